Context: an optimization exercise on an open-source flow, tuned for small area. The choices shown serve that exercise and are no tape-out recipe.
Function was checked by simulation only, so behaviour that the tests miss may differ from the original.
Runs are listed by start time; runs that overlapped did not see each other's results, and the first one shown may already differ from the original design.
The series may have gaps, and a smaller design here may also do less where the tests do not look.
The flow treats the clock pin as an ideal source, which a real chip does not have.
Power and IR drop assume default switching activity.

===== flow/config.mk =====
export PLATFORM = sky130hd
export DESIGN_NAME = MyUART
export DESIGN_NICKNAME = MyUART
export VERILOG_FILES = /design/flow/design.v
export SDC_FILE = /design/flow/constraint.sdc
export NUM_CORES = 4
export LEC_CHECK = 0
export CAP_MARGIN = 20
export CORE_MARGIN = 2
export CORE_UTILIZATION = 40
export SLEW_MARGIN = 20

===== flow/constraint.sdc =====
create_clock -name core_clock -period 10.0 [get_ports {clk}]
set_input_delay 2.0000 -clock core_clock [delete_from_list [all_inputs] [get_ports {clk}]]
set_output_delay 2.0000 -clock core_clock [all_outputs]
set_load 0.01 [all_outputs]

===== flow/design.v =====
module Timer 
				#(parameter n = 8)
				(
				input clk,reset_n,
				input [n-1:0] final_value,
				output reg done
				);
				reg [n-1:0] Q;
				always @ (posedge clk , negedge reset_n)
				begin
					if (~reset_n)
						Q <= 'b0;
					else
					begin
						if ( Q == final_value)
						begin
							done <= 1'b1;
							Q <= 'b0;
						end
						else 
						begin
							done <= 1'b0;
							Q <= Q+1;
						end
					end
				end
endmodule 					
module MyFIFO 
				#(parameter Adress = 8,  
				parameter DataBits = 9)  
				(
				input clk,reset_n,
				input rd_en,wr_en,
				input [DataBits-2:0] data_wr,
				output reg [DataBits-2:0] data_rd,
				output [DataBits-2:0] head,                  
				output reg full,empty
				);
				reg [DataBits-2:0] MyFIFO [Adress-1:0];
				reg [2:0] wr_ptr,rd_ptr;
				reg [3:0] count;
				wire do_rd = !empty && rd_en;
				wire do_wr = !full && wr_en;
				always @ (*)
				begin
					empty = (count == 0);
					full = (count == 8);
				end
				always @ (posedge clk,negedge reset_n)       
				begin
					if (~reset_n)
						count <= 0;
					else if (do_rd && !do_wr)
						count <= count - 1;
					else if (do_wr && !do_rd)
						count <= count + 1;
					else
						count <= count;
				end
				always @ (posedge clk,negedge reset_n)      
				begin
					if (~reset_n)
						data_rd <= 0;
					else
					begin
						if (do_rd)
							data_rd <= MyFIFO[rd_ptr];
						else
							data_rd <= data_rd;
					end
				end
				assign head = MyFIFO[rd_ptr];
				always @ (posedge clk)    
				begin
					if (do_wr)
						MyFIFO[wr_ptr] <= data_wr ;
				end
				always @ (posedge clk ,negedge reset_n)         
				begin
					if (~reset_n)
					begin
						wr_ptr <= 0;
						rd_ptr <= 0;
					end
					else
				   begin	
						if (do_wr)
							wr_ptr <= wr_ptr + 1;
						else
							wr_ptr <= wr_ptr;
						if (do_rd)
							rd_ptr <= rd_ptr + 1;
						else
							rd_ptr <= rd_ptr;
					end
				end	
endmodule
module MyTransmitter
						 #(parameter DataBits = 9,ClkTicks = 16)
						 (
						 input clk,reset_n,
						 input tick,
						 input [DataBits-2:0] DataIn,
						 input DataTStart,
						 output reg DataTake,
						 output reg DataDone,
						 output DataT
						 );
						 reg [1:0] Q_next, Q_present;                            
						 reg DataT_next, DataT_present;
						 reg [$clog2(ClkTicks)-1:0] c_next, c_present;                                  
						 reg [$clog2(DataBits)-1:0] n_next, n_present;                          
						 reg [DataBits-2:0] st_next, st_present;                                   
						 reg parity_next,parity_present;
						 localparam idle = 0, start = 1, trans = 2, stop = 3;
						 always @ (posedge clk,negedge reset_n)
						 begin
							if (~reset_n)
							begin
								Q_present <= idle;
								c_present <= 0;
								n_present <= 0;
								st_present <= 0;
								DataT_present <= 1'b1;
								parity_present <= 1'b0;
							end
							else
							begin
								Q_present <= Q_next;
								c_present <= c_next;
								n_present <= n_next;
								st_present <= st_next;
								parity_present	<= parity_next;
								DataT_present <= DataT_next;
							end
						end
						always @ (*)
						begin
							Q_next = Q_present;
							st_next = st_present;
							c_next = c_present;
							n_next = n_present;
							DataTake = 1'b0;
							DataDone = 1'b0;
							parity_next	= parity_present;
							DataT_next = 1'b1;
							case (Q_present)
								idle:                                       
								begin
									DataT_next = 1'b1;
									if (DataTStart)
									begin
										c_next = 0;
										n_next = 0;
										st_next = DataIn;
										parity_next = 1'b0;
										DataTake = 1'b1;
										Q_next = start;
									end
									else
										Q_next = idle;
								end
								start:                                       
								begin
									DataT_next = 1'b0;
									if (tick)
									begin
										if (c_next == (ClkTicks-1))
										begin
											c_next = 0;
											n_next = 0;
											Q_next = trans;
										end
										else
										begin
											c_next = c_next + 1;
											Q_next = start;
										end
									end
									else
										Q_next = start;
								end
								trans:                                               
								begin
									if (n_next == (DataBits-1))
										DataT_next = parity_next;
									else
										DataT_next = st_next[0];
									if (tick)
									begin
										if (c_next == (ClkTicks-1))
										begin
											c_next = 0;
											if (n_next == (DataBits-1))
											begin
												n_next = 0;
												Q_next = stop;
											end
											else
											begin
												n_next = n_next + 1;
												parity_next = parity_next ^ st_next[0];
												st_next = st_next >> 1;
												Q_next = trans;
											end
										end
										else
										begin
											c_next = c_next + 1;
											Q_next = trans;
										end
									end
									else
										Q_next = trans;
								end
								stop:                                                                
								begin
									DataT_next = 1'b1;
									if (tick)
									begin
										if (c_next == (ClkTicks-1))
										begin
											DataDone = 1'b1;
											c_next = 0;
											Q_next = idle;
										end
										else
										begin
											c_next = c_next + 1;
											Q_next = stop;
										end
									end
									else
										Q_next = stop;
								end
								default:
									Q_next = idle;
							endcase
						end
					assign DataT = DataT_present;
endmodule
module MyReceiver 
						 #(parameter DataBits = 9,ClkTicks = 16)
						 (
						 input clk,reset_n,
						 input tick,
						 input DataR,
						 output reg DataDone,
						 output reg error_check,                                            
						 output [DataBits-2:0] DataROut
						 );
						 reg [1:0] Q_next , Q_present;
						 reg [$clog2(ClkTicks)-1:0] c_next, c_present;                                  
						 reg [$clog2(DataBits)-1:0] n_next, n_present;                          
						 reg [DataBits-2:0] st_next, st_present;                                   
						 reg parity_next,parity_present;
						 localparam idle = 0, start = 1, recieve = 2, stop = 3;
						 always @ (posedge clk,negedge reset_n)
						 begin
							if (~reset_n)
							begin
								Q_present <= idle;
								c_present <= 0;
								n_present <= 0;
								st_present <= 0;
								parity_present <= 0;
							end
							else
							begin
								Q_present <= Q_next;
								c_present <= c_next;
								n_present <= n_next;
								st_present <= st_next;
								parity_present	<=	parity_next;			
							end
						end
						always @ (*)
						begin
							Q_next = Q_present;
							st_next = st_present;
							c_next = c_present;
							n_next = n_present;
							DataDone = 1'b0;
							parity_next = parity_present;
							error_check = 0;
							case (Q_present)
								idle:                                       
								begin
									if (~DataR)
									begin
										c_next = 0;
										n_next = 0;
										parity_next = 1'b0;
										Q_next = start;
									end
									else
										Q_next = idle;
								end
								start:                                       
								begin
									if (tick)
									begin
										if (c_next == 7)
										begin
											c_next = 0;
											n_next = 0;
											Q_next = recieve;
										end
										else
										begin
											c_next = c_next + 1;
											Q_next = start;
										end
									end
									else
										Q_next = start;
								end
								recieve:                                               
								begin
									if (tick)
									begin
										if (c_next == (ClkTicks-1))
										begin
											c_next = 0;
											if (n_next == (DataBits-1))
											begin
												DataDone = 1'b1;
												Q_next = stop;
												error_check = (parity_next == DataR);
											end
											else
											begin
												st_next = {DataR,st_next[DataBits-2:1]};
												parity_next = parity_next ^ DataR;
												n_next = n_next + 1;
												Q_next = recieve;
											end
										end
										else
										begin
											c_next = c_next + 1;
											Q_next = recieve;
										end
									end
									else
										Q_next = recieve;
								end
								stop:                                                                
								begin
									if (tick)
									begin
										if (c_next == (ClkTicks-1))
										begin
											c_next = 0;
											Q_next = idle;								
										end
										else
										begin
											c_next = c_next + 1;
											Q_next = stop;
										end
									end
									else
										Q_next = stop;
								end
								default:
									Q_next = idle;
							endcase
						end
					assign DataROut = st_present;
endmodule
module MyUART 
				#(parameter DataBits = 9,ClkTicks = 16)
				(
				input clk,reset_n,
				input [11:0] FinalValue,
				input [DataBits-2:0] w_data,
				input wr_en,
				output T_full,
				output tx,                      
				input rx,                       
				output [DataBits-2:0] r_data,
				input rd_en,
				output R_empty,
			   output error_check
				);
				wire tick_en;               
				wire read_en_FIFO;          
				wire FIFO_T_empty;
				wire startT_en;             
				wire [DataBits-2:0] Data_FT;          
				wire write_en_FIFO;
				wire [DataBits-2:0] Data_RF; 
				Timer #(.n(12)) Stage0
				(
				.clk(clk),
				.reset_n(reset_n),
				.final_value(FinalValue),               
				.done(tick_en)                                 
				);   
				MyFIFO #(.DataBits(DataBits), .Adress(8)) Stage1
				(
				.clk(clk),
				.reset_n(reset_n),
			   .wr_en(wr_en),                                           
				.rd_en(read_en_FIFO),                                          
				.data_wr(w_data),                                            
				.data_rd(),
				.head(Data_FT),                                          
				.empty(FIFO_T_empty),                                               
				.full(T_full)                                                
				);
				assign startT_en = ~FIFO_T_empty;
				MyTransmitter #(.DataBits(DataBits), .ClkTicks(ClkTicks)) Stage2
				(
				.clk(clk),
				.reset_n(reset_n),
			   .tick(tick_en),                                             
				.DataIn(Data_FT),                                          
				.DataTStart(startT_en),                                     
				.DataTake(read_en_FIFO),                                      
				.DataDone(),
				.DataT(tx)
				);
				MyReceiver #(.DataBits(DataBits), .ClkTicks(ClkTicks))  Stage3
				(
				.clk(clk),
				.reset_n(reset_n),
				.tick(tick_en),																		
				.DataR(rx),
				.DataDone(write_en_FIFO),
            .DataROut(Data_RF),
				.error_check(error_check)
				);
				MyFIFO #(.DataBits(DataBits), .Adress(8)) Stage4
				(
				.clk(clk),
				.reset_n(reset_n),
			   .wr_en(write_en_FIFO),
				.rd_en(rd_en),
				.data_wr(Data_RF),
				.data_rd(r_data),
				.head(),
				.empty(R_empty),
				.full()
				);
endmodule

===== flow/run.sh =====
#!/bin/bash
# synth_recipe.tcl (not shown) runs the flow's synth.tcl, then flattens the netlist and writes it again
# the make line also repeats each setting of config.mk as NAME=value (left out here)
make -C /OpenROAD-flow-scripts/flow DESIGN_CONFIG=/design/flow/config.mk WORK_HOME=/design/flow/orfs CLKGATE_MAP_FILE= SYNTH_SCRIPT=/design/flow/synth_recipe.tcl finish

==> results of run 1 <==
==> power breakdown <==
| part | switching (W) | internal, W | total, W |
|---|---|---|---|
| logic | 0.000285 | 0.000357 | 0.000642 |
| registers | 0.000219 | 0.00106 | 0.00128 |
| clock network | 0.000335 | 0.000502 | 0.000837 |
| total | 0.000838 | 0.00192 | 0.00276 |
==> per-layer routing <==
metal / up-vias / part of all wire
met2: 77 / 0.51
met1: 2579 / 0.44
li1: 2415 / -
met4: 0 / 0.027
met3: 31 / 0.026
met5: - / 0
==> logic make-up after synthesis <==
logic type,Yosys count,synth area share
simple gates,162,0.0938
mux,64,0.116
fa+ha+maj,24,0.0345
compound gates,73,0.0553
buf+inv,48,0.0229
xor+xnor,38,0.0365
flops,208,0.641
==> per-stage QoR <==
stage               utilization  setup WS (ns)  cells
floorplan                     -           5.33    617
global placement          0.435           4.50    921
detailed placement        0.435           4.43    921
CTS                       0.468           4.43    963
global route              0.468           4.40    963
finish                    0.468           4.43    963
==> synth_stat cells, types with 8 or more instances <==
master	instances	area, um2
ha_1	22	275
nor2_1	31	116
xnor2_1	26	228
nand2b_1	9	56.3
nor3_1	16	80.1
xor2_1	12	105
nand3_1	16	80.1
mux4_2	32	721
o21ai_0	31	155
a221o_1	8	80.1
clkbuf_1	9	33.8
mux2_2	13	146
inv_1	23	86.3
nand2_1	39	146
edfxtp_1	129	3870
mux2i_1	19	190
dfrtp_1	78	1950
==> layout make-up <==
class | count | area, um2
Multi-Input combinational cell | 361 | 3080
Clock inverter | 14 | 155
Timing Repair Buffer | 44 | 418
Tap cell | 285 | 357
Sequential cell | 208 | 5850
Inverter | 23 | 86.3
Clock buffer | 28 | 594
Fill cell | 1939 | 12000
==> final timing paths <==
| kind | from | end | slack, ns |
|---|---|---|---|
| setup / recovery | rx | error_check | 4.43 |
| hold / removal | Stage4.data_rd[7] | Stage4.data_rd[7] | 0.48 |
| setup reg to reg | Stage3.c_present[1] | Stage4.count[3] | 6.95 |
| hold reg to reg | Stage4.data_rd[7] | Stage4.data_rd[7] | 0.48 |
| max in group asynchronous | reset_n | Stage1.rd_ptr[1] | 7.46 |
| min in group asynchronous | reset_n | Stage4.data_rd[7] | 1.33 |
==> critical path: cells and delay by family <==
kind	cells	cell delay, ns
XOR/XNOR	1	0.22
AND/OR/NAND/NOR	1	0.22
buffers and inverters	2	1.13
==> sequential cells by signal, summed over array words and instances, names as in the netlist, 2 cells and up <==
| signal | cells |
|---|---|
| Stage2.c_present | 4 |
| Stage1.count | 4 |
| Stage0.Q | 12 |
| Stage4.MyFIFO | 64 |
| Stage4.rd_ptr | 3 |
| Stage3.c_present | 4 |
| Stage3.n_present | 4 |
| Stage4.wr_ptr | 3 |
| Stage2.st_present | 8 |
| Stage1.MyFIFO | 64 |
| Stage2.n_present | 4 |
| Stage4.data_rd | 8 |
| Stage2.Q_present | 2 |
| Stage1.wr_ptr | 3 |
| Stage3.Q_present | 2 |
| Stage1.rd_ptr | 3 |
| Stage3.st_present | 8 |
| Stage4.count | 4 |
==> flow_summary.ini, run 1 <==
[global_route]
grt_pass1_wl_mm = 27.1
antenna_found_initial = 0
grt_pass1_vias = 5306
globalRouteOverflowTotal = 0
gr-usage-met3 = 0.0223
grt_usage = 0.140
grt_max_degree = 69
grt.met1_usage = 0.174
grt_util_met2 = 0.251
grt_busiest_layer = met2

[timing]
setup_tns_ns = 0
relSlewSlack = 0.388
setup_violations = 0
period_minus_slack_ns = 5.57
clock_skew_ns = 0.0114
hold_violations = 0
slew_violations = 0
rsz0062_at_grt = no
tightest_slew_ns = 0.918
fmax_mhz = 180
fin_crit_sh = 0.557
fin_hold_ws_ns = 0.478

[routing]
route.detailed.wl_per_inst_um = 16.7
vias = 5102
drtPass1Iterations = 4
drc = 0
detail_route.vias_per_cell = 5.30
drt-total-wl_mm = 16.1
drtIter0Drc = 239
ant_nets = 0

[power]
total_power_w = 0.00276
p_leak_nw = 3.81
p_per_area_mw_per_mm2 = 262
vdd_ir_drop_max_mv = 0.155

[logic_synthesis]
yosysWarnings = 4
ys_ff_latch = 208
ys.flop_type = edfxtp_1
synth_nets = 666
syn_inst = 617
ys_seq_area_frac = 0.641
yosysUniqueCellTypes = 61
synth_edf_count = 129
async_flop_share = 0.380
syn_avg_cell_area_um2 = 14.8
syn-cell-area_mm2 = 0.00913

[finish]
final_common_cell = edfxtp_1
num_antenna_cells = 0
finalInstanceArea_mm2 = 0.0105
nets = 710
final_cell_mix = edfxtp_1, dfrtp_1, nand2_1
area_growth_pct = 15.5
layout-drive-gt1-share = 0.149

[run_status]
run_status = no timing/DRC/antenna violations

[clocking]
insertion_delay_ns = 0.51
clk_pin_slew_ns = 0.06
ctsResizeCount = 0
cts_tree = built
clock-sinks = 208
clk_path_buf_depth = 3
post_cts_buffers = 0
htreeDepth = 1
holdBufCountCts = 0
clockRootBuffer = clkbuf_16
numCtsBuffers = 23

[worst_setup_path]
cp_max_fo = 8
crit_arrival_ns = 3.57
rr_worst_depth = 9
critPathMaxStageDelay_ns = 0.60
critPathSlowestCell = clkdlybuf4s50_1
crit_path_end_kind = primary output
worst-setup-path-type = in -> out
worstPathCellList = clkdlybuf4s50_1 > xor2_1 > nor4_1 > clkdlybuf4s50_1
cp_common_cell = clkdlybuf4s50_1
worstPathRequired_ns = 8.00
critPathLaunchType = input pin

[job]
max-cap-violations = 0

[place]
place.gp.congestion = 0.737
io_buffers = 36
placed_area_mm2 = 0.00979
hpwl_mm = 10.6

[floorplan]
rows = 55
core_mm2 = 0.0225
die_x_um = 155
initial_utilization = 0.406
io_pins = 37
fp.dieArea_mm2 = 0.0240
die_h_um = 155

[hold_path]
hold_path.class = reg -> reg
hold_depth = 2
==> run 2, diff against run 1 <==
==> flow/design.v (replaced) <==
module Timer
				#(parameter n = 12)
				(
				input clk,reset_n,
				input [n-1:0] final_value,
				output reg done
				);
				reg [n-1:0] Q;
				wire hit = (Q == final_value);
				always @ (posedge clk , negedge reset_n)
					if (~reset_n)
						Q <= 'b0;
					else
						Q <= hit ? {n{1'b0}} : Q + 1'b1;
				always @ (posedge clk)
					done <= hit;
endmodule
module MyFIFO
				(
				input clk,reset_n,
				input rd_en,wr_en,
				input [7:0] data_wr,
				output [7:0] head,
				output full,empty
				);
				reg [7:0] mem [0:7];
				reg [3:0] wr_ptr,rd_ptr;
				assign empty = (wr_ptr == rd_ptr);
				assign full  = (wr_ptr == {~rd_ptr[3],rd_ptr[2:0]});
				assign head  = mem[rd_ptr[2:0]];
				wire do_rd = !empty && rd_en;
				wire do_wr = !full && wr_en;
				always @ (posedge clk)
					if (do_wr)
						mem[wr_ptr[2:0]] <= data_wr;
				always @ (posedge clk ,negedge reset_n)
					if (~reset_n)
					begin
						wr_ptr <= 0;
						rd_ptr <= 0;
					end
					else
					begin
						if (do_wr)
							wr_ptr <= wr_ptr + 1'b1;
						if (do_rd)
							rd_ptr <= rd_ptr + 1'b1;
					end
endmodule
module MyTransmitter
						 (
						 input clk,reset_n,
						 input tick,
						 input [7:0] DataIn,
						 input DataTStart,
						 output DataTake,
						 output reg DataT
						 );
						 reg [3:0] s;
						 reg [3:0] c;
						 reg [7:0] st;
						 wire idle = (s == 4'd0);
						 wire last = tick && (c == 4'd15);
						 assign DataTake = idle && DataTStart;
						 always @ (posedge clk,negedge reset_n)
							if (~reset_n)
								s <= 4'd0;
							else if (DataTake)
								s <= 4'd5;
							else if (!idle && last)
								s <= s + 1'b1;
						 always @ (posedge clk)
							if (DataTake)
								c <= 4'd0;
							else if (!idle && tick)
								c <= c + 1'b1;
						 always @ (posedge clk)
							if (DataTake)
								st <= DataIn;
							else if (last && (s[3] || (s[2] && s[1])))
								st <= {st[0]^st[7], st[7:1]};
						 reg tx_next;
						 always @ (*)
							case (s)
								4'd5:  tx_next = 1'b0;
								4'd14: tx_next = st[6];
								4'd15: tx_next = 1'b1;
								4'd0:  tx_next = 1'b1;
								default: tx_next = st[0];
							endcase
						 always @ (posedge clk,negedge reset_n)
							if (~reset_n)
								DataT <= 1'b1;
							else
								DataT <= tx_next;
endmodule
module MyReceiver
						 (
						 input clk,reset_n,
						 input tick,
						 input DataR,
						 output DataDone,
						 output error_check,
						 output reg [7:0] st
						 );
						 reg [3:0] s;
						 reg [3:0] c;
						 reg parity;
						 wire idle = (s == 4'd0);
						 wire last = tick && (c == 4'd15);
						 wire go = idle && !DataR;
						 assign DataDone = last && (s == 4'd14);
						 assign error_check = DataDone && (parity == DataR);
						 always @ (posedge clk,negedge reset_n)
							if (~reset_n)
								s <= 4'd0;
							else if (go)
								s <= 4'd5;
							else if (!idle && last)
								s <= s + 1'b1;
						 always @ (posedge clk)
							if (go)
								c <= 4'd8;
							else if (!idle && tick)
								c <= c + 1'b1;
						 always @ (posedge clk)
							if (last)
								st <= {DataR, st[7:1]};
						 always @ (posedge clk)
							if (s == 4'd5)
								parity <= 1'b0;
							else if (last)
								parity <= parity ^ DataR;
endmodule
module MyUART
				(
				input clk,reset_n,
				input [11:0] FinalValue,
				input [7:0] w_data,
				input wr_en,
				output T_full,
				output tx,
				input rx,
				output reg [7:0] r_data,
				input rd_en,
				output R_empty,
				output error_check
				);
				wire tick;
				wire t_empty, t_take;
				wire [7:0] t_head;
				wire r_wr, r_full;
				wire [7:0] r_byte, r_head;
				Timer #(.n(12)) Stage0 (.clk(clk), .reset_n(reset_n), .final_value(FinalValue), .done(tick));
				MyFIFO Stage1 (.clk(clk), .reset_n(reset_n), .wr_en(wr_en), .rd_en(t_take),
				               .data_wr(w_data), .head(t_head), .empty(t_empty), .full(T_full));
				MyTransmitter Stage2 (.clk(clk), .reset_n(reset_n), .tick(tick), .DataIn(t_head),
				                      .DataTStart(~t_empty), .DataTake(t_take), .DataT(tx));
				MyReceiver Stage3 (.clk(clk), .reset_n(reset_n), .tick(tick), .DataR(rx),
				                   .DataDone(r_wr), .error_check(error_check), .st(r_byte));
				MyFIFO Stage4 (.clk(clk), .reset_n(reset_n), .wr_en(r_wr), .rd_en(rd_en),
				               .data_wr(r_byte), .head(r_head), .empty(R_empty), .full(r_full));
				wire r_pop = rd_en && !R_empty;
				always @ (posedge clk, negedge reset_n)
					if (~reset_n)
						r_data <= 8'd0;
					else if (r_pop)
						r_data <= r_head;
endmodule
==> flow_summary.ini, run 2 <==
[logic_synthesis]
synth_edf_count = 144
synth_nets = 568
yosysMostFrequentCell = edfxtp_1
ys_seq_area_frac = 0.677
syn_inst = 528
yosysWarnings = 5
yosysUniqueCellTypes = 48
yosysTopAreaCell = edfxtp_1
syn_avg_cell_area_um2 = 15.8
synth_top_area_frac = 0.518
async_flop_share = 0.226
synthTopCellsByCount = edfxtp_1, dfrtp_1, xnor2_1
ys_ff_latch = 199
syn-cell-area_mm2 = 0.00835
ys.flop_type = edfxtp_1
netlist_top_cells_area = edfxtp_1, dfrtp_1, mux4_2

[timing]
rsz0062_at_grt = no
setup_tns_ns = 0
hold_violations = 0
fmax_mhz = 186
tightest_slew_ns = 1.03
clock_skew_ns = 0.0151
relSlewSlack = 0.313
fin_crit_sh = 0.537
postLayoutSetupSlackWorst_ns = 4.63
slew_violations = 0
setup_violations = 0
period_minus_slack_ns = 5.37

[global_route]
globalRouteOverflowTotal = 0
grt_usage = 0.142
grt_pass1_vias = 4464
antenna_found_initial = 0
grt_max_degree = 46
grt_pass1_wl_mm = 23.7

[worst_setup_path]
endpoint = error_check
crit_path_end_kind = primary output
cp_max_fo = 4
worst-setup-path-type = in -> out
r2r_end = Stage1.mem[3][1]
worstPathCellList = clkdlybuf4s50_1 > xor2_1 > nor3_1 > clkdlybuf4s50_1
r2r-start = Stage1.rd_ptr[1]
rr_worst_depth = 4
critPathMaxStageDelay_ns = 0.56
r2r_slack_ns = 7.20
worstPathRequired_ns = 8.00
critPathSlowestCell = clkdlybuf4s50_1
cp_common_cell = clkdlybuf4s50_1
crit_path_start = rx
crit_arrival_ns = 3.37
critPathLaunchType = input pin

[power]
p_leak_nw = 3.35
vdd_ir_drop_max_mv = 0.136
p_per_area_mw_per_mm2 = 241

[hold_path]
hold_path.class = reg -> reg

[floorplan]
fp.dieArea_mm2 = 0.0220
initial_utilization = 0.410
die_x_um = 148
die_h_um = 148
core_mm2 = 0.0204
io_pins = 37
rows = 52

[clocking]
clockRootBuffer = clkbuf_16
ctsResizeCount = 0
post_cts_buffers = 0
holdBufCountCts = 0
numCtsBuffers = 17
cts_tree = built
clock-sinks = 199
htreeDepth = 4
clk_path_buf_depth = 2
clk_pin_slew_ns = 0.07
insertion_delay_ns = 0.43

[finish]
area_growth_pct = 14.8
final_cell_mix = edfxtp_1, dfrtp_1, xnor2_1
final_common_cell = edfxtp_1
nets = 609
finalInstanceArea_mm2 = 0.00958
layout-drive-gt1-share = 0.153
finalNonFillerCells = 852
num_antenna_cells = 0

[place]
place.gp.congestion = 0.734
dp_slack_ns = 4.64
placed_area_mm2 = 0.00899
hpwl_mm = 9.29
io_buffers = 36
place_inst = 820

[routing]
drt-total-wl_mm = 14.8
wl_met1_mm = 6.84
vias = 4318
drtPass1Iterations = 4
dr.max_layer_used = met4
route.met2.wl_mm = 7.30
drc = 0
drtIter0Drc = 143
detail_route.vias_per_cell = 5.07
wl_met3_um = 482
route.detailed.wl_per_inst_um = 17.3
ant_nets = 0

[run_status]
run_status = no timing/DRC/antenna violations

[job]
max-cap-violations = 0
run 2: layer usage:
metal  global-route usage  vias up
met1                0.188     2195
met2                0.234       63
li1                     -     2052
met4               0.0457        0
met3               0.0347        8
met5                    0        -
run 2: report_power, final:
part	leakage, nW	switching, W	internal, W
registers	1.94	0.000121	0.000984
clock network	0.279	0.000323	0.000357
logic	1.14	0.000243	0.000283
run 2: how the worst min path moves through the flow:
stage | start | depth (start not counted) | slack (ns) | end
floorplan | Stage3.c[3] | 1 | 0.43 | Stage3.c[3]
global placement | Stage3.c[3] | 1 | 0.44 | Stage3.c[3]
detailed placement | r_data[1] | 2 | 0.47 | r_data[1]
CTS | Stage3.c[3] | 1 | 0.48 | Stage3.c[3]
global route | Stage3.c[3] | 1 | 0.49 | Stage3.c[3]
finish | Stage3.c[3] | 1 | 0.48 | Stage3.c[3]
run 2: logic make-up after synthesis:
family | count (synthesis) | share of synthesized area
buffers and inverters | 40 | 0.0235
adder cells (fa/ha/maj) | 15 | 0.0225
AO/OA/AOI/OAI | 45 | 0.0343
XOR/XNOR | 53 | 0.0596
flip-flops | 199 | 0.677
multiplexers | 52 | 0.111
AND/OR/NAND/NOR | 124 | 0.0718
run 2: worst max-delay path, delay by kind of cell:
| family | cells | cell delay [ns] |
|---|---|---|
| buf+inv | 2 | 1.05 |
| xor+xnor | 1 | 0.17 |
| simple gates | 1 | 0.15 |
run 2: metrics by stage:
stage | hold WS [ns] | power (W) | util
2_1_floorplan | 0.429 | 0.00150 | -
3_3_place_gp | 0.442 | 0.00164 | 0.442
3_5_place_dp | 0.473 | 0.00166 | 0.442
4_1_cts | 0.484 | 0.00234 | 0.471
5_1_grt | 0.494 | 0.00243 | 0.471
6_report | 0.480 | 0.00231 | 0.471
run 2: cell type report:
cell class	count	area, um2
clock inverters	14	163
fillers	1744	10800
clock buffers	18	429
flip-flops and latches	199	5650
well taps	270	338
repair buffers	45	423
multi-input cells	289	2520
inverters	17	63.8
==> run 3, diff against run 2 <==
--- a/flow/design.v
+++ b/flow/design.v
@@ -24,27 +24,33 @@
 				output full,empty
 				);
-				reg [7:0] mem [0:7];
-				reg [3:0] wr_ptr,rd_ptr;
-				assign empty = (wr_ptr == rd_ptr);
-				assign full  = (wr_ptr == {~rd_ptr[3],rd_ptr[2:0]});
-				assign head  = mem[rd_ptr[2:0]];
+				reg [63:0] sr;
+				reg [3:0] m;
+				assign empty = m[3];
+				assign full  = (m == 4'd7);
+				reg [7:0] head_r;
+				always @ (*)
+					case (m[2:0])
+						3'd0: head_r = sr[7:0];
+						3'd1: head_r = sr[15:8];
+						3'd2: head_r = sr[23:16];
+						3'd3: head_r = sr[31:24];
+						3'd4: head_r = sr[39:32];
+						3'd5: head_r = sr[47:40];
+						3'd6: head_r = sr[55:48];
+						default: head_r = sr[63:56];
+					endcase
+				assign head = head_r;
 				wire do_rd = !empty && rd_en;
 				wire do_wr = !full && wr_en;
 				always @ (posedge clk)
 					if (do_wr)
-						mem[wr_ptr[2:0]] <= data_wr;
+						sr <= {sr[55:0], data_wr};
 				always @ (posedge clk ,negedge reset_n)
 					if (~reset_n)
-					begin
-						wr_ptr <= 0;
-						rd_ptr <= 0;
-					end
-					else
-					begin
-						if (do_wr)
-							wr_ptr <= wr_ptr + 1'b1;
-						if (do_rd)
-							rd_ptr <= rd_ptr + 1'b1;
-					end
+						m <= 4'd15;
+					else if (do_wr && !do_rd)
+						m <= m + 1'b1;
+					else if (do_rd && !do_wr)
+						m <= m - 1'b1;
 endmodule
 module MyTransmitter
==> flow/flow/run.sh (new file) <==
#!/bin/bash
set -euo pipefail
bash standard.sh \
  "BUFFER_PORTS_ARGS=-buffer_cell sky130_fd_sc_hd__buf_1" \
  "CTS_ARGS=-sink_clustering_enable -repair_clock_nets -dont_use_dummy_load -buf_list sky130_fd_sc_hd__clkbuf_8" \
  finish > standard.log 2>&1
==> flow/standard.sh (new file) <==
#!/bin/bash
# synth_recipe.tcl (not shown) runs the flow's synth.tcl, then flattens the netlist and writes it again
# the make line also repeats each setting of config.mk as NAME=value (left out here)
make -C /OpenROAD-flow-scripts/flow DESIGN_CONFIG=/design/flow/config.mk WORK_HOME=/design/flow/orfs CLKGATE_MAP_FILE= SYNTH_SCRIPT=/design/flow/synth_recipe.tcl "${@:-finish}"
removed: flow/run.sh
==> flow_summary.ini, run 3 <==
[timing]
fin_crit_sh = 0.451
fmax_mhz = 222
setup_violations = 0
slew_violations = 0
relSlewSlack = 0.396
postLayoutSetupSlackWorst_ns = 5.49
fin_hold_ws_ns = 0.431
rsz0062_at_grt = no
period_minus_slack_ns = 4.51
clock_skew_ns = 0.0402
setup_tns_ns = 0
tightest_slew_ns = 0.907
hold_violations = 0

[worst_setup_path]
critPathLaunchType = input pin
worst-setup-path-type = in -> out
crit_arrival_ns = 2.51
worstPathRequired_ns = 8.00
r2r_end = Stage4.m[3]
r2r-start = Stage0.done
crit_path_start = rx
crit_path_end_kind = primary output
cp_max_fo = 5
rr_worst_depth = 10
r2r_slack_ns = 6.12

[floorplan]
core_mm2 = 0.0200
io_pins = 37
initial_utilization = 0.405
fp.dieArea_mm2 = 0.0214
die_x_um = 146
rows = 52
die_h_um = 146

[finish]
finalNonFillerCells = 868
finalInstanceArea_mm2 = 0.00871
final_cell_mix = edfxtp_1, o21ai_0, nor2_1
num_antenna_cells = 0
nets = 644
fillers = 1838
area_growth_pct = 7.34
layout-drive-gt1-share = 0.0803
final_common_cell = edfxtp_1

[place]
place.gp.congestion = 0.756
hpwl_mm = 8.98
dp_slack_ns = 5.48
place_inst = 851
placed_area_mm2 = 0.00848
io_buffers = 36

[hold_path]
hold_end = Stage3.st[6]
hold_path.class = reg -> reg
hold_depth = 0
hold_start = Stage3.st[7]

[power]
p_leak_nw = 3.02
p_comb_frac = 0.241
p_per_area_mw_per_mm2 = 230
clock_power_share = 0.190
p_switching_w = 0.000648
power_frac_seq = 0.569
p_int_w = 0.00136
swShare = 0.323
vdd_ir_drop_max_mv = 0.108

[logic_synthesis]
syn-cell-area_mm2 = 0.00812
netlist_top_cells_area = edfxtp_1, dfrtp_1, mux2i_1
yosysWarnings = 5
synth_top_area_frac = 0.533
synth_edf_count = 144
syn_inst = 570
yosysTopAreaCell = edfxtp_1
synthTopCellsByCount = edfxtp_1, o21ai_0, nor2_1
ys_ff_latch = 191
yosysUniqueCellTypes = 56
ys.flop_type = edfxtp_1
synth_nets = 614
yosysMostFrequentCell = edfxtp_1
ys_seq_area_frac = 0.673
syn_avg_cell_area_um2 = 14.2
async_flop_share = 0.194

[routing]
drt-total-wl_mm = 14.0
wl_met1_mm = 6.60
route.detailed.wl_per_inst_um = 16.1
drtPass1Iterations = 4
detail_route.vias_per_cell = 5.26
drtIter0Drc = 322
ant_nets = 0
wl_met3_um = 381
dr.max_layer_used = met4
vias = 4570
drc = 0
route.met2.wl_mm = 6.88

[global_route]
grt_usage = 0.139
globalRouteOverflowTotal = 0
grt_max_degree = 66
grt_pass1_vias = 4680
antenna_found_initial = 0
grt_pass1_wl_mm = 23.9

[clocking]
clk_pin_slew_ns = 0.11
insertion_delay_ns = 0.46
clockRootBuffer = clkbuf_8
clk_path_buf_depth = 2
ctsResizeCount = 0
post_cts_buffers = 0
holdBufCountCts = 0
cts_tree = built
htreeDepth = 4
clock-sinks = 191
numCtsBuffers = 17

[job]
max-cap-violations = 0

[run_status]
run_status = no timing/DRC/antenna violations
run 3: cell count changes after synthesis, sizes merged, moves of 7 or more:
cell | previous run | this run
o31ai | 1 | 10
a21oi | 10 | 22
a211o | 0 | 7
and2 | 0 | 11
xnor2 | 38 | 21
dfstp | 1 | 9
clkbuf | 5 | 13
mux2i | 16 | 29
dfrtp | 44 | 28
a22o | 0 | 7
mux4 | 32 | 6
o21ai | 26 | 38
a21boi | 0 | 7
a211oi | 0 | 8
run 3: critical path, stage by stage:
cell and delay [ns]:
buf_1 0.12, xor2_1 0.15, nor2_1 0.08, buf_1 0.15
run 3: routing by layer:
metal | vias up | GRT usage
met5 | - | 0
met4 | 0 | 0.0442
met3 | 10 | 0.0309
met2 | 74 | 0.225
met1 | 2283 | 0.188
li1 | 2203 | -
run 3: how the worst max path moves through the flow:
stage / endpoint / depth (start not counted)
6_report: error_check / 4
5_1_grt: error_check / 4
4_1_cts: error_check / 4
3_5_place_dp: Stage1.m[3] / 9
3_3_place_gp: error_check / 4
2_1_floorplan: Stage1.m[3] / 7
run 3: stage by stage:
stage               total power, W   util
finish                     0.00201  0.435
detailed placement         0.00164  0.423
global route               0.00213  0.435
floorplan                  0.00150      -
global placement           0.00162  0.423
CTS                        0.00203  0.435
run 3: logic make-up after synthesis:
group | count (synthesis) | share of synthesized area
AO/OA/AOI/OAI | 125 | 0.102
multiplexers | 38 | 0.0566
AND/OR/NAND/NOR | 125 | 0.0789
XOR/XNOR | 32 | 0.0345
adder cells (fa/ha/maj) | 19 | 0.0311
flip-flops | 191 | 0.673
buffers and inverters | 40 | 0.0241
run 3: cell type report:
class / instances / area [um2] / share of cell area
timing repair buffer: 39 / 159 / 0.0182
inverter: 12 / 45.0 / 0.00517
sequential: 191 / 5460 / 0.627
clock buffer: 17 / 234 / 0.0269
multi-input combinational: 339 / 2470 / 0.284
tap: 270 / 338 / 0.0388
run 3: power by group through the flow:
stage	sequential (W)	combinational, W	clock [W]
finish	0.00114	0.000484	0.000381
global route	0.00117	0.000541	0.000422
CTS	0.00115	0.000483	0.000400
detailed placement	0.00116	0.000481	0
global placement	0.00116	0.000459	0
floorplan	0.00106	0.000438	0
==> run 4, diff against run 3 <==
--- a/flow/design.v
+++ b/flow/design.v
@@ -28,17 +28,9 @@
 				assign empty = m[3];
 				assign full  = (m == 4'd7);
-				reg [7:0] head_r;
-				always @ (*)
-					case (m[2:0])
-						3'd0: head_r = sr[7:0];
-						3'd1: head_r = sr[15:8];
-						3'd2: head_r = sr[23:16];
-						3'd3: head_r = sr[31:24];
-						3'd4: head_r = sr[39:32];
-						3'd5: head_r = sr[47:40];
-						3'd6: head_r = sr[55:48];
-						default: head_r = sr[63:56];
-					endcase
-				assign head = head_r;
+				wire [7:0] e0 = sr[7:0],   e1 = sr[15:8],  e2 = sr[23:16], e3 = sr[31:24];
+				wire [7:0] e4 = sr[39:32], e5 = sr[47:40], e6 = sr[55:48], e7 = sr[63:56];
+				wire [7:0] lo = m[1] ? (m[0] ? e3 : e2) : (m[0] ? e1 : e0);
+				wire [7:0] hi = m[1] ? (m[0] ? e7 : e6) : (m[0] ? e5 : e4);
+				assign head = m[2] ? hi : lo;
 				wire do_rd = !empty && rd_en;
 				wire do_wr = !full && wr_en;
@@ -66,12 +58,14 @@
 						 reg [3:0] c;
 						 reg [7:0] st;
-						 wire idle = (s == 4'd0);
+						 wire parity = ^st;
+						 wire idle = (s == 4'd2);
 						 wire last = tick && (c == 4'd15);
+						 wire bitv = st[s[2:0]];
 						 assign DataTake = idle && DataTStart;
 						 always @ (posedge clk,negedge reset_n)
 							if (~reset_n)
-								s <= 4'd0;
+								s <= 4'd2;
 							else if (DataTake)
-								s <= 4'd5;
+								s <= 4'd7;
 							else if (!idle && last)
 								s <= s + 1'b1;
@@ -84,15 +78,14 @@
 							if (DataTake)
 								st <= DataIn;
-							else if (last && (s[3] || (s[2] && s[1])))
-								st <= {st[0]^st[7], st[7:1]};
 						 reg tx_next;
 						 always @ (*)
-							case (s)
-								4'd5:  tx_next = 1'b0;
-								4'd14: tx_next = st[6];
-								4'd15: tx_next = 1'b1;
-								4'd0:  tx_next = 1'b1;
-								default: tx_next = st[0];
-							endcase
+							if (s[3])
+								tx_next = bitv;
+							else if (s == 4'd7)
+								tx_next = 1'b0;
+							else if (s == 4'd0)
+								tx_next = parity;
+							else
+								tx_next = 1'b1;
 						 always @ (posedge clk,negedge reset_n)
 							if (~reset_n)
@@ -113,14 +106,14 @@
 						 reg [3:0] c;
 						 reg parity;
-						 wire idle = (s == 4'd0);
+						 wire idle = (s == 4'd2);
 						 wire last = tick && (c == 4'd15);
 						 wire go = idle && !DataR;
-						 assign DataDone = last && (s == 4'd14);
+						 assign DataDone = last && (s == 4'd0);
 						 assign error_check = DataDone && (parity == DataR);
 						 always @ (posedge clk,negedge reset_n)
 							if (~reset_n)
-								s <= 4'd0;
+								s <= 4'd2;
 							else if (go)
-								s <= 4'd5;
+								s <= 4'd7;
 							else if (!idle && last)
 								s <= s + 1'b1;
@@ -134,5 +127,5 @@
 								st <= {DataR, st[7:1]};
 						 always @ (posedge clk)
-							if (s == 4'd5)
+							if (s == 4'd7)
 								parity <= 1'b0;
 							else if (last)
==> flow_summary.ini, run 4 <==
[worst_setup_path]
crit_path_end_kind = primary output
critPathMaxStageDelay_ns = 0.16
critPathSlowestCell = xor2_1
crit_arrival_ns = 2.55
cp_common_cell = buf_1
worstPathCellList = buf_1 > xor2_1 > nor2_1 > buf_1
r2r-start = Stage2.s[1]
critPathLaunchType = input pin
worst-setup-path-type = in -> out
crit_family = buffers and inverters
crit_buf_inv = 2
crit_path_start = rx
worstPathRequired_ns = 8.00
cp_max_fo = 6

[job]
max-cap-violations = 0

[logic_synthesis]
syn_inst = 451
yosysTopAreaCell = edfxtp_1
yosysMostFrequentCell = edfxtp_1
syn_avg_cell_area_um2 = 17.5
synth_edf_count = 144
synthTopCellsByCount = edfxtp_1, xnor2_1, mux4_2
yosysUniqueCellTypes = 45
synth_nets = 493
ys.flop_type = edfxtp_1
async_flop_share = 0.194
synth_top_area_frac = 0.547
yosysWarnings = 5
ys_seq_area_frac = 0.691
syn-cell-area_mm2 = 0.00791
ys_ff_latch = 191
netlist_top_cells_area = edfxtp_1, mux4_2, dfrtp_1

[hold_path]
hold_start = Stage3.st[0]
hold_path.class = reg -> reg

[global_route]
grt_pass1_wl_mm = 19.8
antenna_found_initial = 0
globalRouteOverflowTotal = 0
grt_usage = 0.123
grt_pass1_vias = 3907
grt_max_degree = 65

[floorplan]
die_x_um = 145
fp.dieArea_mm2 = 0.0209
initial_utilization = 0.406
rows = 51
core_mm2 = 0.0195
io_pins = 37
die_h_um = 145

[place]
io_buffers = 36
place_inst = 739
hpwl_mm = 7.52
place.gp.congestion = 0.683

[routing]
detail_route.vias_per_cell = 5.02
vias = 3792
drt-total-wl_mm = 11.9
drc = 0
drtIter0Drc = 280
route.detailed.wl_per_inst_um = 15.7
drtPass1Iterations = 4
ant_nets = 0

[timing]
setup_tns_ns = 0
setup_violations = 0
relSlewSlack = 0.321
slew_violations = 0
tightest_slew_ns = 1.02
fin_crit_sh = 0.455
hold_violations = 0
rsz0062_at_grt = no
clock_skew_ns = 0.0428
fmax_mhz = 220
period_minus_slack_ns = 4.55

[clocking]
insertion_delay_ns = 0.46
htreeDepth = 4
clk_pin_slew_ns = 0.08
clockRootBuffer = clkbuf_8
numCtsBuffers = 17
ctsResizeCount = 0
cts_tree = built
holdBufCountCts = 0
clock-sinks = 191
post_cts_buffers = 0
clk_path_buf_depth = 2

[finish]
nets = 535
final_common_cell = edfxtp_1
area_growth_pct = 7.48
finalNonFillerCells = 756
layout-drive-gt1-share = 0.167
final_cell_mix = edfxtp_1, buf_1, xnor2_1
num_antenna_cells = 0
fillers = 1738

[power]
p_leak_nw = 2.86
vdd_ir_drop_max_mv = 0.113
p_per_area_mw_per_mm2 = 220

[run_status]
run_status = no timing/DRC/antenna violations
[run 4: final cells by class]
type                       instances  area, um2  area share
sequential                       191       5460       0.643
multi-input combinational        232       2270       0.267
tap                              265        332      0.0390
clock buffer                      17        234      0.0275
timing repair buffer              39        159      0.0187
inverter                          12       45.0     0.00530
[run 4: worst paths after layout]
kind,cells after the start,to,slack [ns]
max,4,error_check,5.45
min,0,Stage4.sr[0],0.42
max reg2reg,11,Stage1.m[3],6.73
min reg2reg,0,Stage4.sr[0],0.42
max in group asynchronous,1,Stage2.s[2],7.73
min in group asynchronous,1,r_data[1],1.66
[run 4: layer usage]
layer / wire length, um / share of wire / track usage / vias up
met5: 0 / 0 / 0 / -
met4: 161 / 0.014 / 0.0470 / 0
met3: 430 / 0.036 / 0.0328 / 14
met2: 5620 / 0.47 / 0.187 / 65
met1: 5670 / 0.48 / 0.172 / 1922
li1: - / - / - / 1791
[run 4: kinds of logic (layout without fill, tap and decap cells)]
| group | after synthesis | count (layout) | synth area share |
|---|---|---|---|
| flops | 191 | 191 | 0.691 |
| compound gates | 38 | 38 | 0.0283 |
| buf+inv | 28 | 68 | 0.0258 |
| simple gates | 78 | 78 | 0.0505 |
| xor+xnor | 42 | 42 | 0.0465 |
| fa+ha+maj | 17 | 17 | 0.0288 |
| mux | 57 | 57 | 0.129 |
[run 4: stage by stage]
| stage | setup WS (ns) | cell area [um2] | power (W) | hold slack, ns | util |
|---|---|---|---|---|---|
| finish | 5.45 | 8500 | 0.00187 | 0.424 | 0.437 |
| global route | 5.39 | 8500 | 0.00199 | 0.434 | 0.437 |
| global placement | 5.44 | 8270 | 0.00151 | 0.405 | 0.425 |
| floorplan | 3.52 | 7910 | 0.00145 | 0.400 | - |
| CTS | 5.43 | 8500 | 0.00191 | 0.426 | 0.437 |
| detailed placement | 5.43 | 8270 | 0.00153 | 0.406 | 0.425 |
[run 4: report_power, final]
part / internal (W) / total (W) / leakage (nW) / switching [W]
combinational: 0.000237 / 0.000372 / 0.871 / 0.000135
clock: 0.000151 / 0.000375 / 0.122 / 0.000224
sequential: 0.000973 / 0.00113 / 1.86 / 0.000153
total: 0.00136 / 0.00187 / 2.86 / 0.000512
==> run 5, diff against run 4 <==
==> flow/design.v (replaced) <==
module RdMux
				(
				input [7:0] sel,
				input [63:0] d,
				output reg [7:0] q
				);
				integer i;
				always @ (*)
				begin
					q = 8'd0;
					for (i = 0; i < 8; i = i + 1)
						q = q | ({8{sel[i]}} & d[i*8 +: 8]);
				end
endmodule
module MyUART
				(
				input clk,reset_n,
				input [11:0] FinalValue,
				input [7:0] w_data,
				input wr_en,
				output T_full,
				output reg tx,
				input rx,
				output reg [7:0] r_data,
				input rd_en,
				output R_empty,
				output error_check
				);
				reg [11:0] q;
				reg tick;                                   
				wire hit = (q == FinalValue);
				always @ (posedge clk, negedge reset_n)
					if (~reset_n)
						q <= 12'd0;
					else
						q <= hit ? 12'd0 : q + 1'b1;
				always @ (posedge clk)
					tick <= hit;
				reg [63:0] t_sr;
				reg [3:0] t_k;
				wire [3:0] t_m = ~t_k;
				wire t_empty = t_m[3];
				assign T_full = (t_m == 4'd7);
				wire [7:0] t_head;
				RdMux t_mux (.sel(8'd1 << t_m[2:0]), .d(t_sr), .q(t_head));
				wire t_push = wr_en && !T_full;
				wire t_pop;
				always @ (posedge clk)
					if (t_push)
						t_sr <= {t_sr[55:0], w_data};
				always @ (posedge clk, negedge reset_n)
					if (~reset_n)
						t_k <= 4'd0;
					else if (t_push && !t_pop)
						t_k <= t_k - 1'b1;
					else if (t_pop && !t_push)
						t_k <= t_k + 1'b1;
				reg [3:0] t_sx;
				wire [3:0] t_s = t_sx ^ 4'd2;
				reg [3:0] t_c;
				reg [7:0] t_st;
				wire t_idle = (t_s == 4'd2);
				wire t_last = tick && (t_c == 4'd15);
				wire t_bit = t_st[t_s[2:0]];
				assign t_pop = t_idle && !t_empty;
				always @ (posedge clk, negedge reset_n)
					if (~reset_n)
						t_sx <= 4'd0;
					else if (t_pop)
						t_sx <= 4'd7 ^ 4'd2;
					else if (!t_idle && t_last)
						t_sx <= (t_s + 1'b1) ^ 4'd2;
				always @ (posedge clk)
					if (t_pop)
						t_c <= 4'd0;
					else if (tick)
						t_c <= t_c + 1'b1;
				always @ (posedge clk)
					if (t_pop)
						t_st <= t_head;
				reg tx_next;
				always @ (*)
					if (t_s[3])
						tx_next = t_bit;
					else if (t_s == 4'd7)
						tx_next = 1'b0;
					else if (t_s == 4'd0)
						tx_next = ^t_st;
					else
						tx_next = 1'b1;
				always @ (posedge clk, negedge reset_n)
					if (~reset_n)
						tx <= 1'b1;
					else
						tx <= tx_next;
				reg [3:0] r_sx;
				wire [3:0] r_s = r_sx ^ 4'd2;
				reg [3:0] r_c;
				reg [7:0] r_st;
				reg r_par;
				wire r_idle = (r_s == 4'd2);
				wire r_last = tick && (r_c == 4'd15);
				wire r_go = r_idle && !rx;
				wire r_done = r_last && (r_s == 4'd0);
				assign error_check = r_done && (r_par == rx);
				always @ (posedge clk, negedge reset_n)
					if (~reset_n)
						r_sx <= 4'd0;
					else if (r_go)
						r_sx <= 4'd7 ^ 4'd2;
					else if (!r_idle && r_last)
						r_sx <= (r_s + 1'b1) ^ 4'd2;
				always @ (posedge clk)
					if (r_go)
						r_c <= 4'd8;
					else if (tick)
						r_c <= r_c + 1'b1;
				always @ (posedge clk)
					if (r_last)
						r_st <= {rx, r_st[7:1]};
				always @ (posedge clk)
					if (r_s == 4'd7)
						r_par <= 1'b0;
					else if (r_last)
						r_par <= r_par ^ rx;
				reg [63:0] r_sr;
				reg [3:0] r_k;
				wire [3:0] r_m = ~r_k;
				assign R_empty = r_m[3];
				wire r_full = (r_m == 4'd7);
				wire [7:0] r_head;
				RdMux r_mux (.sel(8'd1 << r_m[2:0]), .d(r_sr), .q(r_head));
				wire r_push = r_done && !r_full;
				wire r_pop = rd_en && !R_empty;
				always @ (posedge clk)
					if (r_push)
						r_sr <= {r_sr[55:0], r_st};
				always @ (posedge clk, negedge reset_n)
					if (~reset_n)
						r_k <= 4'd0;
					else if (r_push && !r_pop)
						r_k <= r_k - 1'b1;
					else if (r_pop && !r_push)
						r_k <= r_k + 1'b1;
				always @ (posedge clk, negedge reset_n)
					if (~reset_n)
						r_data <= 8'd0;
					else if (r_pop)
						r_data <= r_head;
endmodule
--- a/flow/config.mk
+++ b/flow/config.mk
@@ -10,2 +10,4 @@
 export CORE_UTILIZATION = 40
 export SLEW_MARGIN = 20
+export SYNTH_HIERARCHICAL = 1
+export SYNTH_MINIMUM_KEEP_SIZE = 0
==> flow_summary.ini, run 5 <==
[worst_setup_path]
cp_max_fo = 5
worstPathRequired_ns = 8.00
r2r-start = tick
rr_worst_depth = 10
crit_path_end_kind = primary output
r2r_slack_ns = 6.44
crit_path_start = rx
worst-setup-path-type = in -> out
crit_arrival_ns = 2.56
critPathLaunchType = input pin

[floorplan]
die_h_um = 143
core_mm2 = 0.0188
fp.dieArea_mm2 = 0.0203
rows = 50
die_x_um = 143
initial_utilization = 0.410
io_pins = 37

[place]
place.gp.congestion = 0.762
hpwl_mm = 8.52
io_buffers = 36
placed_area_mm2 = 0.00798

[finish]
layout-drive-gt1-share = 0.0849
area_growth_pct = 7.23
final_common_cell = edfxtp_1
multi_input_area_mm2 = 0.00205
seq_area_mm2 = 0.00545
finalInstanceArea_mm2 = 0.00824
fillers = 1672
final_cell_mix = edfxtp_1, a22oi_1, xnor2_1
num_antenna_cells = 0
final_core_utilization = 0.439
nets = 574

[clocking]
holdBufCountCts = 0
htreeDepth = 4
numCtsBuffers = 17
clockRootBuffer = clkbuf_8
clock-sinks = 191
cts_tree = built
clk_pin_slew_ns = 0.08
post_cts_buffers = 0
insertion_delay_ns = 0.46
clk_path_buf_depth = 2
ctsResizeCount = 0

[global_route]
grt_pass1_vias = 4146
grt_usage = 0.133
grt_pass1_wl_mm = 21.2
grt_max_degree = 66
globalRouteOverflowTotal = 0
antenna_found_initial = 0

[timing]
hold_violations = 0
fin_hold_ws_ns = 0.414
clock_skew_ns = 0.0332
rsz0062_at_grt = no
fin_crit_sh = 0.456
relSlewSlack = 0.254
fmax_mhz = 219
tightest_slew_ns = 1.11
slew_violations = 0
period_minus_slack_ns = 4.56
setup_tns_ns = 0
setup_violations = 0

[logic_synthesis]
syn_avg_cell_area_um2 = 15.5
synth_edf_count = 144
yosysUniqueCellTypes = 38
ys.flop_type = edfxtp_1
ys_ff_latch = 191
syn-cell-area_mm2 = 0.00769
syn_inst = 497
yosysWarnings = 8
async_flop_share = 0.194
synth_nets = 539
netlist_top_cells_area = edfxtp_1, dfrtp_1, a22oi_1
yosysTopAreaCell = edfxtp_1
synth_top_area_frac = 0.563
ys_seq_area_frac = 0.709
yosysMostFrequentCell = edfxtp_1
synthTopCellsByCount = edfxtp_1, a22oi_1, xnor2_1

[routing]
ant_nets = 0
detail_route.vias_per_cell = 5.38
route.detailed.wl_per_inst_um = 17.1
drt-total-wl_mm = 13.1
drtPass1Iterations = 5
drc = 0
vias = 4109
drtIter0Drc = 370

[run_status]
run_status = no timing/DRC/antenna violations

[job]
max-cap-violations = 0

[power]
p_per_area_mw_per_mm2 = 207
p_leak_nw = 2.83
vdd_ir_drop_max_mv = 0.123
total_power_w = 0.00171

[hold_path]
hold_depth = 0
hold_path.class = reg -> reg
hold_start = r_st[0]
==> run 5: cell count changes after synthesis, moves of 10 or more <==
cell / before / now
nor3_1: 3 / 14
nand4_1: 10 / 25
dfrtp_1: 26 / 36
mux4_2: 31 / 0
dfstp_2: 11 / 1
o21ai_0: 19 / 5
a22oi_1: 0 / 58
==> run 5: per-layer routing <==
| layer | wire (um) | vias to the layer above | global-route usage |
|---|---|---|---|
| met4 | 182 | 0 | 0.0474 |
| met1 | 6090 | 2062 | 0.182 |
| met2 | 6330 | 85 | 0.209 |
| met5 | 0 | - | 0 |
| met3 | 468 | 12 | 0.0322 |
| li1 | - | 1950 | - |
==> run 5: final timing paths <==
kind / end
max: error_check
min: r_sr[0]
max reg2reg: r_k[3]
min reg2reg: r_sr[0]
max in group asynchronous: r_sx[0]
min in group asynchronous: r_data[1]
==> run 5: worst max-delay path, cell delays in order <==
cell and delay, ns:
buf_1 0.13, xor2_1 0.16, nor2_1 0.11, buf_1 0.16
==> run 5: kinds of logic after synthesis <==
logic type	count (synthesis)	share of synthesized area
DFF	191	0.709
and+or+nand+nor	102	0.0664
AOI/OAI and AO/OA	84	0.0824
xor gates and xnor gates	47	0.0535
buffers and inverters	39	0.0311
muxes	17	0.0278
adders and majority gates	17	0.0296
==> run 5: power by group <==
group | switching, W | internal, W
clock network | 0.000225 | 0.000151
logic | 0.000173 | 0.000122
registers | 0.0000758 | 0.000964
==> run 5: cell type report <==
type,instances,area share
flip-flops and latches,191,0.661
well taps,234,0.0355
repair buffers,39,0.0193
inverters,16,0.00729
multi-input cells,267,0.248
clock buffers,17,0.0284
==> run 5: Yosys stat by module (local to each module, per instance) <==
module / area, um2 / cells inside / flip-flops and latches
MyUART: 6930 / 401 / 191
RdMux: 379 / 48 / 0
==> run 5: stage by stage <==
| step | setup slack, ns | cells |
|---|---|---|
| floorplan | 3.58 | 497 |
| global placement | 5.47 | 747 |
| detailed placement | 5.45 | 747 |
| CTS | 5.45 | 764 |
| global route | 5.39 | 764 |
| finish | 5.44 | 764 |
==> run 6, diff against run 5 <==
==> flow/flow/run.sh (replaced) <==
#!/bin/bash
set -euo pipefail
bash standard.sh \
  "BUFFER_PORTS_ARGS=-buffer_cell sky130_fd_sc_hd__buf_1" \
  "CTS_ARGS=-sink_clustering_enable -repair_clock_nets -dont_use_dummy_load -buf_list sky130_fd_sc_hd__clkbuf_4" \
  "POST_CTS_TCL=$PWD/flow/fix_clk.tcl" \
  finish > standard.log 2>&1
==> flow/flow/fix_clk.tcl (new file) <==
# Clock-tree buffer sizing, run after CTS (POST_CTS_TCL). CTS builds the tree
# from one buffer size; this gives each clock buffer the smallest clkbuf size
# for which the slews at the pins it drives stay under a target: clk_ff_ps at
# flip-flop clock pins, clk_buf_ps at the inputs of the next clock buffers.
if {![info exists clk_ff_ps]} { set clk_ff_ps 118.0 }
if {![info exists clk_buf_ps]} { set clk_buf_ps 350.0 }
set clk_sizes {sky130_fd_sc_hd__clkbuf_1 sky130_fd_sc_hd__clkbuf_2 sky130_fd_sc_hd__clkbuf_4 sky130_fd_sc_hd__clkbuf_8 sky130_fd_sc_hd__clkbuf_16}

proc clk_pin_slew_ps {p} {
  set worst 0
  foreach e {rise fall} { foreach a {min max} {
    set ps [expr {[sta::time_ui_sta [get_property $p slew_${a}_$e]] * 1e12}]
    if {$ps > $worst} { set worst $ps }
  }}
  return $worst
}

# 1 if a load pin driven by inst is over its target
proc clk_over {inst} {
  global clk_ff_ps clk_buf_ps
  foreach opin [get_pins -of_objects $inst -filter "direction == output"] {
    foreach p [get_pins -of_objects [get_nets -of_objects $opin] -filter "direction == input"] {
      set load [get_cells -of_objects $p]
      set lim [expr {[string match clkbuf_* [get_full_name $load]] ? $clk_buf_ps : $clk_ff_ps}]
      if {[clk_pin_slew_ps $p] > $lim} { return 1 }
    }
  }
  return 0
}

proc clk_bufs {} {
  set r {}
  foreach inst [get_cells clkbuf_*] {
    if {[string match sky130_fd_sc_hd__clkbuf_* [get_property $inst ref_name]]} { lappend r $inst }
  }
  return $r
}

set_propagated_clock [all_clocks]
estimate_parasitics -placement
# shrink each buffer as far as its loads allow
foreach inst [clk_bufs] {
  while {1} {
    set m [get_property $inst ref_name]
    set i [lsearch $clk_sizes $m]
    if {$i <= 0} { break }
    replace_cell $inst [lindex $clk_sizes [expr {$i - 1}]]
    estimate_parasitics -placement
    if {[clk_over $inst]} {
      replace_cell $inst $m
      estimate_parasitics -placement
      break
    }
  }
}
# then grow any buffer whose loads miss the target (a driver's slew moves its loads' slews)
for {set iter 0} {$iter < 8} {incr iter} {
  set changed 0
  foreach inst [clk_bufs] {
    set i [lsearch $clk_sizes [get_property $inst ref_name]]
    if {[clk_over $inst] && $i < [llength $clk_sizes] - 1} {
      replace_cell $inst [lindex $clk_sizes [expr {$i + 1}]]
      estimate_parasitics -placement
      incr changed
    }
  }
  puts "fix_clk: grow pass $iter changed $changed"
  if {$changed == 0} { break }
}
set mx 0
foreach pin [all_registers -clock_pins -edge_triggered] {
  set s [clk_pin_slew_ps $pin]
  if {$s > $mx} { set mx $s }
}
puts "fix_clk: worst flip-flop clock pin slew $mx ps"
foreach inst [clk_bufs] { puts "fix_clk: [get_full_name $inst] [get_property $inst ref_name]" }
detailed_placement
check_placement -verbose
estimate_parasitics -placement
==> flow_summary.ini, run 6 <==
[logic_synthesis]
syn_avg_cell_area_um2 = 15.5
yosysUniqueCellTypes = 38
synth-simple-area-share = 0.0664
synth_adder_area_share = 0.0296
synth_top_area_frac = 0.563
netlist_top_cells_area = edfxtp_1, dfrtp_1, a22oi_1
ys_seq_area_frac = 0.709
synth_nets = 539
synth_top_family_by_area = compound AO/OA/AOI/OAI gates
yosysMostFrequentCell = edfxtp_1
yosysTopAreaCell = edfxtp_1
syn-cell-area_mm2 = 0.00769
synthTopCellsByCount = edfxtp_1, a22oi_1, xnor2_1
synth-compound-area-share = 0.0824
synth_xor_area_frac = 0.0535
yosysWarnings = 8
syn_inst = 497
ys.flop_type = edfxtp_1
ys_ff_latch = 191
synth_edf_count = 144
yosys-mux-area-fraction = 0.0278
async_flop_share = 0.194

[place]
place_inst = 747
placed_area_mm2 = 0.00798
io_buffers = 36
place.gp.congestion = 0.762
hpwl_mm = 8.52

[floorplan]
io_pins = 37
die_x_um = 143
initial_utilization = 0.410
die_h_um = 143
rows = 50

[clocking]
clock-sinks = 191

[run_status]
haltStage = clock tree synthesis (4_1_cts)
tool.error = Error: cts.tcl, 90 can't read "clk_ff_ps": no such variable
run_status = stopped before the end
-- run 6: cell counts after synthesis --
No cell type changed its count.
-- run 6: modules after synthesis, one instance, submodules excluded --
module,times used,cells,area (um2),flip-flops and latches
MyUART,1,401,6930,191
RdMux,2,48,379,0
-- run 6: power by group through the flow --
stage	clock network, W	registers (W)	logic, W
floorplan	0	0.00103	0.000240
global placement	0	0.00105	0.000275
detailed placement	0	0.00105	0.000293
-- run 6: kinds of logic after synthesis --
logic type,after synthesis
muxes,17
adders and majority gates,17
buffers and inverters,39
AOI/OAI and AO/OA,84
and+or+nand+nor,102
DFF,191
xor gates and xnor gates,47
-- run 6: worst max-delay path by stage --
stage                      from     endpoint  slack [ns]  cells after the start
after detailed placement     rx  error_check        5.45                      4
after global placement       rx  error_check        5.47                      4
after floorplan           wr_en       t_k[3]        3.58                      7
-- run 6: stage by stage --
stage          setup WS [ns]  utilization
2_1_floorplan           3.58            -
3_3_place_gp            5.47        0.425
3_5_place_dp            5.45        0.425
==> run 7, diff against run 6 <==
==> flow/flow/run.sh (replaced) <==
#!/bin/bash
# Layout flow: the standard layout (standard.sh) with these changes:
#  - synthesis maps the logic with flow/abc_area_nf.script (area-oriented ABC
#    mapping with relaxed delay, no buffering or upsizing) in place of ORFS's
#    abc_speed.script; everything else in synthesis is ORFS's and the standard flow's own
#    (synth_recipe.tcl), so the registers, their names and cells are unchanged;
#  - port buffers are sky130_fd_sc_hd__buf_1;
#  - CTS builds the tree from clkbuf_4 cells and inserts no dummy loads;
#  - after CTS, flow/fix_clk.tcl resizes each clock buffer to the smallest
#    clkbuf that keeps flip-flop clock-pin slews under 118 ps.
# Each ORFS step writes its full log under orfs/logs/ (fix_clk.tcl's output is
# in 4_1_cts.log); make's output goes to standard.log.
set -euo pipefail
rm -rf orfs_scripts
cp -r "$FLOW_HOME/scripts" orfs_scripts
cp flow/abc_area_nf.script orfs_scripts/abc_speed.script
bash standard.sh \
  "SCRIPTS_DIR=$PWD/orfs_scripts" \
  "BUFFER_PORTS_ARGS=-buffer_cell sky130_fd_sc_hd__buf_1" \
  "CTS_ARGS=-sink_clustering_enable -repair_clock_nets -dont_use_dummy_load -buf_list sky130_fd_sc_hd__clkbuf_4" \
  "POST_CTS_TCL=$PWD/flow/fix_clk.tcl" \
  finish > standard.log 2>&1
==> flow/flow/abc_area_nf.script (new file) <==
strash
dc2
strash
&get -n
&dch -f
&nf -R 1000 -p
&put
--- a/flow/flow/fix_clk.tcl
+++ b/flow/flow/fix_clk.tcl
@@ -1,9 +1,10 @@
+# (sourced inside a proc by ORFS: its settings are globals)
 # Clock-tree buffer sizing, run after CTS (POST_CTS_TCL). CTS builds the tree
 # from one buffer size; this gives each clock buffer the smallest clkbuf size
 # for which the slews at the pins it drives stay under a target: clk_ff_ps at
 # flip-flop clock pins, clk_buf_ps at the inputs of the next clock buffers.
-if {![info exists clk_ff_ps]} { set clk_ff_ps 118.0 }
-if {![info exists clk_buf_ps]} { set clk_buf_ps 350.0 }
-set clk_sizes {sky130_fd_sc_hd__clkbuf_1 sky130_fd_sc_hd__clkbuf_2 sky130_fd_sc_hd__clkbuf_4 sky130_fd_sc_hd__clkbuf_8 sky130_fd_sc_hd__clkbuf_16}
+if {![info exists ::clk_ff_ps]} { set ::clk_ff_ps 118.0 }
+if {![info exists ::clk_buf_ps]} { set ::clk_buf_ps 350.0 }
+set ::clk_sizes {sky130_fd_sc_hd__clkbuf_1 sky130_fd_sc_hd__clkbuf_2 sky130_fd_sc_hd__clkbuf_4 sky130_fd_sc_hd__clkbuf_8 sky130_fd_sc_hd__clkbuf_16}
 
 proc clk_pin_slew_ps {p} {
@@ -18,9 +19,8 @@
 # 1 if a load pin driven by inst is over its target
 proc clk_over {inst} {
-  global clk_ff_ps clk_buf_ps
   foreach opin [get_pins -of_objects $inst -filter "direction == output"] {
     foreach p [get_pins -of_objects [get_nets -of_objects $opin] -filter "direction == input"] {
       set load [get_cells -of_objects $p]
-      set lim [expr {[string match clkbuf_* [get_full_name $load]] ? $clk_buf_ps : $clk_ff_ps}]
+      set lim [expr {[string match clkbuf_* [get_full_name $load]] ? $::clk_buf_ps : $::clk_ff_ps}]
       if {[clk_pin_slew_ps $p] > $lim} { return 1 }
     }
@@ -43,7 +43,7 @@
   while {1} {
     set m [get_property $inst ref_name]
-    set i [lsearch $clk_sizes $m]
+    set i [lsearch $::clk_sizes $m]
     if {$i <= 0} { break }
-    replace_cell $inst [lindex $clk_sizes [expr {$i - 1}]]
+    replace_cell $inst [lindex $::clk_sizes [expr {$i - 1}]]
     estimate_parasitics -placement
     if {[clk_over $inst]} {
@@ -58,7 +58,7 @@
   set changed 0
   foreach inst [clk_bufs] {
-    set i [lsearch $clk_sizes [get_property $inst ref_name]]
-    if {[clk_over $inst] && $i < [llength $clk_sizes] - 1} {
-      replace_cell $inst [lindex $clk_sizes [expr {$i + 1}]]
+    set i [lsearch $::clk_sizes [get_property $inst ref_name]]
+    if {[clk_over $inst] && $i < [llength $::clk_sizes] - 1} {
+      replace_cell $inst [lindex $::clk_sizes [expr {$i + 1}]]
       estimate_parasitics -placement
       incr changed
--- a/flow/config.mk
+++ b/flow/config.mk
@@ -10,4 +10,2 @@
 export CORE_UTILIZATION = 40
 export SLEW_MARGIN = 20
-export SYNTH_HIERARCHICAL = 1
-export SYNTH_MINIMUM_KEEP_SIZE = 0
==> flow_summary.ini, run 7 <==
[run_status]
run_status = no timing/DRC/antenna violations

[finish]
multi_input_area_mm2 = 0.00188
finalNonFillerCells = 747
layout-drive-gt1-share = 0.0658
fillers = 1589
area_growth_pct = 9.72
final_common_cell = edfxtp_1
final_cell_mix = edfxtp_1, dfrtp_1, buf_1
seq_area_mm2 = 0.00545
nets = 561

[timing]
fmax_mhz = 220
period_minus_slack_ns = 4.54
setup_tns_ns = 0
rsz0062_at_grt = no
clock_skew_ns = 0.0298
fin_crit_sh = 0.454
slew_violations = 0
hold_violations = 0
tightest_slew_ns = 0.934
setup_violations = 0
relSlewSlack = 0.374

[logic_synthesis]
yosysMostFrequentCell = edfxtp_1
syn-cell-area_mm2 = 0.00734
synth_nets = 499
yosysTopAreaCell = edfxtp_1
synth-compound-area-share = 0.0977
yosys-mux-area-fraction = 0.0102
syn_inst = 457
synthTopCellsByCount = edfxtp_1, dfrtp_1, a222oi_1
ys.flop_type = edfxtp_1
async_flop_share = 0.194
synth_xor_area_frac = 0.0394
ys_ff_latch = 191
netlist_top_cells_area = edfxtp_1, dfrtp_1, a222oi_1
synth_top_area_frac = 0.589
synth_top_family_by_area = compound AO/OA/AOI/OAI gates
synth_adder_area_share = 0.0310
syn_avg_cell_area_um2 = 16.1
synth_edf_count = 144
yosysUniqueCellTypes = 37
synth-simple-area-share = 0.0719
ys_seq_area_frac = 0.743
yosysWarnings = 2

[floorplan]
die_x_um = 139
fp.dieArea_mm2 = 0.0195
die_h_um = 139
rows = 49
io_pins = 37
core_mm2 = 0.0180
initial_utilization = 0.409

[place]
place_inst = 729
io_buffers = 36
place.gp.congestion = 0.767
hpwl_mm = 8.59

[global_route]
grt_pass1_wl_mm = 22.8
grt_usage = 0.148
antenna_found_initial = 1
grt_max_degree = 66
grt_pass1_vias = 4355
globalRouteOverflowTotal = 0

[routing]
drtPass1Iterations = 6
drc = 0
ant_nets = 0
vias = 4188
detail_route.vias_per_cell = 5.61
drt-total-wl_mm = 13.7
drtIter0Drc = 445
route.detailed.wl_per_inst_um = 18.3

[clocking]
insertion_delay_ns = 0.56
clk_pin_slew_ns = 0.10
cts_tree = built
clock-sinks = 191

[worst_setup_path]
crit_path_end_kind = primary output
worstPathRequired_ns = 8.00
crit_arrival_ns = 2.54
cp_max_fo = 4
critPathLaunchType = input pin
worst-setup-path-type = in -> out

[power]
p_leak_nw = 2.72
p_per_area_mw_per_mm2 = 232
vdd_ir_drop_max_mv = 0.110

[hold_path]
hold_path.class = reg -> reg

[job]
max-cap-violations = 0
==> run 7: changes by cell type after synthesis, moves of 9 or more <==
cell,change
a22oi_1,-47
a222oi_1,+29
xnor2_1,-19
nand4_1,-17
inv_1,-16
clkinv_1,+14
a21oi_1,+11
nand3_1,+11
buf_6,-10
mux2_2,-9
nor2_1,-9
==> run 7: worst max-delay path: stages <==
cell	delay [ns]
buf_1	0.15
xor2_1	0.21
nor2_1	0.05
buf_1	0.12
==> run 7: cell families (layout without fill, tap and decap cells) <==
| family | after synthesis | after routing |
|---|---|---|
| and+or+nand+nor | 104 | 104 |
| DFF | 191 | 191 |
| other | 0 | 1 |
| buffers and inverters | 14 | 74 |
| AOI/OAI and AO/OA | 93 | 93 |
| adders and majority gates | 17 | 17 |
| xor gates and xnor gates | 33 | 33 |
| muxes | 5 | 5 |
==> run 7: through the flow <==
| stage | instance area [um2] | setup slack, ns | hold WS [ns] | util | total power (W) |
|---|---|---|---|---|---|
| final | 8050 | 5.46 | 0.421 | 0.448 | 0.00187 |
| after global placement | 7840 | 5.48 | 0.421 | 0.436 | 0.00152 |
| after floorplan | 7340 | 3.60 | 0.400 | - | 0.00138 |
| after detailed placement | 7850 | 5.40 | 0.434 | 0.437 | 0.00154 |
| after global routing | 8050 | 5.22 | 0.432 | 0.448 | 0.00199 |
==> run 7: layout make-up <==
cell class,instances,share of cell area
flip-flops and latches,191,0.677
multi-input cells,252,0.233
well taps,229,0.0356
clock buffers,17,0.0244
repair buffers,43,0.0235
inverters,14,0.00652
diodes,1,0.000311
==> run 7: worst paths after layout <==
path,slack (ns),to,cells past startpoint,startpoint
min reg2reg,0.42,r_sr[0],0,r_st[0]
max,5.46,error_check,4,rx
min in group asynchronous,1.57,r_data[0],1,reset_n
max reg2reg,6.14,r_k[3],12,tick
min,0.42,r_sr[0],0,r_st[0]
max in group asynchronous,7.84,r_k[3],1,reset_n
==> run 7: power breakdown <==
part           switching, W  internal (W)  leakage [nW]
clock network      0.000226      0.000124         0.107
logic              0.000256      0.000181         0.749
registers         0.0000961      0.000989          1.86
==> run 7: per-layer routing <==
layer | wire (um) | vias to the layer above | global-route usage | share of wire
met4 | 140 | 0 | 0.0521 | 0.010
met3 | 788 | 12 | 0.0341 | 0.058
met1 | 6290 | 2079 | 0.206 | 0.46
met2 | 6490 | 145 | 0.231 | 0.47
met5 | 0 | - | 0 | 0
li1 | - | 1952 | - | -
==> run 8, diff against run 7 <==
--- a/flow/design.v
+++ b/flow/design.v
@@ -3,13 +3,10 @@
 				input [7:0] sel,
 				input [63:0] d,
-				output reg [7:0] q
+				output [7:0] q
 				);
-				integer i;
-				always @ (*)
-				begin
-					q = 8'd0;
-					for (i = 0; i < 8; i = i + 1)
-						q = q | ({8{sel[i]}} & d[i*8 +: 8]);
-				end
+				assign q = ({8{sel[0]}} & d[7:0])   | ({8{sel[1]}} & d[15:8])  |
+				           ({8{sel[2]}} & d[23:16]) | ({8{sel[3]}} & d[31:24]) |
+				           ({8{sel[4]}} & d[39:32]) | ({8{sel[5]}} & d[47:40]) |
+				           ({8{sel[6]}} & d[55:48]) | ({8{sel[7]}} & d[63:56]);
 endmodule
 module MyUART
@@ -62,5 +59,5 @@
 				wire t_idle = (t_s == 4'd2);
 				wire t_last = tick && (t_c == 4'd15);
-				wire t_bit = t_st[t_s[2:0]];
+				wire t_bit = t_st[0];
 				assign t_pop = t_idle && !t_empty;
 				always @ (posedge clk, negedge reset_n)
@@ -79,4 +76,6 @@
 					if (t_pop)
 						t_st <= t_head;
+					else if (t_last && t_s[3])
+						t_st <= {t_st[0] ^ t_st[7], t_st[7:1]};
 				reg tx_next;
 				always @ (*)
@@ -86,5 +85,5 @@
 						tx_next = 1'b0;
 					else if (t_s == 4'd0)
-						tx_next = ^t_st;
+						tx_next = t_st[6];
 					else
 						tx_next = 1'b1;
@@ -130,7 +129,8 @@
 				wire r_full = (r_m == 4'd7);
 				wire [7:0] r_head;
-				RdMux r_mux (.sel(8'd1 << r_m[2:0]), .d(r_sr), .q(r_head));
+				wire r_pop;
+				RdMux r_mux (.sel({8{r_pop}} & (8'd1 << r_m[2:0])), .d(r_sr), .q(r_head));
 				wire r_push = r_done && !r_full;
-				wire r_pop = rd_en && !R_empty;
+				assign r_pop = rd_en && !R_empty;
 				always @ (posedge clk)
 					if (r_push)
@@ -146,5 +146,5 @@
 					if (~reset_n)
 						r_data <= 8'd0;
-					else if (r_pop)
-						r_data <= r_head;
+					else
+						r_data <= r_head | ({8{~r_pop}} & r_data);
 endmodule
==> flow_summary.ini, run 8 <==
[floorplan]
fp.dieArea_mm2 = 0.0193
initial_utilization = 0.407
rows = 49
io_pins = 37
die_h_um = 139
core_mm2 = 0.0179
die_x_um = 139

[clocking]
clk_pin_slew_ns = 0.09
insertion_delay_ns = 0.57
clock-sinks = 191
cts_tree = built

[timing]
setup_tns_ns = 0
slew_violations = 0
period_minus_slack_ns = 4.57
rsz0062_at_grt = no
postLayoutSetupSlackWorst_ns = 5.43
clock_skew_ns = 0.0326
relSlewSlack = 0.316
fin_crit_sh = 0.457
hold_violations = 0
fmax_mhz = 219
tightest_slew_ns = 1.02
setup_violations = 0

[logic_synthesis]
ys.flop_type = edfxtp_1
yosysWarnings = 1
yosysTopAreaCell = edfxtp_1
syn-cell-area_mm2 = 0.00729
ys_seq_area_frac = 0.748
netlist_top_cells_area = edfxtp_1, dfrtp_1, a222oi_1
syn_avg_cell_area_um2 = 15.8
ys_ff_latch = 191
yosysMostFrequentCell = edfxtp_1
synth_nets = 502
yosysUniqueCellTypes = 37
synth_edf_count = 144
syn_inst = 461
synthTopCellsByCount = edfxtp_1, dfrtp_1, a222oi_1
synth_top_area_frac = 0.593
async_flop_share = 0.194

[place]
place_inst = 736
place.gp.congestion = 0.776
io_buffers = 36
hpwl_mm = 8.70
dp_slack_ns = 5.46

[global_route]
antenna_found_initial = 1
grt_usage = 0.150
globalRouteOverflowTotal = 0
grt_pass1_vias = 4260
grt_pass1_wl_mm = 23.1
grt_max_degree = 67

[worst_setup_path]
r2r_slack_ns = 6.11
cp_max_fo = 12
worst-setup-path-type = reg -> out
worstPathRequired_ns = 8.00
critPathLaunchType = register
r2r-start = tick
crit_arrival_ns = 2.57
r2r_end = r_k[2]
rr_worst_depth = 11
crit_path_end_kind = primary output

[power]
p_per_area_mw_per_mm2 = 199
vdd_ir_drop_max_mv = 0.121
p_leak_nw = 2.78

[run_status]
run_status = no timing/DRC/antenna violations

[finish]
final_cell_mix = edfxtp_1, dfrtp_1, buf_1
nets = 567
finalNonFillerCells = 754
final_common_cell = edfxtp_1
area_growth_pct = 9.88
layout-drive-gt1-share = 0.0630

[routing]
route.detailed.wl_per_inst_um = 18.6
drtIter0Drc = 496
vias = 4286
drc = 0
drtPass1Iterations = 5
detail_route.vias_per_cell = 5.68
drt-total-wl_mm = 14.0
ant_nets = 0

[hold_path]
hold_end = r_sr[0]
hold_depth = 0
hold_path.class = reg -> reg
hold_start = r_st[0]

[job]
max-cap-violations = 0
==> run 8: kinds of logic after synthesis <==
group                      count (synthesis)  share of synthesized area
DFF                                      191                      0.748
and+or+nand+nor                          115                     0.0784
AOI/OAI and AO/OA                         95                     0.0989
xor gates and xnor gates                  28                     0.0336
adders and majority gates                 16                     0.0285
buffers and inverters                     11                    0.00566
muxes                                      5                    0.00721
==> run 8: metal layers <==
metal  track usage  wire, um  vias up
met4        0.0452       145        0
met3        0.0363       798       13
met5             0         0        -
met1         0.210      6380     2156
li1              -         -     1980
met2         0.235      6710      137
==> run 8: worst max-delay path, cell delays in order, from the launching register on <==
cell and delay (ns):
dfxtp_1 0.56, and3_1 0.25, and2_0 0.61, nand3_1 0.26
nor2_1 0.16, buf_1 0.16
==> run 8: through the flow <==
step                power (W)  hold slack (ns)   util  cell area (um2)
global route          0.00168            0.442  0.448             8010
global placement      0.00126            0.403  0.436             7810
finish                0.00160            0.427  0.448             8010
floorplan             0.00118            0.400      -             7290
detailed placement    0.00127            0.412  0.437             7820
==> run 8: final cells by class <==
type | instances | area [um2]
Tap cell | 229 | 287
Sequential cell | 191 | 5450
Inverter | 11 | 41.3
Antenna cell | 1 | 2.50
Timing Repair Buffer | 46 | 211
Clock buffer | 17 | 190
Fill cell | 1612 | 9890
Multi-Input combinational cell | 259 | 1830
==> run 8: where the power goes <==
part | switching (W) | internal [W]
clock network | 0.000224 | 0.000120
logic | 0.000137 | 0.0000923
registers | 0.0000677 | 0.000954
==> run 8: worst max-delay path by stage <==
stage,to,cells after the start,startpoint
floorplan,t_k[3],8,wr_en
global placement,error_check,4,rx
detailed placement,error_check,4,rx
global route,error_check,5,tick
finish,error_check,5,tick
==> run 9, diff against run 8 <==
--- a/flow/flow/run.sh
+++ b/flow/flow/run.sh
@@ -8,5 +8,5 @@
 #  - CTS builds the tree from clkbuf_4 cells and inserts no dummy loads;
 #  - after CTS, flow/fix_clk.tcl resizes each clock buffer to the smallest
-#    clkbuf that keeps flip-flop clock-pin slews under 118 ps.
+#    clkbuf that keeps flip-flop clock-pin slews under 110 ps.
 # Each ORFS step writes its full log under orfs/logs/ (fix_clk.tcl's output is
 # in 4_1_cts.log); make's output goes to standard.log.
==> flow/flow/abc_area_nf.script (replaced) <==
strash
dc2
strash
&get -n
&dch -f
&nf -R 1000 -p -C 32
&put
--- a/flow/flow/fix_clk.tcl
+++ b/flow/flow/fix_clk.tcl
@@ -4,5 +4,5 @@
 # for which the slews at the pins it drives stay under a target: clk_ff_ps at
 # flip-flop clock pins, clk_buf_ps at the inputs of the next clock buffers.
-if {![info exists ::clk_ff_ps]} { set ::clk_ff_ps 118.0 }
+if {![info exists ::clk_ff_ps]} { set ::clk_ff_ps 110.0 }
 if {![info exists ::clk_buf_ps]} { set ::clk_buf_ps 350.0 }
 set ::clk_sizes {sky130_fd_sc_hd__clkbuf_1 sky130_fd_sc_hd__clkbuf_2 sky130_fd_sc_hd__clkbuf_4 sky130_fd_sc_hd__clkbuf_8 sky130_fd_sc_hd__clkbuf_16}
==> flow_summary.ini, run 9 <==
[finish]
num_antenna_cells = 0
fillers = 1587
area_growth_pct = 10.4
seq_area_mm2 = 0.00545
finalInstanceArea_mm2 = 0.00801
finalNonFillerCells = 742
final_common_cell = edfxtp_1
nets = 556
multi_input_area_mm2 = 0.00181
layout-drive-gt1-share = 0.0663
final_cell_mix = edfxtp_1, a222oi_1, dfrtp_1

[hold_path]
hold_path.class = reg -> reg
hold_depth = 0
hold_end = r_sr[0]
hold_start = r_st[0]

[logic_synthesis]
syn-cell-area_mm2 = 0.00726
yosysMostFrequentCell = edfxtp_1
ys.flop_type = edfxtp_1
syn_avg_cell_area_um2 = 16.1
ys_seq_area_frac = 0.751
yosysTopAreaCell = edfxtp_1
synth_nets = 492
ys_ff_latch = 191
yosysWarnings = 1
synthTopCellsByCount = edfxtp_1, a222oi_1, dfrtp_1
syn_inst = 451
netlist_top_cells_area = edfxtp_1, dfrtp_1, a222oi_1
synth_edf_count = 144
async_flop_share = 0.194
yosysUniqueCellTypes = 37
synth_top_area_frac = 0.596

[worst_setup_path]
r2r-start = tick
worstPathRequired_ns = 8.00
r2r_slack_ns = 6.05
r2r_end = r_k[2]
critPathLaunchType = input pin
worstPathCellList = buf_1 > xor2_1 > nor2_1 > buf_1
cp_max_fo = 4
crit_path_end_kind = primary output
crit_arrival_ns = 2.54
critPathMaxStageDelay_ns = 0.21
worst-setup-path-type = in -> out
cp_common_cell = buf_1
critPathSlowestCell = xor2_1
rr_worst_depth = 11

[clocking]
clock-sinks = 191
clk_pin_slew_ns = 0.08
insertion_delay_ns = 0.45
cts_tree = built

[global_route]
antenna_found_initial = 0
grt_usage = 0.147
grt_pass1_vias = 4343
grt_pass1_wl_mm = 22.4
grt_max_degree = 67
globalRouteOverflowTotal = 0

[routing]
drt-total-wl_mm = 13.8
vias = 4245
detail_route.vias_per_cell = 5.72
drtPass1Iterations = 7
route.detailed.wl_per_inst_um = 18.6
drtIter0Drc = 614
ant_nets = 0
drc = 0

[floorplan]
die_h_um = 139
initial_utilization = 0.406
io_pins = 37
core_mm2 = 0.0179
die_x_um = 139
fp.dieArea_mm2 = 0.0192
rows = 49

[place]
placed_area_mm2 = 0.00779
io_buffers = 36
hpwl_mm = 8.63
place_inst = 725
place.gp.congestion = 0.737

[timing]
rsz0062_at_grt = no
fmax_mhz = 220
period_minus_slack_ns = 4.54
hold_violations = 0
slew_violations = 0
setup_violations = 0
fin_crit_sh = 0.454
clock_skew_ns = 0.0308
relSlewSlack = 0.256
setup_tns_ns = 0
tightest_slew_ns = 1.11

[power]
p_per_area_mw_per_mm2 = 202
vdd_ir_drop_max_mv = 0.103
p_leak_nw = 2.76

[run_status]
run_status = no timing/DRC/antenna violations

[job]
max-cap-violations = 0
-- run 9: changes by cell type after synthesis, sizes merged, moves of 3 or more --
| cell | previous run | this run |
|---|---|---|
| a31oi | 4 | 8 |
| and3 | 13 | 10 |
| a222oi | 34 | 38 |
| xor2 | 13 | 10 |
| a21oi | 25 | 18 |
| a22oi | 6 | 2 |
-- run 9: layout make-up --
class / count / share of cell area
timing repair buffer: 45 / 0.0255
inverter: 10 / 0.00468
clock buffer: 17 / 0.0276
tap: 229 / 0.0358
multi-input combinational: 250 / 0.226
sequential: 191 / 0.680
-- run 9: worst max-delay path by stage --
stage,startpoint,depth (start not counted),endpoint
after floorplan,wr_en,8,t_k[3]
after global placement,rx,4,error_check
after detailed placement,rx,4,error_check
after global routing,tick,5,error_check
final,rx,4,error_check
-- run 9: kinds of logic (layout without fill, tap and decap cells) --
kind of cell             count (synthesis)  after routing  synth area share
AO/OA/AOI/OAI                           93             93             0.101
buffers and inverters                   10             72           0.00517
XOR/XNOR                                27             27            0.0326
AND/OR/NAND/NOR                        109            109            0.0743
flip-flops                             191            191             0.751
adder cells (fa/ha/maj)                 16             16            0.0286
multiplexers                             5              5           0.00724
-- run 9: stage by stage --
| step | worst slack [ns] | utilization | total power (W) | hold slack, ns |
|---|---|---|---|---|
| 6_report | 5.46 | 0.448 | 0.00162 | 0.443 |
| 5_1_grt | 5.27 | 0.448 | 0.00170 | 0.454 |
| 3_5_place_dp | 5.45 | 0.435 | 0.00127 | 0.424 |
| 3_3_place_gp | 5.48 | 0.435 | 0.00125 | 0.410 |
| 2_1_floorplan | 3.60 | - | 0.00118 | 0.400 |
-- run 9: power breakdown --
group	switching, W	internal (W)
sequential	0.0000681	0.000954
clock	0.000225	0.000143
combinational	0.000135	0.0000910
total	0.000428	0.00119
-- run 9: layer usage --
metal  GRT usage  vias up  wire length [um]
met3      0.0401       18               901
met1       0.189     2108              6040
li1            -     1962                 -
met5           0        -                 0
met4      0.0542        0               201
met2       0.240      157              6680
-- run 9: critical path: cells and delay by family --
kind | cells | cell delay (ns)
xor+xnor | 1 | 0.21
simple gates | 1 | 0.06
buf+inv | 2 | 0.27
==> run 10, diff against run 9 <==
--- a/flow/config.mk
+++ b/flow/config.mk
@@ -8,4 +8,4 @@
 export CAP_MARGIN = 20
 export CORE_MARGIN = 2
-export CORE_UTILIZATION = 40
+export CORE_UTILIZATION = 70
 export SLEW_MARGIN = 20
==> flow_summary.ini, run 10 <==
[run_status]
run_status = no timing/DRC/antenna violations

[logic_synthesis]
yosysWarnings = 1
async_flop_share = 0.194
ys_seq_area_frac = 0.751
ys_ff_latch = 191
syn_avg_cell_area_um2 = 16.1
ys.flop_type = edfxtp_1
syn_inst = 451
synth_nets = 492
yosysMostFrequentCell = edfxtp_1
yosysUniqueCellTypes = 37
synthTopCellsByCount = edfxtp_1, a222oi_1, dfrtp_1
syn-cell-area_mm2 = 0.00726
synth_top_area_frac = 0.596
yosysTopAreaCell = edfxtp_1
netlist_top_cells_area = edfxtp_1, dfrtp_1, a222oi_1
synth_edf_count = 144

[global_route]
antenna_found_initial = 0
grt_pass1_wl_mm = 21.7
globalRouteOverflowTotal = 0
grt_usage = 0.258
grt_pass1_vias = 4272
grt_max_degree = 66

[power]
p_leak_nw = 2.73
swShare = 0.265
p_switching_w = 0.000423
p_per_area_mw_per_mm2 = 203
p_comb_frac = 0.140
vdd_ir_drop_max_mv = 0.151
clock_power_share = 0.219
p_int_w = 0.00117
power_frac_seq = 0.642

[timing]
fin_hold_ws_ns = 0.431
tightest_slew_ns = 1.09
setup_violations = 0
clock_skew_ns = 0.0332
hold_violations = 0
period_minus_slack_ns = 4.56
relSlewSlack = 0.266
setup_tns_ns = 0
slew_violations = 0
fin_crit_sh = 0.456
fmax_mhz = 219
rsz0062_at_grt = no

[floorplan]
rows = 37
core_mm2 = 0.0102
io_pins = 37
die_h_um = 106
fp.dieArea_mm2 = 0.0112
initial_utilization = 0.713
die_x_um = 106

[finish]
num_antenna_cells = 0
final_common_cell = edfxtp_1
area_growth_pct = 8.20
layout-drive-gt1-share = 0.0630
final_cell_mix = edfxtp_1, a222oi_1, dfrtp_1
nets = 551

[clocking]
cts_tree = built
insertion_delay_ns = 0.44
clock-sinks = 191
clk_pin_slew_ns = 0.11

[routing]
detail_route.vias_per_cell = 6.64
vias = 4278
drtIter0Drc = 552
route.detailed.wl_per_inst_um = 21.1
drc = 0
drt-total-wl_mm = 13.6
drtPass1Iterations = 7
ant_nets = 0

[place]
io_buffers = 36
place.gp.congestion = 0.820
hpwl_mm = 8.62

[worst_setup_path]
crit_arrival_ns = 2.56
worstPathRequired_ns = 8.00
cp_max_fo = 4
crit_path_start = rx
critPathLaunchType = input pin
crit_path_end_kind = primary output
r2r-start = tick
worst-setup-path-type = in -> out
r2r_slack_ns = 6.38

[hold_path]
hold_start = r_st[4]
hold_path.class = reg -> reg

[job]
max-cap-violations = 0
[run 10: logic make-up after synthesis]
| family | Yosys count | synth area share |
|---|---|---|
| simple gates | 109 | 0.0743 |
| fa+ha+maj | 16 | 0.0286 |
| buf+inv | 10 | 0.00517 |
| xor+xnor | 27 | 0.0326 |
| flops | 191 | 0.751 |
| compound gates | 93 | 0.101 |
| mux | 5 | 0.00724 |
[run 10: worst max-delay path: stages]
cell	delay (ns)
buf_1	0.17
xor2_1	0.20
nor2_1	0.06
buf_1	0.13
[run 10: layout make-up]
| class | count | area [um2] |
|---|---|---|
| tap | 136 | 170 |
| sequential | 191 | 5450 |
| inverter | 10 | 37.5 |
| multi-input combinational | 250 | 1830 |
| fill | 611 | 2330 |
| timing repair buffer | 40 | 166 |
| clock buffer | 17 | 203 |
[run 10: per-layer routing]
| layer | GRT usage | routed length (um) | up-vias |
|---|---|---|---|
| met5 | 0 | 0 | - |
| met4 | 0.102 | 124 | 0 |
| met3 | 0.0631 | 872 | 12 |
| met2 | 0.401 | 6770 | 206 |
| met1 | 0.360 | 5850 | 2118 |
| li1 | - | - | 1942 |
[run 10: metrics by stage]
| step | setup WS, ns | area (um2) | cells | total power [W] | util |
|---|---|---|---|---|---|
| global placement | 5.49 | 7630 | 627 | 0.00124 | 0.749 |
| floorplan | 3.60 | 7260 | 451 | 0.00118 | - |
| global route | 5.23 | 7860 | 644 | 0.00166 | 0.771 |
| detailed placement | 5.44 | 7630 | 627 | 0.00126 | 0.749 |
| finish | 5.44 | 7860 | 644 | 0.00159 | 0.771 |
[run 10: power by group through the flow]
stage	Clock, W	Combinational [W]	Sequential [W]
after floorplan	0	0.000155	0.00102
after global placement	0	0.000212	0.00103
after detailed placement	0	0.000221	0.00104
after global routing	0.000383	0.000249	0.00103
final	0.000349	0.000223	0.00102
[run 10: final timing paths]
path / to / cells after the start
min reg2reg: r_sr[4] / 0
max in group asynchronous: r_sx[3] / 1
max reg2reg: r_k[3] / 9
min: r_sr[4] / 0
max: error_check / 4
min in group asynchronous: q[8] / 1
==> run 11, diff against run 10 <==
--- a/flow/config.mk
+++ b/flow/config.mk
@@ -8,4 +8,4 @@
 export CAP_MARGIN = 20
 export CORE_MARGIN = 2
-export CORE_UTILIZATION = 70
+export CORE_UTILIZATION = 78
 export SLEW_MARGIN = 20
==> flow_summary.ini, run 11 <==
[run_status]
run_status = no timing/DRC/antenna violations

[routing]
detail_route.vias_per_cell = 7.11
vias = 4392
ant_nets = 0
drtPass1Iterations = 8
drtIter0Drc = 575
route.detailed.wl_per_inst_um = 22.4
drt-total-wl_mm = 13.9
drc = 0

[global_route]
grt_pass1_wl_mm = 21.2
grt_pass1_vias = 4187
antenna_found_initial = 0
grt_usage = 0.288
globalRouteOverflowTotal = 0
grt_max_degree = 67

[place]
placed_area_mm2 = 0.00759
io_buffers = 36
place.gp.congestion = 0.819
hpwl_mm = 8.83

[timing]
fin_hold_ws_ns = 0.437
setup_violations = 0
hold_violations = 0
rsz0062_at_grt = no
clock_skew_ns = 0.0364
fmax_mhz = 214
period_minus_slack_ns = 4.67
fin_crit_sh = 0.467
relSlewSlack = 0.210
slew_violations = 0
setup_tns_ns = 0
tightest_slew_ns = 1.18

[clocking]
clock-sinks = 191
cts_tree = built
insertion_delay_ns = 0.57
clk_pin_slew_ns = 0.11

[finish]
final_cell_mix = edfxtp_1, a222oi_1, dfrtp_1
layout-drive-gt1-share = 0.0611
fillers = 464
final_common_cell = edfxtp_1
area_growth_pct = 7.41
nets = 550
num_antenna_cells = 0
finalInstanceArea_mm2 = 0.00780

[worst_setup_path]
crit_arrival_ns = 2.67
crit_family = simple AND/OR/NAND/NOR gates
r2r_end = r_k[2]
critPathMaxStageDelay_ns = 0.60
r2r-start = tick
r2r_slack_ns = 6.00
worstPathCellList = and3_1 > and2_0 > nand3_1 > nor2_1 > buf_1
critPathLaunchType = register
cp_max_fo = 12
critPathSlowestCell = and2_0
rr_worst_depth = 11
worstPathRequired_ns = 8.00
crit_path_end_kind = primary output
crit_buf_inv = 1
worst-setup-path-type = reg -> out

[floorplan]
rows = 35
die_x_um = 100
initial_utilization = 0.793
core_mm2 = 0.00915
fp.dieArea_mm2 = 0.0101
die_h_um = 100
io_pins = 37

[logic_synthesis]
synth_nets = 492
syn-cell-area_mm2 = 0.00726
yosysTopAreaCell = edfxtp_1
ys_ff_latch = 191
async_flop_share = 0.194
ys_seq_area_frac = 0.751
syn_inst = 451
netlist_top_cells_area = edfxtp_1, dfrtp_1, a222oi_1
yosysMostFrequentCell = edfxtp_1
synthTopCellsByCount = edfxtp_1, a222oi_1, dfrtp_1
ys.flop_type = edfxtp_1
synth_edf_count = 144
synth_top_area_frac = 0.596
syn_avg_cell_area_um2 = 16.1
yosysUniqueCellTypes = 37
yosysWarnings = 1

[power]
vdd_ir_drop_max_mv = 0.223
p_per_area_mw_per_mm2 = 202
total_power_w = 0.00158
p_leak_nw = 2.72

[hold_path]
hold_start = r_sr[10]
hold_depth = 0
hold_end = r_sr[18]
hold_path.class = reg -> reg

[job]
max-cap-violations = 0
## run 11: cell counts after synthesis
Identical to the previous run, type by type.
## run 11: area by class of cell
type	count	area, um2	share of cell area
flip-flops and latches	191	5450	0.699
repair buffers	39	159	0.0204
inverters	10	37.5	0.00481
well taps	111	139	0.0178
clock buffers	17	184	0.0236
multi-input cells	250	1830	0.234
## run 11: worst max-delay path by stage
stage               start  cells after the start  slack (ns)           to
global route         tick                      5        5.10  error_check
global placement       rx                      4        5.49  error_check
detailed placement     rx                      4        5.41  error_check
finish               tick                      5        5.33  error_check
floorplan           wr_en                      8        3.60       t_k[3]
## run 11: report_power, final
group | leakage (nW) | switching, W | internal [W]
registers | 1.89 | 0.0000716 | 0.000954
clock network | 0.102 | 0.000215 | 0.000116
logic | 0.723 | 0.000134 | 0.0000855
total | 2.72 | 0.000420 | 0.00116
## run 11: kinds of logic (layout without fill, tap and decap cells)
family,after synthesis,count (layout),synth area share
compound gates,93,93,0.101
buf+inv,10,66,0.00517
flops,191,191,0.751
xor+xnor,27,27,0.0326
simple gates,109,109,0.0743
fa+ha+maj,16,16,0.0286
mux,5,5,0.00724
## run 11: routing by layer
layer / global-route usage / up-vias / part of all wire
met1: 0.398 / 2130 / 0.39
met2: 0.435 / 293 / 0.48
met5: 0 / - / 0
met4: 0.130 / 0 / 0.020
met3: 0.0874 / 30 / 0.10
li1: - / 1939 / -
## run 11: through the flow
stage,setup slack [ns],instances,util
final,5.33,618,0.852
after global routing,5.10,618,0.852
after detailed placement,5.41,601,0.830
after floorplan,3.60,451,-
after global placement,5.49,601,0.829
==> run 12, diff against run 11 <==
--- a/flow/design.v
+++ b/flow/design.v
@@ -53,19 +53,23 @@
 					else if (t_pop && !t_push)
 						t_k <= t_k + 1'b1;
-				reg [3:0] t_sx;
+				reg [2:0] t_sxr;                           
+				reg t_sx2;                                 
+				wire [3:0] t_sx = {t_sxr[2], t_sx2, t_sxr[1:0]};
 				wire [3:0] t_s = t_sx ^ 4'd2;
 				reg [3:0] t_c;
 				reg [7:0] t_st;
-				wire t_idle = (t_s == 4'd2);
+				wire t_idle = !t_sx[3] && !t_sx[1] && !t_sx[0];
 				wire t_last = tick && (t_c == 4'd15);
 				wire t_bit = t_st[0];
 				assign t_pop = t_idle && !t_empty;
+				wire [3:0] t_sx_next = t_pop ? 4'd7 ^ 4'd2 :
+				                        (!t_idle && t_last) ? (t_s + 1'b1) ^ 4'd2 : t_sx;
 				always @ (posedge clk, negedge reset_n)
 					if (~reset_n)
-						t_sx <= 4'd0;
-					else if (t_pop)
-						t_sx <= 4'd7 ^ 4'd2;
-					else if (!t_idle && t_last)
-						t_sx <= (t_s + 1'b1) ^ 4'd2;
+						t_sxr <= 3'd0;
+					else
+						t_sxr <= {t_sx_next[3], t_sx_next[1:0]};
+				always @ (posedge clk)
+					t_sx2 <= t_sx_next[2];
 				always @ (posedge clk)
 					if (t_pop)
@@ -93,21 +97,25 @@
 					else
 						tx <= tx_next;
-				reg [3:0] r_sx;
+				reg [2:0] r_sxr;                           
+				reg r_sx2;                                 
+				wire [3:0] r_sx = {r_sxr[2], r_sx2, r_sxr[1:0]};
 				wire [3:0] r_s = r_sx ^ 4'd2;
 				reg [3:0] r_c;
 				reg [7:0] r_st;
 				reg r_par;
-				wire r_idle = (r_s == 4'd2);
+				wire r_idle = !r_sx[3] && !r_sx[1] && !r_sx[0];
 				wire r_last = tick && (r_c == 4'd15);
 				wire r_go = r_idle && !rx;
 				wire r_done = r_last && (r_s == 4'd0);
 				assign error_check = r_done && (r_par == rx);
+				wire [3:0] r_sx_next = r_go ? 4'd7 ^ 4'd2 :
+				                        (!r_idle && r_last) ? (r_s + 1'b1) ^ 4'd2 : r_sx;
 				always @ (posedge clk, negedge reset_n)
 					if (~reset_n)
-						r_sx <= 4'd0;
-					else if (r_go)
-						r_sx <= 4'd7 ^ 4'd2;
-					else if (!r_idle && r_last)
-						r_sx <= (r_s + 1'b1) ^ 4'd2;
+						r_sxr <= 3'd0;
+					else
+						r_sxr <= {r_sx_next[3], r_sx_next[1:0]};
+				always @ (posedge clk)
+					r_sx2 <= r_sx_next[2];
 				always @ (posedge clk)
 					if (r_go)
==> flow_summary.ini, run 12 <==
[run_status]
run_status = no timing/DRC/antenna violations

[finish]
layout-drive-gt1-share = 0.0607
area_growth_pct = 7.65
seq_area_mm2 = 0.00544
final_common_cell = edfxtp_1
num_antenna_cells = 0
final_cell_mix = edfxtp_1, buf_1, a222oi_1, dfrtp_1, nor2_1
nets = 552
finalInstanceArea_mm2 = 0.00780
fillers = 430
multi_input_area_mm2 = 0.00181

[timing]
hold_violations = 0
setup_violations = 0
setup_tns_ns = 0
clock_skew_ns = 0.0327
tightest_slew_ns = 1.18
slew_violations = 0
fin_crit_sh = 0.463
relSlewSlack = 0.208
period_minus_slack_ns = 4.63
rsz0062_at_grt = no
fmax_mhz = 216

[worst_setup_path]
crit_arrival_ns = 2.63
r2r-start = tick
cp_max_fo = 14
rr_worst_depth = 11
r2r_end = r_k[2]
endpoint = error_check
worstPathRequired_ns = 8.00
r2r_slack_ns = 5.98
crit_path_start = tick
critPathLaunchType = register
worst-setup-path-type = reg -> out
crit_path_end_kind = primary output

[logic_synthesis]
syn-cell-area_mm2 = 0.00725
yosysUniqueCellTypes = 38
yosysWarnings = 1
netlist_top_cells_area = edfxtp_1, dfrtp_1, a222oi_1
synth_top_area_frac = 0.597
ys_ff_latch = 191
ys_seq_area_frac = 0.751
yosysTopAreaCell = edfxtp_1
synth_edf_count = 144
syn_avg_cell_area_um2 = 16.0
ys.flop_type = edfxtp_1
async_flop_share = 0.183
synthTopCellsByCount = edfxtp_1, a222oi_1, dfrtp_1
yosysMostFrequentCell = edfxtp_1
synth_nets = 491
syn_inst = 452

[place]
place.gp.congestion = 0.804
placed_area_mm2 = 0.00760
io_buffers = 36
hpwl_mm = 8.65

[floorplan]
rows = 35
die_x_um = 100
die_h_um = 100
initial_utilization = 0.795
fp.dieArea_mm2 = 0.0101
io_pins = 37
core_mm2 = 0.00911

[global_route]
grt_usage = 0.282
grt_max_degree = 67
gr-usage-met3 = 0.0710
grt_pass1_wl_mm = 21.2
grt_pass1_vias = 4150
antenna_found_initial = 0
grt_util_met2 = 0.463
globalRouteOverflowTotal = 0
grt.met1_usage = 0.382
grt_busiest_layer = met2

[clocking]
clock-sinks = 191
clk_pin_slew_ns = 0.10
cts_tree = built
insertion_delay_ns = 0.56

[routing]
drt-total-wl_mm = 13.4
detail_route.vias_per_cell = 6.91
route.detailed.wl_per_inst_um = 21.5
drtPass1Iterations = 7
drc = 0
ant_nets = 0
vias = 4301
drtIter0Drc = 488

[power]
p_per_area_mw_per_mm2 = 203
p_leak_nw = 2.74
vdd_ir_drop_max_mv = 0.184

[hold_path]
hold_path.class = reg -> reg
hold_start = r_sr[39]

[job]
max-cap-violations = 0
==> run 12: cell count changes after synthesis, sizes merged, moves of 3 or more <==
cell	delta
nor2	-4
a21oi	+4
a22oi	+5
a31oi	-7
nand2	+4
a221oi	-3
a41oi	+5
a222oi	-4
==> run 12: area by class of cell <==
class | count | area share
tap | 111 | 0.0178
sequential | 191 | 0.698
clock buffer | 17 | 0.0236
multi-input combinational | 250 | 0.232
inverter | 11 | 0.00529
timing repair buffer | 42 | 0.0233
==> run 12: worst min path at each step <==
stage / to / slack, ns / cells past startpoint
after floorplan: r_sr[0] / 0.40 / 0
after global placement: r_sr[0] / 0.40 / 0
after detailed placement: r_sr[43] / 0.43 / 0
after global routing: t_sr[62] / 0.46 / 0
final: r_sr[47] / 0.45 / 0
==> run 12: power breakdown <==
part / internal, W / leakage [nW] / switching, W
clock: 0.000116 / 0.102 / 0.000213
combinational: 0.0000903 / 0.746 / 0.000142
sequential: 0.000956 / 1.89 / 0.0000668
==> run 12: worst max-delay path, stage by stage, from the launching register on <==
cell and delay [ns]:
dfxtp_1 0.55, and3_1 0.25, and2_0 0.67, nand3_1 0.30
nor2b_1 0.17, buf_1 0.16
==> run 12: routing by layer <==
layer  vias to the layer above  part of all wire
li1                       1942                 -
met1                      2126              0.40
met2                       214              0.51
met3                        19             0.077
met4                         0            0.0098
met5                         -                 0
==> run 12: kinds of logic after synthesis <==
family,count (synthesis),synth area share
AOI/OAI and AO/OA,93,0.101
xor gates and xnor gates,28,0.0338
adders and majority gates,14,0.0252
buffers and inverters,11,0.00570
DFF,191,0.751
muxes,6,0.00863
and+or+nand+nor,109,0.0748
==> run 12: stage by stage <==
step	setup WS (ns)	utilization	power, W	hold slack, ns	instances
6_report	5.37	0.856	0.00158	0.448	622
3_3_place_gp	5.43	0.833	0.00125	0.402	604
5_1_grt	5.10	0.856	0.00165	0.459	622
3_5_place_dp	5.40	0.834	0.00126	0.435	605
2_1_floorplan	3.57	-	0.00118	0.400	452

==> separate check: timing with driven ports <==
In the flow no input, the clock included, has a driving cell. The finished layouts below were timed again as built, in two steps.
Step 1 sets driving cells, clkbuf_16 on the clock port and buf_2 on the other inputs (assumed; they add their load-dependent delay and slew).
Step 2 moves the port delays by t, midway between the first and last clock arrival at a register: inputs arrive t later, outputs are due t later. That takes back most of the time a late clock gives input paths.
Three values: ideal, step 1, step 2; two values: the first two.
run | t, ns | slack for setup (ns) | worst hold slack (ns) | clock arrival spread, ns
run 1 | 0.546 | 4.430 / 4.407 / 4.407 | 0.478 / 0.478 / 0.478 | 0.012 / 0.012
run 2 | 0.467 | 4.631 / 4.609 / 4.609 | 0.480 / 0.480 / 0.480 | 0.015 / 0.016
run 3 | 0.480 | 5.494 / 5.471 / 5.456 | 0.431 / 0.431 / 0.431 | 0.041 / 0.041
run 4 | 0.477 | 5.449 / 5.426 / 5.426 | 0.424 / 0.424 / 0.424 | 0.044 / 0.043
run 5 | 0.476 | 5.435 / 5.413 / 5.413 | 0.414 / 0.414 / 0.414 | 0.039 / 0.039
run 7 | 0.586 | 5.460 / 5.433 / 5.413 | 0.421 / 0.421 / 0.421 | 0.034 / 0.034
run 8 | 0.591 | 5.431 / 5.394 / 5.444 | 0.427 / 0.427 / 0.427 | 0.035 / 0.035
run 9 | 0.469 | 5.462 / 5.438 / 5.438 | 0.443 / 0.443 / 0.443 | 0.031 / 0.031
run 10 | 0.463 | 5.437 / 5.397 / 5.397 | 0.431 / 0.431 / 0.431 | 0.034 / 0.034
run 11 | 0.583 | 5.326 / 5.295 / 5.397 | 0.437 / 0.436 / 0.436 | 0.037 / 0.036
run 12 | 0.574 | 5.368 / 5.338 / 5.382 | 0.448 / 0.448 / 0.448 | 0.033 / 0.033
After both steps setup and hold are still met in every run listed. The setup slack of run 7, which loses most, moves by -0.027 ns with the drivers and by -0.047 ns with both steps.
